Background: an optimization exercise with open tools, aiming at small area. Do not read the settings as production practice. RTL that was checked went through simulation tests only; none was proved equivalent to the original. Order is by start time. A run may have started before the one above it ended, and the first run may already hold edits. Not every run is shown, and edits may drop behaviour that the tests do not exercise. Function not checked in runs 3 and 4: the RTL went through the layout flow alone. In runs 5 to 10 the design's own scripts or RTL, not TritonCTS, make the clock network. The clock port is modelled as an ideal driver, which makes a skipped or thinned clock tree look cheaper than it is; a real chip needs a root buffer or a tree. No activity file was given, so power comes from the tool's default toggle rates.

<file path="design/flow/design.v">
module Add_Sub
#(      
    parameter DATA_WIDTH = 16
 )
(
    input signed[DATA_WIDTH-1 : 0] A,
    input signed[DATA_WIDTH-1 : 0] B,
    output[DATA_WIDTH-1 : 0 ] result,
	output overflow,
	input cin
);
wire [DATA_WIDTH/2-1:0] c0,c1;
wire [DATA_WIDTH/2-1:0]c;
wire [DATA_WIDTH-1:0]result0;
wire [DATA_WIDTH-1:0]result1;
assign overflow = (~result[DATA_WIDTH-1]&A[DATA_WIDTH-1]&B[DATA_WIDTH-1])|(result[DATA_WIDTH-1]&(~A[DATA_WIDTH-1])&(~B[DATA_WIDTH-1]));
  genvar i;
    generate 
	 FA_Block Add1_0(A[1:0],B[1:0],1'b0,result0[1:0],c0[0]);
	 FA_Block Add1_1(A[1:0],B[1:0],1'b1,result1[1:0],c1[0]);
	 mux2X1 #(2) ms0(
				.in0(result0[1:0]),
				.in1(result1[1:0]),
				.c0(c0[0]),
				.c1(c1[0]),
				.sel(cin),
				.out(result[1:0]),
				.c(c[0]));
        for ( i = 2; i <= DATA_WIDTH-1; i = i + 2 )
        begin
						 FA_Block Add1_0(A[i+1:i],B[i+1:i],1'b0,result0[i+1:i],c0[i-i/2]);
						 FA_Block Add1_1(A[i+1:i],B[i+1:i],1'b1,result1[i+1:i],c1[i-i/2]);
						 mux2X1 #(2) ms0(
								.in0(result0[i+1:i]),
								.in1(result1[i+1:i]),
								.c0(c0[i-i/2]),
								.c1(c1[i-i/2]),
								.sel(c[i-i/2-1]),
								.out(result[i+1:i]),
								.c(c[i-i/2]));
        end 
    endgenerate  
endmodule
module FA_Block(A,B,cin,sum,cout);
input [1:0] A,B;
input cin;
output [1:0] sum;
output cout;
wire c1,c2;
full_Adder fA0(
.A(A[0]),
.B(B[0]),
.cin(cin),
.sum(sum[0]),
.cout(c1));
full_Adder fA1(
.A(A[1]),
.B(B[1]),
.cin(c1),
.sum(sum[1]),
.cout(cout));
endmodule
module mux2X1( in0,in1,c0,c1,sel,out,c);
parameter width=16; 
input [width-1:0] in0,in1;
input c0,c1;
output c;
input sel;
output [width-1:0] out;
assign out=(sel)?in1:in0;
assign c=(sel)?c1:c0;
endmodule
module full_Adder(A,B,cin,sum, cout);
input A,B,cin;
output sum, cout;
wire x,y,z;
half_Adder h1(.A(A), .B(B), .sum(x), .cout(y));
half_Adder h2(.A(x), .B(cin), .sum(sum), .cout(z));
or or_1(cout,z,y);
endmodule
module half_Adder( A,B, sum, cout );
input A,B;
output sum, cout;
xor xor_1 (sum,A,B);
and And_1 (cout,A,B);
endmodule
module shiftadd(p,a,b,clk,reset);
output signed [31:0]p;  
input signed [15:0]a,b;  
reg signed [15:0]x;  
reg signed [32:0]y;  
reg [4:0] i ;
wire [15:0] sum;
wire ov;
wire co;  
input clk,reset;
Add_Sub adder (.A(y[31:16]),.B(x),.result(sum),.overflow(ov),.cin('b0));
assign co = (y[31]&x[15]) | ((y[31]|x[15]) & ~sum[15]);
always @(posedge clk)
begin
if(reset )
begin
if(a[15] ==1 )
x=-a;
else
x=a;
if(b[15]==1)
 y[15:0]=-b;
else 
y[15:0]=b;
y[32:16]=17'b00000000000000000;  
i=5'b00000;
end
else if(i<16)
begin
case({y[1],y[0]})  
2'b00:begin
if(i < 15)
begin
y=y>>2;
i=i+2;
end
else 
begin
y=y>>1;
i=i+1;
end
end 
2'b01:begin
if(i <15)
begin
y[31:16]=sum;
y[32]=co;
y=y>>2;
i=i+2;
end
else 
begin
y[31:16]=sum;
y[32]=co;
y=y>>1;
i=i+1;
end
end
2'b10:begin
y=y>>1;
i=i+1;
end
2'b11:begin
y[31:16]=sum;
y[32]=co;
y=y>>1;
i=i+1;
end
endcase
if((a[15]^b[15] ==1) && (i ==16))
y=-y;
else 
y=y;
end
end
assign p=y;  
endmodule
module multiplier (
multiplicand,
multiplier,
o_result,
overflow_flag,
clk,
reset
);
input signed[15:0] multiplicand;
input signed [15:0] multiplier;
output signed [15:0] o_result;
input clk;
input reset;
output overflow_flag;
wire signed[31:0]result;
wire signed [31:0] bin=32'b0000000000000000000000010000000 ; 
wire signed [31:0] rounded;
shiftadd s(result,multiplicand,multiplier,clk,reset);
assign rounded = result+bin;
assign overflow_flag = ~((&rounded[31:23]) | ~(|rounded[31:23]));
assign o_result=rounded>>>8; 
endmodule
module fxmul_q88 (
input signed [15:0] multiplicand,
input signed [15:0] multiplier,
output signed [15:0] o_result,
output overflow_flag,
input clk,
input reset
);
multiplier u_mul (
.multiplicand(multiplicand),
.multiplier(multiplier),
.o_result(o_result),
.overflow_flag(overflow_flag),
.clk(clk),
.reset(reset)
);
endmodule
</file>
<file path="design/flow/run.sh">
#!/bin/bash
# synth_recipe.tcl (not shown) runs the flow's synth.tcl, then flattens the netlist and writes it again
# the make line also repeats each setting of config.mk as NAME=value (left out here)
make -C /OpenROAD-flow-scripts/flow DESIGN_CONFIG=/design/flow/config.mk WORK_HOME=/design/flow/orfs CLKGATE_MAP_FILE= SYNTH_SCRIPT=/design/flow/synth_recipe.tcl finish
</file>
<file path="design/flow/config.mk">
export PLATFORM = sky130hd
export DESIGN_NAME = fxmul_q88
export DESIGN_NICKNAME = fxmul_q88
export VERILOG_FILES = /design/flow/design.v
export SDC_FILE = /design/flow/constraint.sdc
export NUM_CORES = 4
export LEC_CHECK = 0
export CAP_MARGIN = 20
export CORE_MARGIN = 2
export CORE_UTILIZATION = 40
export SLEW_MARGIN = 20
</file>
<file path="design/flow/constraint.sdc">
create_clock -name core_clock -period 10.0 [get_ports {clk}]
set_input_delay 2.0000 -clock core_clock [delete_from_list [all_inputs] [get_ports {clk}]]
set_output_delay 2.0000 -clock core_clock [all_outputs]
set_load 0.01 [all_outputs]
</file>
==> results of run 1 <==
[registers in the layout, indices dropped and copies added (netlist names)]
signal / flops
u_mul.s.i: 5
u_mul.s.y: 33
u_mul.s.x: 16
[placed cells by master (no fill, tap or decap), types with 8 or more instances in the layout]
| master | count |
|---|---|
| nand2_1 | 70 |
| inv_1 | 50 |
| clkdlybuf4s50_1 | 49 |
| o21ai_0 | 44 |
| xnor2_1 | 44 |
| nor2_1 | 40 |
| edfxtp_1 | 32 |
| a21oi_1 | 29 |
| nand3_1 | 26 |
| xor2_1 | 23 |
| dfxtp_1 | 22 |
| ha_1 | 21 |
| or3_1 | 20 |
| a211oi_1 | 18 |
| mux2i_1 | 17 |
| o31ai_1 | 14 |
| nand4_1 | 12 |
| o211ai_1 | 11 |
| nor3_1 | 10 |
| a31oi_1 | 9 |
| and3_1 | 9 |
| nor4_1 | 8 |
| fa_1 | 8 |
[cell type report]
class | instances | area, sq um | area share [%]
multi-input combinational | 548 | 3884 | 60.72
sequential | 54 | 1401 | 21.91
timing repair buffer | 57 | 548.0 | 8.568
tap | 180 | 225.2 | 3.521
inverter | 50 | 187.7 | 2.934
clock buffer | 6 | 138.9 | 2.171
clock inverter | 2 | 11.26 | 0.1761
[cells by family after synthesis]
logic type,count (synthesis),share of synthesized area (%)
buf+inv,109,7.699
mux,25,5.468
flops,54,24.50
compound gates,191,23.32
fa+ha+maj,29,7.393
xor+xnor,67,10.26
simple gates,236,21.37
[critical path, stage by stage, from the launching register on]
cell      delay [ns]
dfxtp_1         0.49
ha_1            0.20
inv_1           0.05
fa_1            0.43
nor2_1          0.11
a21oi_1         0.06
fa_1            0.43
nor2_1          0.13
a21oi_1         0.06
fa_1            0.42
mux2i_1         0.15
fa_1            0.42
mux2i_1         0.15
fa_1            0.42
mux2i_1         0.16
fa_1            0.43
mux2i_1         0.16
fa_1            0.42
nand2_1         0.09
o21ai_0         0.11
fa_1            0.49
inv_1           0.05
mux4_2          0.48
or2_2           0.31
or3_1           0.37
o311ai_0        0.33
nand2_1         0.08
[metal layers]
layer / wire length [um] / vias up / part of all wire [%] / GRT usage, %
li1: - / 2631 / - / -
met1: 6802 / 2569 / 45 / 26.70
met2: 7417 / 118 / 50 / 34.86
met3: 573 / 18 / 3.8 / 3.205
met4: 186 / 0 / 1.2 / 5.327
met5: 0 / - / 0 / 0
[stage by stage]
stage | cells | setup WS, ns | instance area (sq um) | power [mW]
6_report | 897 | 2.901 | 6396 | 1.275
5_1_grt | 897 | 2.503 | 6396 | 1.383
4_1_cts | 897 | 2.880 | 6396 | 1.281
3_5_place_dp | 889 | 2.870 | 6246 | 1.085
3_3_place_gp | 889 | 3.086 | 6246 | 1.066
2_1_floorplan | 711 | 3.307 | 5720 | 0.8863
[where the power goes]
group	internal, mW	leakage (nW)	total, mW	switching, mW
Sequential	0.289	0.512	0.391	0.102
Combinational	0.322	1.73	0.692	0.371
Clock	0.0999	0.0772	0.192	0.0921
[how the worst max path moves through the flow]
stage / to / slack, ns / depth (start not counted) / startpoint
final: u_mul.s.y[32] / 2.90 / 26 / u_mul.s.y[16]
after global routing: u_mul.s.y[32] / 2.50 / 26 / u_mul.s.y[16]
after CTS: u_mul.s.y[30] / 2.88 / 26 / u_mul.s.y[16]
after detailed placement: u_mul.s.y[32] / 2.87 / 26 / u_mul.s.y[16]
after global placement: u_mul.s.y[30] / 3.09 / 26 / u_mul.s.y[16]
after floorplan: u_mul.s.y[30] / 3.31 / 26 / u_mul.s.y[17]
==> reports/qor.yml, run 1 <==
outcome: "complete, no violations"
synth.cell_area_sq_um: 5720
htree_levels: 2
reg2reg_to: "u_mul.s.y[32]"
fp-row-count: 43
ff2ff_path_depth: 26
worstMarginPinSlew_ns: 0.9436
hold_end: "u_mul.s.y[32]"
post-route-period-util_pct: 70.99
grt.overflow.total: 0
antenna_found_initial: 0
syn_inst: 711
clk_pin_slew_ns: 0.07
rsz0062_at_grt: "false"
drtIter0Drc: 425
netlist.area_leader.share_pct: 16.80
yosysWarnings: 1
min_path_cells: 2
clockRootBuffer: "clkbuf_16"
whs_ns: 0.4795
critPathMaxFanout: 9
startpoint_type: "flip-flop"
tns_ns: 0
reg2reg_slack_ns: 2.90
place.gp.congestion: 0.8733
ys_ff_latch: 54
dp_hpwl_um: 10920
fillers: 1388
maxCapViolations: 0
detail-route-antenna-nets: 0
clkSinkCount: 54
grt_pass1_wl_um: 24760
cp.required_ns: 10.19
slew_violations: 0
numCtsBuffers: 5
ys_seq_area_share_pct: 24.50
antenna_cells: 0
post-route-util_pct: 45.90
pin_count: 51
relSlewSlack_pct: 37.10
yosysMostFrequentCell: "nand2_1"
hold_class: "reg -> reg"
core_sq_um: 13930
drt-pass1-iter-count: 6
holdBufCountCts: 0
grt_usage_pct: 20.34
nets: 779
initial_core_util_pct: 41.05
synth_edf_count: 32
end_kind: "flip-flop"
max-vdd-ir-drop_uv: 89.33
cts_tree: "done"
skew_ns: 0.006380
dominantRegCellSynth: "edfxtp_1"
finalSetupViolCount: 0
post_drt_wl_per_cell_um: 16.70
grt_max_degree: 71
via_per_inst: 5.949
syn_area_per_cell_sq_um: 8.046
synth_area_leaders: "edfxtp_1 (17%), dfxtp_1 (7.7%), xnor2_1 (6.7%)"
yosysTopAreaCell: "edfxtp_1"
cts_resized: 0
fp.dieW_um: 123.6
grt_pass1_vias: 4976
drc: 0
synth_common_cells: "nand2_1 (70), inv_1 (50), clkbuf_1 (47), o21ai_0 (44), xnor2_1 (44)"
crit_type: "reg -> reg"
clk_latency_ns: 0.31
min_from: "u_mul.s.y[32]"
worstPathArrival_ns: 7.29
vias: 5336
power_density_nw_per_um2: 199.4
drive_gt1_share_pct: 5.439
die_y_um: 123.6
die_area_sq_um: 15270
drt-total-wl_um: 14980
areaGrowthSynthToFinish_pct: 11.81
fmax_mhz: 140.9
finalHoldViolCount: 0
r2r_start: "u_mul.s.y[16]"
postCtsSetupRepairBufs: 0
portBuffers: 50
syn_nets: 774
ys_async_sr_fraction_pct: 0
layout_min_cycle_time_ns: 7.099
synth.distinct_cells: 79
p_leak_nw: 2.315
cts.path.max_buffers: 2
==> inputs of run 2 (changes only) <==
==> design/flow/design.v (replaced) <==
module fxmul_q88 (
input signed [15:0] multiplicand,
input signed [15:0] multiplier,
output signed [15:0] o_result,
output overflow_flag,
input clk,
input reset
);
reg [15:0] acc;    
reg [7:0]  lo;     
reg [4:0]  cnt;    
reg        ovf;
wire run  = ~cnt[4];
wire last = (cnt[3:0] == 4'd15);
wire bsel = multiplier[cnt[3:0]];
wire [15:0] pp = ({16{bsel}} & multiplicand) ^ {~last, {15{last}}};
wire [16:0] c;
wire [15:0] s;
assign c[0] = 1'b1;
genvar k;
generate for (k = 0; k < 16; k = k + 1) begin : g_add
  assign s[k]   = acc[k] ^ pp[k] ^ c[k];
  assign c[k+1] = (acc[k] & pp[k]) | (c[k] & (acc[k] ^ pp[k]));
end endgenerate
wire [16:0] t = {c[16], s};
wire [8:0] top = {~t[16], t[15:8]};
wire ovf_now = ~((&top) | ~(|top));
always @(posedge clk) begin
  if (reset) begin
    acc <= 16'd129;           
    cnt <= 5'd0;
  end else begin
    cnt <= cnt + {4'd0, run};
    acc[15:8] <= t[16:9];
    if (run) begin
      acc[7:0] <= t[8:1];
      lo <= {t[0], lo[7:1]};
    end
  end
  if (last) ovf <= ovf_now;
end
assign o_result = {acc[7:0], lo};
assign overflow_flag = ovf;
endmodule
==> run 2 against run 1 <==
Via count shrank 68%. Maximum frequency shrank 26%. Largest cell class unchanged. Still clean. Non-clock buffer count grew 1. Global-route usage shrank 4.2 points. Sequential power shrank 54%. Combinational power shrank 63%. Synthesized cell count shrank 68%. Setup slack lost 2.5 ns. Utilization grew 8.1 points. Clock skew is essentially flat.
==> reports/qor.yml, run 2 <==
outcome: "complete, no violations"  # unchanged
die_area_sq_um: 5993  # was 15,270 sq um
crit_slowest_cell: "mux4_2"  # was dfxtp_1
numCtsBuffers: 5  # unchanged
hold_end: "lo[4]"  # was u_mul.s.y[32]
drt-pass1-iter-count: 4  # was 6
slew_violations: 0  # unchanged
drive_gt1_share_pct: 10.26  # was 5.439%
crit_path_max_incr_delay_ns: 0.48  # was 0.49 ns
yosysTopAreaCell: "dfxtp_1"  # was edfxtp_1
relSlewSlack_pct: 55.20  # was 37.10%
grt_max_degree: 31  # was 71
antenna_found_initial: 0  # unchanged
p_leak_nw: 1.042  # was 2.315 nW
vias: 1716  # was 5,336
portBuffers: 50  # unchanged
fp-row-count: 26  # was 43
placedCellCount: 335  # was 889
synth.cell_area_sq_um: 2156  # was 5720 sq um
synth_area_leaders: "dfxtp_1 (20%), fa_1 (14%), edfxtp_1 (13%)"  # was edfxtp_1 (17%), dfxtp_1 (7.7%), xnor2_1 (6.7%)
dp_hpwl_um: 3400  # was 10,920 um
yosysWarnings: 1  # unchanged
stdcell_count: 343  # was 897
fmax_mhz: 104.0  # was 140.9 MHz
gr-usage-met1_pct: 21.19  # was 26.70%
clk_latency_ns: 0.28  # was 0.31 ns
nets: 324  # was 779
end_kind: "flip-flop"  # unchanged
dominantRegCellSynth: "dfxtp_1"  # was edfxtp_1
yosysMostFrequentCell: "a21oi_1"  # was nand2_1
drc: 0  # unchanged
syn_nets: 281  # was 774
grt.busiest_layer: "met2"  # unchanged
detail-route-antenna-nets: 0  # unchanged
reg2reg_to: "ovf"  # was u_mul.s.y[32]
worstPathArrival_ns: 9.63  # was 7.29 ns
cts.path.max_buffers: 2  # unchanged
min_from: "lo[5]"  # was u_mul.s.y[32]
path_delay_family: "adder cells"  # unchanged
finalSetupViolCount: 0  # unchanged
synth_edf_count: 9  # was 32
rsz0062_at_grt: "false"  # unchanged
place.gp.congestion: 0.7688  # was 0.8733
critPathMaxFanout: 3  # was 9
critPathBufInv: 4  # was 2
layout_min_cycle_time_ns: 9.616  # was 7.099 ns
r2r_start: "cnt[2]"  # was u_mul.s.y[16]
grt.overflow.total: 0  # unchanged
holdBufCountCts: 0  # unchanged
pin_count: 51  # unchanged
htree_levels: 2  # unchanged
core_sq_um: 5140  # was 13,930 sq um
fillers: 521  # was 1,388
crit_type: "in -> reg"  # was reg -> reg
critPathMostFrequentCell: "fa_1"  # unchanged
areaGrowthSynthToFinish_pct: 28.84  # was 11.81%
cp.required_ns: 10.01  # was 10.19 ns
antenna_cells: 0  # unchanged
ys_seq_area_share_pct: 32.04  # was 24.50%
clk_pin_slew_ns: 0.06  # was 0.07 ns
fp.dieW_um: 77.42  # was 123.6 um
final_common_cell: "clkdlybuf4s50_1"  # was nand2_1
grt_use_met3_pct: 3.953  # was 3.205%
final_cell_mix: "clkdlybuf4s50_1 (50), a21oi_1 (22), nor2b_1 (21), nor2_1 (21), dfxtp_1 (21)"  # was nand2_1 (70), inv_1 (50), clkdlybuf4s50_1 (49)
hold_class: "reg -> reg"  # unchanged
synth.distinct_cells: 31  # was 79
ff2ff_path_depth: 26  # unchanged
via_per_inst: 5.003  # was 5.949
syn_inst: 229  # was 711
cts_tree: "done"  # unchanged
drtIter0Drc: 47  # was 425
syn_area_per_cell_sq_um: 9.414  # was 8.046 sq um
synth_common_cells: "a21oi_1 (22), dfxtp_1 (21), nor2_1 (21), nor2b_1 (21), inv_1 (20)"  # was nand2_1 (70), inv_1 (50), clkbuf_1 (47), o21ai_0 (44), xnor2_1 (44)
largest_reg_flops: 16  # was 33
post-route-period-util_pct: 96.16  # was 70.99%
ys_ff_latch: 30  # was 54
drt-total-wl_um: 4531  # was 14,980 um
whs_ns: 0.4512  # was 0.4795 ns
netlist.area_leader.share_pct: 19.50  # was 16.80%
post_drt_wl_per_cell_um: 13.21  # was 16.70 um
ys_async_sr_fraction_pct: 0  # unchanged
reg2reg_slack_ns: 1.78  # was 2.90 ns
die_y_um: 77.42  # was 123.6 um
clockRootBuffer: "clkbuf_8"  # was clkbuf_16
power_density_nw_per_um2: 190.1  # was 199.4 nW/um^2
finalHoldViolCount: 0  # unchanged
grt_pass1_vias: 1684  # was 4,976
initial_core_util_pct: 41.94  # was 41.05%
min_path_cells: 0  # was 2
startpoint_type: "input port"  # was flip-flop
power_mw: 0.5279  # was 1.275 mW
maxCapViolations: 0  # unchanged
grt_pass1_wl_um: 7762  # was 24,760 um
grt_usage_pct: 16.17  # was 20.34%
worstMarginPinSlew_ns: 0.6720  # was 0.9436 ns
clkSinkCount: 30  # was 54
grt_util_met2_pct: 26.78  # was 34.86%
max-vdd-ir-drop_uv: 101.7  # was 89.33 uV
skew_ns: 0.006150  # was 0.006380 ns
run 2: kinds of logic (layout without fill, tap and decap cells):
logic type               count (synthesis)  count (layout)  share of synthesized area (%)
AND/OR/NAND/NOR                         71              71                          16.37
AO/OA/AOI/OAI                           41              41                          13.76
buffers and inverters                   42              86                          9.576
adder cells (fa/ha/maj)                 18              18                          15.67
flip-flops                              30              30                          32.04
multiplexers                             8               8                          4.875
XOR/XNOR                                19              19                          7.719
run 2: through the flow:
step	util [%]	cell area (sq um)	setup TNS, ns	setup WS, ns
floorplan	-	2156	0	0.4788
CTS	53.65	2758	0	0.1568
finish	54.04	2778	0	0.3842
global placement	52.00	2673	0	0.0005826
detailed placement	52.00	2673	-0.1505	-0.1505
global route	54.04	2778	0	0.04644
run 2: per-layer routing:
metal	vias up	part of all wire [%]
met5	-	0
met4	0	0.55
met3	4	4.3
met2	41	51
met1	822	44
li1	849	-
run 2: report_power, final:
group	switching [mW]	internal (mW)	total [mW]
registers	0.0188	0.160	0.179
clock network	0.0465	0.0475	0.0941
logic	0.123	0.132	0.255
run 2: cell type report:
class	instances	area [sq um]	area share (%)
Tap cell	70	87.58	3.153
Inverter	20	75.07	2.703
Sequential cell	30	690.7	24.86
Multi-Input combinational cell	157	1279	46.04
Clock buffer	5	68.82	2.477
Clock inverter	3	16.27	0.5856
Timing Repair Buffer	58	560.5	20.18
run 2: worst max path at each step:
stage           to  cells after the start           start  slack [ns]
2_1_floorplan  ovf                     26   multiplier[9]        0.48
3_3_place_gp   ovf                     27   multiplier[9]      0.0006
3_5_place_dp   ovf                     27   multiplier[9]       -0.15
4_1_cts        ovf                     27   multiplier[9]        0.16
5_1_grt        ovf                     27  multiplier[11]        0.05
6_report       ovf                     27   multiplier[9]        0.38
run 2: worst reg2reg max path, stage by stage, from the launching register on:
cell and delay [ns]:
dfxtp_1 0.47, and2_1 0.61, nand2_1 0.18, buf_4 0.25, a32oi_1 0.22, xnor2_1 0.12
fa_1 0.41, fa_1 0.39, fa_2 0.35, fa_1 0.39, fa_1 0.39, fa_2 0.35
fa_2 0.35, fa_2 0.35, fa_1 0.38, fa_2 0.34, fa_1 0.38, fa_1 0.36
inv_1 0.07, fa_1 0.15, inv_1 0.05, fa_1 0.34, inv_1 0.07, fa_1 0.42
nor4bb_1 0.26, and3_1 0.18, a41oi_1 0.12
run 2: what timing repair did:
item                       CTS  global route
resized for setup            0             6
setup endpoints to repair    0             1
hold endpoints to repair     0             0
setup buffers                0             0
==> inputs of run 3 (changes only) <==
--- a/design/flow/design.v
+++ b/design/flow/design.v
@@ -12,7 +12,13 @@
 reg        ovf;
 wire run  = ~cnt[4];
 wire last = (cnt[3:0] == 4'd15);
-wire bsel = multiplier[cnt[3:0]];
+wire bsel;
+wire [3:0] m;
+mux4 u_m0 (.d(multiplier[3:0]),   .s(cnt[1:0]), .y(m[0]));
+mux4 u_m1 (.d(multiplier[7:4]),   .s(cnt[1:0]), .y(m[1]));
+mux4 u_m2 (.d(multiplier[11:8]),  .s(cnt[1:0]), .y(m[2]));
+mux4 u_m3 (.d(multiplier[15:12]), .s(cnt[1:0]), .y(m[3]));
+mux4 u_m4 (.d(m),                 .s(cnt[3:2]), .y(bsel));
 wire [15:0] pp = ({16{bsel}} & multiplicand) ^ {~last, {15{last}}};
 wire [16:0] c;
 wire [15:0] s;
@@ -42,3 +48,6 @@
 assign o_result = {acc[7:0], lo};
 assign overflow_flag = ovf;
 endmodule
+module mux4 (input [3:0] d, input [1:0] s, output y);
+assign y = s[1] ? (s[0] ? d[3] : d[2]) : (s[0] ? d[1] : d[0]);
+endmodule
==> design/flow/flow/run.sh (new file) <==
#!/bin/bash
# Standard layout, with the smallest buffer on each input and output port.
set -euo pipefail
export BUFFER_PORTS_ARGS="-buffer_cell sky130_fd_sc_hd__buf_1"
bash standard.sh > standard.log 2>&1
==> design/flow/standard.sh (new file) <==
#!/bin/bash
# synth_recipe.tcl (not shown) runs the flow's synth.tcl, then flattens the netlist and writes it again
# the make line also repeats each setting of config.mk as NAME=value (left out here)
make -C /OpenROAD-flow-scripts/flow DESIGN_CONFIG=/design/flow/config.mk WORK_HOME=/design/flow/orfs CLKGATE_MAP_FILE= SYNTH_SCRIPT=/design/flow/synth_recipe.tcl "${@:-finish}"
--- a/design/flow/config.mk
+++ b/design/flow/config.mk
@@ -5,7 +5,12 @@
 export SDC_FILE = /design/flow/constraint.sdc
 export NUM_CORES = 4
 export LEC_CHECK = 0
+export ABC_AREA = 1
 export CAP_MARGIN = 20
 export CORE_MARGIN = 2
 export CORE_UTILIZATION = 40
+export CTS_BUF_LIST = sky130_fd_sc_hd__clkbuf_8
+export CTS_CLUSTER_DIAMETER = 300
+export CTS_CLUSTER_SIZE = 40
 export SLEW_MARGIN = 20
+export SYNTH_HIERARCHICAL = 1
removed: design/flow/run.sh
==> run 3 against run 2 <==
Clock skew about the same. Critical path depth grew 9. Wire length down 24%. Via count decreased by 10%. Design area fell by 19%. Synthesized cell count increased by 8.7%. Maximum frequency up 4.7%. Register-to-register slack improved by 0.14 ns. Clock-buffer cell count unchanged. Die area decreased by 7.7%. Still clean on timing, DRC and antenna. Final cell count grew 5.5%. Global-route usage decreased by 1.9 points.
==> reports/qor.yml, run 3 <==
outcome: "complete, no violations"  # unchanged
placedCellCount: 354  # was 335
cp.depth: 36  # was 27
min_from: "lo[6]"  # was lo[5]
min_path_cells: 0  # unchanged
stdcell_count: 362  # was 343
skew_ns: 0.006334  # was 0.006150 ns
synth_edf_count: 9  # unchanged
core_sq_um: 4755  # was 5140 sq um
clockRootBuffer: "clkbuf_8"  # unchanged
final_cell_mix: "inv_1 (62), nand2_1 (58), buf_1 (50)"  # was clkdlybuf4s50_1 (50), a21oi_1 (22), nor2b_1 (21), nor2_1 (21), dfxtp_1 (21)
cts_tree: "done"  # unchanged
holdBufCountCts: 0  # unchanged
areaGrowthSynthToFinish_pct: 13.46  # was 28.84%
via_per_inst: 4.243  # was 5.003
relSlewSlack_pct: 51.38  # was 55.20%
largest_reg_flops: 16  # unchanged
dp_hpwl_um: 2635  # was 3400 um
tns_ns: 0  # unchanged
clk_latency_ns: 0.28  # about the same
drc: 0  # unchanged
critPathBufInv: 7  # was 4
numCtsBuffers: 5  # unchanged
clkSinkCount: 30  # unchanged
drt-total-wl_um: 3456  # was 4531 um
fillers: 516  # was 521
multiInputGateArea_sq_um: 959.7  # was 1279 sq um
grt_pass1_wl_um: 6065  # was 7762 um
grt_pass1_vias: 1461  # was 1,684
fp.dieW_um: 74.37  # was 77.42 um
crit_slowest_cell: "fa_1"  # was mux4_2
r2r_start: "cnt[0]"  # was cnt[2]
nets: 346  # was 324
synth.distinct_cells: 19  # was 31
p_leak_nw: 1.057  # was 1.042 nW
ys_seq_area_share_pct: 34.87  # was 32.04%
startpoint_type: "input port"  # unchanged
slew_violations: 0  # unchanged
pin_count: 51  # unchanged
yosysTopAreaCell: "dfxtp_1"  # unchanged
postCtsSetupRepairBufs: 0  # unchanged
worst_slack_ns: 0.8124  # was 0.3842 ns
syn_inst: 249  # was 229
cts_resized: 0  # unchanged
yosysWarnings: 7  # was 1
dominantRegCellSynth: "dfxtp_1"  # unchanged
drive_gt1_share_pct: 4.068  # was 10.26%
path_delay_family: "adder cells"  # unchanged
layout_min_cycle_time_ns: 9.188  # was 9.616 ns
grt_max_degree: 18  # was 31
fp-row-count: 25  # was 26
post_drt_wl_per_cell_um: 9.547  # was 13.21 um
finalSetupViolCount: 0  # unchanged
syn_area_per_cell_sq_um: 7.954  # was 9.414 sq um
antenna_cells: 0  # unchanged
grt.overflow.total: 0  # unchanged
netlist.area_leader.share_pct: 21.23  # was 19.50%
syn_nets: 301  # was 281
ys_async_sr_fraction_pct: 0  # unchanged
critPathMostFrequentCell: "fa_1"  # unchanged
critPathMaxFanout: 3  # unchanged
synth_common_cells: "inv_1 (62), nand2_1 (58), dfxtp_1 (21), nor2_1 (20), fa_1 (15)"  # was a21oi_1 (22), dfxtp_1 (21), nor2_1 (21), nor2b_1 (21), inv_1 (20)
final_common_cell: "inv_1"  # was clkdlybuf4s50_1
reg2reg_slack_ns: 1.92  # was 1.78 ns
drtIter0Drc: 65  # was 47
grt_usage_pct: 14.31  # was 16.17%
hold_end: "lo[5]"  # was lo[4]
antenna_found_initial: 0  # unchanged
seqCellArea_sq_um: 690.7  # unchanged
post-route-period-util_pct: 91.88  # was 96.16%
maxCapViolations: 0  # unchanged
crit_type: "in -> reg"  # unchanged
hold_class: "reg -> reg"  # unchanged
htree_levels: 2  # unchanged
place.gp.congestion: 0.7566  # was 0.7688
worstPathArrival_ns: 9.23  # was 9.63 ns
synth.cell_area_sq_um: 1981  # was 2156 sq um
ff2ff_path_depth: 35  # was 26
max-vdd-ir-drop_uv: 94.09  # was 101.7 uV
worstMarginPinSlew_ns: 0.7293  # was 0.6720 ns
finalHoldViolCount: 0  # unchanged
clk_pin_slew_ns: 0.07  # was 0.06 ns
detail-route-antenna-nets: 0  # unchanged
pre_cts_ws_ns: 0.4989  # was -0.1505 ns
die_y_um: 74.37  # was 77.42 um
cp.required_ns: 10.04  # was 10.01 ns
power_density_nw_per_um2: 203.5  # was 190.1 nW/um^2
synth_area_leaders: "dfxtp_1 (21%), fa_1 (15%), edfxtp_1 (14%)"  # was dfxtp_1 (20%), fa_1 (14%), edfxtp_1 (13%)
die_area_sq_um: 5530  # was 5993 sq um
portBuffers: 50  # unchanged
yosysMostFrequentCell: "inv_1"  # was a21oi_1
rsz0062_at_grt: "false"  # unchanged
drt-pass1-iter-count: 4  # unchanged
ys_ff_latch: 30  # unchanged
fmax_mhz: 108.8  # was 104.0 MHz
initial_core_util_pct: 41.66  # was 41.94%
end_kind: "flip-flop"  # unchanged
cts.path.max_buffers: 2  # unchanged
reg2reg_to: "ovf"  # unchanged
vias: 1536  # was 1,716
crit_path_max_incr_delay_ns: 0.42  # was 0.48 ns
-- run 3: changes by cell type after synthesis, moves of 8 or more --
cell,previous run,this run
inv_1,20,62
xnor2_1,18,2
a32oi_1,15,0
nor2b_1,21,0
nand3_1,2,12
xor2_1,1,14
a21oi_1,22,8
nand2_1,18,58
o21ai_0,0,8
-- run 3: cell families after synthesis --
family,count (synthesis),synth area share (%)
fa+ha+maj,18,17.06
buf+inv,75,16.68
compound gates,16,4.043
xor+xnor,17,7.897
simple gates,93,19.46
flops,30,34.87
-- run 3: modules after synthesis, one instance, submodules excluded --
| module | copies in the design | cell area (sq um) | cells | flip-flops and latches |
|---|---|---|---|---|
| fxmul_q88 | 1 | 1724 | 184 | 30 |
| mux4 | 5 | 51.30 | 13 | 0 |
-- run 3: final cells by class --
cell class                      instances  area share, %
Timing Repair Buffer                   51          8.686
Clock inverter                          3         0.7238
Clock buffer                            5          3.062
Tap cell                               67          3.731
Sequential cell                        30          30.73
Inverter                               62          10.36
Multi-Input combinational cell        144          42.71
-- run 3: per-stage QoR --
step | hold slack (ns) | utilization, % | power (mW) | instance area, sq um
3_5_place_dp | 0.4373 | 45.47 | 0.3683 | 2162
3_3_place_gp | 0.4349 | 45.47 | 0.3651 | 2162
4_1_cts | 0.4530 | 47.26 | 0.4650 | 2247
6_report | 0.4480 | 47.26 | 0.4572 | 2247
2_1_floorplan | 0.4551 | - | 0.3378 | 1981
5_1_grt | 0.4609 | 47.26 | 0.5065 | 2247
-- run 3: power by group --
part	internal, mW	switching [mW]	leakage, nW
sequential	0.160	0.0195	0.261
clock	0.0475	0.0467	0.0416
combinational	0.0758	0.108	0.754
total	0.283	0.174	1.06
-- run 3: how the worst max path moves through the flow --
stage                              start   to
after global placement    multiplier[11]  ovf
after global routing      multiplier[11]  ovf
after detailed placement  multiplier[11]  ovf
after floorplan           multiplier[15]  ovf
final                     multiplier[11]  ovf
after CTS                 multiplier[11]  ovf
-- run 3: per-layer routing --
layer / vias up / global-route usage, % / wire length, um
li1: 804 / - / -
met1: 691 / 17.45 / 1564
met2: 35 / 23.99 / 1654
met3: 6 / 4.201 / 185
met4: 0 / 5.357 / 52
met5: - / 0 / 0
==> inputs of run 4 (changes only) <==
==> design/flow/design.v (replaced) <==
module fxmul_q88 (
input signed [15:0] multiplicand,
input signed [15:0] multiplier,
output signed [15:0] o_result,
output overflow_flag,
input clk,
input reset
);
reg [15:0] acc;    
reg [7:0]  lo;     
reg [3:0]  cnt;    
reg        busy;   
reg        ovf;
wire last = &cnt;
wire bsel = multiplier[cnt];
wire [15:0] pp = ({16{bsel}} & multiplicand) ^ {~last, {15{last}}};
wire [16:0] c;
wire [15:0] s;
assign c[0] = 1'b1;
genvar k;
generate for (k = 0; k < 16; k = k + 1) begin : g_add
  assign s[k]   = acc[k] ^ pp[k] ^ c[k];
  assign c[k+1] = (acc[k] & pp[k]) | (c[k] & (acc[k] ^ pp[k]));
end endgenerate
wire [16:0] t = {c[16], s};
wire [8:0] top = {~t[16], t[15:8]};
wire ovf_now = ~((&top) | ~(|top));
always @(posedge clk) begin
  if (reset) begin
    acc  <= 16'd129;
    cnt  <= 4'd0;
    busy <= 1'b1;
  end else begin
    cnt  <= cnt + 4'd1;
    busy <= busy & ~last;
    acc[15:8] <= t[16:9];
    if (busy) begin
      acc[7:0] <= t[8:1];
      lo <= {t[0], lo[7:1]};
    end
  end
  if (last & busy) ovf <= ovf_now;
end
assign o_result = {acc[7:0], lo};
assign overflow_flag = ovf;
endmodule
==> design/flow/flow/run.sh (replaced) <==
#!/bin/bash
# Standard synthesis, then the logic between its registers replaced by a
# hand-mapped netlist (gen_netlist.py; the registers keep their names and
# cells), then the standard layout with the smallest port buffers and a
# small clock tree.
set -euo pipefail
R=orfs/results/${FLOW_PLATFORM}/fxmul_q88/base
export BUFFER_PORTS_ARGS="-buffer_cell sky130_fd_sc_hd__buf_1"
export CTS_ARGS="-sink_clustering_enable -repair_clock_nets -dont_use_dummy_load -buf_list sky130_fd_sc_hd__clkbuf_4 -root_buf sky130_fd_sc_hd__clkbuf_4 -sink_clustering_size 40 -sink_clustering_max_diameter 500"
bash standard.sh synth > synth.log 2>&1
cp $R/1_2_yosys.v std_1_2_yosys.v
python3 flow/gen_netlist.py std_1_2_yosys.v $R/1_2_yosys.v > gen.log 2>&1
touch $R/1_2_yosys.v
bash standard.sh > layout.log 2>&1
==> design/flow/flow/gen_netlist.py (new file) <==
#!/usr/bin/env python3
"""Write a hand-mapped gate netlist of fxmul_q88 that keeps the standard
synthesis's registers (same instance names and cell types).

usage: gen_netlist.py STD_NETLIST OUT_NETLIST

The registers are read from STD_NETLIST (the standard synthesis of the RTL);
the logic between them is placed here cell by cell, following
rtl/fxmul_q88.v exactly (same next-state function for every register).
"""
import re
import sys

P = "sky130_fd_sc_hd__"

std = open(sys.argv[1]).read()
regs = {}
for cell, inst in re.findall(r"\b(" + P + r"\w*df\w*)\s+(\\\S+|\w+)\s*\(", std):
    name = inst.lstrip("\\").split("$")[0]
    regs[name] = (cell, inst)

want = (["acc[%d]" % i for i in range(16)] + ["lo[%d]" % i for i in range(8)]
        + ["cnt[%d]" % i for i in range(4)] + ["busy", "ovf"])
missing = [w for w in want if w not in regs]
extra = [r for r in regs if r not in want]
if missing or extra:
    sys.exit("register mismatch: missing %s extra %s" % (missing, extra))

cells = []
n = [0]


def g(cell, **pins):
    n[0] += 1
    conn = ", ".join(".%s(%s)" % (p, v) for p, v in pins.items())
    cells.append("  %s%s g%d (%s);" % (P, cell, n[0], conn))


def ff(reg, d, de=None):
    cell, inst = regs[reg]
    base = cell[len(P):]
    q = "q_" + reg.replace("[", "_").replace("]", "")
    if base.startswith("edfxtp"):
        assert de is not None, reg
        conn = ".CLK(clk), .D(%s), .DE(%s), .Q(%s)" % (d, de, q)
    elif base.startswith("dfxtp"):
        assert de is None, reg
        conn = ".CLK(clk), .D(%s), .Q(%s)" % (d, q)
    else:
        sys.exit("unexpected register cell %s for %s" % (cell, reg))
    if inst.startswith("\\"):
        inst = inst + " "
    cells.append("  %s %s(%s);" % (cell, inst, conn))


def Q(reg):
    return "q_" + reg.replace("[", "_").replace("]", "")


a = ["multiplicand[%d]" % i for i in range(16)]
b = ["multiplier[%d]" % i for i in range(16)]
load = "reset"
acc = [Q("acc[%d]" % i) for i in range(16)]
lo = [Q("lo[%d]" % i) for i in range(8)]
cnt = [Q("cnt[%d]" % i) for i in range(4)]
busy = Q("busy")
ovf = Q("ovf")

# bsel = multiplier[cnt]
for j in range(4):
    g("mux4_2", A0=b[4 * j], A1=b[4 * j + 1], A2=b[4 * j + 2], A3=b[4 * j + 3],
      S0=cnt[0], S1=cnt[1], X="m%d" % j)
g("mux4_2", A0="m0", A1="m1", A2="m2", A3="m3", S0=cnt[2], S1=cnt[3], X="bsel")

# nL = ~last
g("nand4_1", A=cnt[0], B=cnt[1], C=cnt[2], D=cnt[3], Y="nL")
# nX = ~(bsel ^ last)
g("xor2_1", A="bsel", B="nL", X="nX")
# pp[j] = a[j] ? bsel^last : last   (j < 15), via inverting mux
for j in range(15):
    g("mux2i_1", A0="nL", A1="nX", S=a[j], Y="pp%d" % j)
# pp[15] = a15 ? ~(bsel^last) : ~last
g("mux2_1", A0="nL", A1="nX", S=a[15], X="pp15")

# adder, carry-in 1
g("xnor2_1", A=acc[0], B="pp0", Y="s0")
g("or2_1", A=acc[0], B="pp0", X="c1")
for k in range(1, 16):
    g("fa_1", A=acc[k], B="pp%d" % k, CIN="c%d" % k, COUT="c%d" % (k + 1), SUM="s%d" % k)
t = ["s%d" % k for k in range(16)] + ["c16"]

# acc[15:8] <= reset ? 0 : t[16:9]
for k in range(8, 16):
    g("nor2b_1", A=load, B_N=t[k + 1], Y="dacc%d" % k)
    ff("acc[%d]" % k, "dacc%d" % k)
# acc[7:0] <= reset ? K : busy ? t[8:1] : acc[7:0]   (K = 129)
for k in range(8):
    g("mux2i_1", A0=acc[k], A1=t[k + 1], S=busy, Y="hacc%d" % k)
    if k in (0, 7):
        g("or2b_1", A=load, B_N="hacc%d" % k, X="dacc%d" % k)
    else:
        g("nor2_1", A=load, B="hacc%d" % k, Y="dacc%d" % k)
    ff("acc[%d]" % k, "dacc%d" % k)
# lo <= {t[0], lo[7:1]} when busy
for k in range(8):
    ff("lo[%d]" % k, t[0] if k == 7 else lo[k + 1], de=busy)

# cnt <= reset ? 0 : cnt + 1
g("nor2_1", A=load, B=cnt[0], Y="dc0")
g("xnor2_1", A=cnt[1], B=cnt[0], Y="x1")
g("nor2_1", A=load, B="x1", Y="dc1")
g("nand2_1", A=cnt[0], B=cnt[1], Y="n01")
g("xor2_1", A=cnt[2], B="n01", X="x2")
g("nor2_1", A=load, B="x2", Y="dc2")
g("nand3_1", A=cnt[0], B=cnt[1], C=cnt[2], Y="n012")
g("xor2_1", A=cnt[3], B="n012", X="x3")
g("nor2_1", A=load, B="x3", Y="dc3")
for k in range(4):
    ff("cnt[%d]" % k, "dc%d" % k)

# busy <= reset | (busy & ~last)
g("a21o_1", A1=busy, A2="nL", B1=load, X="dbusy")
ff("busy", "dbusy")

# ovf <= ovf_now when last & busy
g("nor2b_1", A="nL", B_N=busy, Y="ovf_en")
g("nand4_1", A=t[12], B=t[13], C=t[14], D=t[15], Y="nh")
g("nand4_1", A=t[8], B=t[9], C=t[10], D=t[11], Y="nl")
g("nor2_1", A="nh", B="nl", Y="all1")
g("nor4_1", A=t[12], B=t[13], C=t[14], D=t[15], Y="zh")
g("nor4_1", A=t[8], B=t[9], C=t[10], D=t[11], Y="zl")
g("and2_1", A="zh", B="zl", X="all0")
# ovf_now = ~(t16 ? all0 : all1)
g("mux2i_1", A0="all1", A1="all0", S=t[16], Y="ovf_now")
ff("ovf", "ovf_now", de="ovf_en")

# outputs
assigns = []
for k in range(8):
    assigns.append("  assign o_result[%d] = %s;" % (k, lo[k]))
    assigns.append("  assign o_result[%d] = %s;" % (k + 8, acc[k]))
assigns.append("  assign overflow_flag = %s;" % ovf)

wires = set()
for line in cells:
    for v in re.findall(r"\.\w+\(([^)]*)\)", line):
        if "[" not in v and v not in ("clk", "reset"):
            wires.add(v)

out = ["module fxmul_q88 (multiplicand, multiplier, o_result, overflow_flag, clk, reset);",
       "  input [15:0] multiplicand;", "  input [15:0] multiplier;",
       "  output [15:0] o_result;", "  output overflow_flag;",
       "  input clk;", "  input reset;"]
out += ["  wire %s;" % w for w in sorted(wires)]
out += cells + assigns + ["endmodule", ""]
open(sys.argv[2], "w").write("\n".join(out))
print("wrote %s: %d cells" % (sys.argv[2], len(cells)))
--- a/design/flow/config.mk
+++ b/design/flow/config.mk
@@ -9,8 +9,4 @@
 export CAP_MARGIN = 20
 export CORE_MARGIN = 2
 export CORE_UTILIZATION = 40
-export CTS_BUF_LIST = sky130_fd_sc_hd__clkbuf_8
-export CTS_CLUSTER_DIAMETER = 300
-export CTS_CLUSTER_SIZE = 40
 export SLEW_MARGIN = 20
-export SYNTH_HIERARCHICAL = 1
==> run 4 against run 3 <==
Hold slack got worse by 0.017 ns. First-iteration DRC count decreased by 25%. Still clean on timing, DRC and antenna. Non-clock buffer count increased by 2. Total power decreased by 5.0%. Wire length decreased by 15%. Critical path type unchanged. Highest routed layer unchanged.
==> reports/qor.yml, run 4 <==
skew_ns: 0.02082  # was 0.006334 ns
post_drt_wl_per_cell_um: 13.43  # was 9.547 um
relSlewSlack_pct: 36.96  # was 51.38%
clk_latency_ns: 0.31  # was 0.28 ns
whs_ns: 0.4308  # was 0.4480 ns
drt-total-wl_um: 2928  # was 3456 um
multiInputGateArea_sq_um: 917.1  # was 959.7 sq um
syn_nets: 161  # was 301
grt_pass1_wl_um: 4802  # was 6065 um
crit_type: "in -> reg"  # unchanged
end_kind: "flip-flop"  # unchanged
cts.path.max_buffers: 2  # unchanged
finalHoldViolCount: 0  # unchanged
critPathMaxFanout: 3  # unchanged
critPathMostFrequentCell: "fa_1"  # unchanged
fp.dieW_um: 66.68  # was 74.37 um
holdBufCountCts: 0  # unchanged
power_density_nw_per_um2: 226.8  # was 203.5 nW/um^2
synth.cell_area_sq_um: 1572  # was 1981 sq um
startpoint_type: "input port"  # unchanged
max-vdd-ir-drop_uv: 99.53  # was 94.09 uV
largest_reg_flops: 16  # unchanged
die_area_sq_um: 4446  # was 5530 sq um
grt_pass1_vias: 1147  # was 1,461
drc: 0  # unchanged
cp.required_ns: 10.07  # was 10.04 ns
fillers: 343  # was 516
crit_slowest_cell: "mux4_2"  # was fa_1
syn_area_per_cell_sq_um: 14.03  # was 7.954 sq um
die_y_um: 66.68  # was 74.37 um
post-route-period-util_pct: 97.07  # was 91.88%
syn_inst: 112  # was 249
fp-row-count: 22  # was 25
numCtsBuffers: 5  # unchanged
slew_violations: 0  # unchanged
grt_max_degree: 22  # was 18
seqCellArea_sq_um: 690.7  # unchanged
core_sq_um: 3716  # was 4755 sq um
yosysWarnings: 1  # was 7
nets: 221  # was 346
worstPathArrival_ns: 9.78  # was 9.23 ns
via_per_inst: 4.885  # was 4.243
dp_hpwl_um: 2240  # was 2635 um
cts_tree: "done"  # unchanged
rsz0062_at_grt: "false"  # unchanged
postCtsSetupRepairBufs: 0  # unchanged
detail-route-antenna-nets: 0  # unchanged
cp_cell_sequence: "buf_1, mux4_2, mux4_2, xor2_4, mux2i_1, or2_1, fa_1, fa_2, fa_1, fa_2, fa_1, fa_2, fa_2, fa_2, fa_1, fa_1, fa_1, fa_2, fa_1, fa_2, fa_1, nor4_1, and2_1, mux2i_1"
place.gp.congestion: 0.6867  # was 0.7566
vias: 1065  # was 1,536
crit_path_max_incr_delay_ns: 0.54  # was 0.42 ns
final_cell_area_sq_um: 1916  # was 2247 sq um
worstMarginPinSlew_ns: 0.9457  # was 0.7293 ns
clockRootBuffer: "clkbuf_4"  # was clkbuf_8
antenna_cells: 0  # unchanged
initial_core_util_pct: 42.29  # was 41.66%
clk_pin_slew_ns: 0.09  # was 0.07 ns
final_common_cell: "buf_1"  # was inv_1
drt-pass1-iter-count: 3  # was 4
grt.overflow.total: 0  # unchanged
place_area_sq_um: 1866  # was 2162 sq um
hold_class: "reg -> reg"  # unchanged
grt_usage_pct: 14.85  # was 14.31%
outcome: "complete, no violations"  # unchanged
p_leak_nw: 0.7831  # was 1.057 nW
maxCapViolations: 0  # unchanged
pin_count: 51  # unchanged
drtIter0Drc: 49  # was 65
post-route-util_pct: 51.55  # was 47.26%
fmax_mhz: 103.0  # was 108.8 MHz
antenna_found_initial: 0  # unchanged
portBuffers: 50  # unchanged
htree_levels: 2  # unchanged
drive_gt1_share_pct: 12.35  # was 4.068%
areaGrowthSynthToFinish_pct: 21.90  # was 13.46%
clkSinkCount: 30  # unchanged
layout_min_cycle_time_ns: 9.707  # was 9.188 ns
finalSetupViolCount: 0  # unchanged
final_cell_mix: "buf_1 (50), mux2i_1 (24), dfxtp_1 (21)"  # was inv_1 (62), nand2_1 (58), buf_1 (50)
-- run 4: critical path: cells and delay by family --
kind	cells	cell delay, ns
adder cells (fa/ha/maj)	15	5.70
multiplexers	4	1.18
AND/OR/NAND/NOR	3	0.69
XOR/XNOR	1	0.15
buffers and inverters	1	0.07
-- run 4: stage by stage --
stage / setup TNS (ns) / setup WS [ns] / cells / total power, mW
4_1_cts: 0 / 0.1653 / 218 / 0.4385
5_1_grt: 0 / 0.02007 / 218 / 0.4743
3_5_place_dp: -0.1585 / -0.1585 / 213 / 0.3784
6_report: 0 / 0.2931 / 218 / 0.4344
3_3_place_gp: -0.09763 / -0.09763 / 213 / 0.3714
2_1_floorplan: 0 / 0.01304 / 112 / 0.3198
-- run 4: final cells by class --
class,instances,share of cell area [%]
sequential,30,36.05
clock buffer,5,1.960
tap,48,3.135
timing repair buffer,53,10.97
multi-input combinational,82,47.88
-- run 4: power by group --
group	internal, mW	leakage, nW	total (mW)	switching (mW)
clock network	0.0234	0.0230	0.0591	0.0357
logic	0.0853	0.485	0.169	0.0839
registers	0.172	0.275	0.206	0.0336
-- run 4: path summary, 6_finish.rpt --
path                                startpoint  cells past startpoint  slack, ns  endpoint
worst min register to register           lo[3]                      0       0.43     lo[2]
worst max register to register          cnt[0]                     23       1.35       ovf
worst max-delay path            multiplier[15]                     24       0.29       ovf
worst min-delay path                     lo[3]                      0       0.43     lo[2]
-- run 4: what timing repair did --
action                                  CTS  global route
endpoints found under the setup margin    0             1
endpoints found under the hold margin     0             0
resized for setup                         0             5
-- run 4: routing by layer --
metal  wire [um]  vias to the layer above  global-route usage, %
li1            -                      517                      -
met3         184                        4                  6.250
met4          32                        0                  5.102
met5           0                        -                      0
met2        1486                       28                  25.87
met1        1224                      516                  16.12
==> inputs of run 5 (changes only) <==
==> design/flow/design.v (replaced) <==
module fxmul_q88 (
input signed [15:0] multiplicand,
input signed [15:0] multiplier,
output signed [15:0] o_result,
output overflow_flag,
input clk,
input reset
);
reg [15:0] acc;    
reg [7:0]  lo;     
reg [3:0]  cnt;    
reg        busy;   
wire zero3 = ~(cnt[0] | cnt[1] | cnt[2]);
wire fb = zero3 | (cnt[0] ^ cnt[3]);
wire last = cnt[3] & zero3;           
wire [3:0] cnt_next = reset ? 4'd0 : {cnt[2:0], fb};
wire [15:0] brow = {multiplier[4],  multiplier[5],  multiplier[6],  multiplier[11],
                    multiplier[9],  multiplier[7],  multiplier[12], ~multiplier[15],
                    multiplier[3],  multiplier[10], multiplier[8],  multiplier[14],
                    multiplier[2],  multiplier[13], multiplier[1],  multiplier[0]};
wire xsel = brow[cnt];
wire [15:0] pp;
genvar j;
generate for (j = 0; j < 15; j = j + 1) begin : g_pp
  assign pp[j] = multiplicand[j] ? xsel : last;
end endgenerate
assign pp[15] = multiplicand[15] ? ~xsel : ~last;
wire [16:0] c;
wire [15:0] s;
assign c[0] = 1'b1;
genvar k;
generate for (k = 0; k < 16; k = k + 1) begin : g_add
  assign s[k]   = acc[k] ^ pp[k] ^ c[k];
  assign c[k+1] = (acc[k] & pp[k]) | (c[k] & (acc[k] ^ pp[k]));
end endgenerate
wire [16:0] t = {c[16], s};
wire [8:0] top = {~acc[15], acc[14:7]};
always @(posedge clk) begin
  cnt  <= cnt_next;
  if (reset) begin
    acc  <= 16'd129;
    lo   <= 8'd0;
    busy <= 1'b1;
  end else begin
    busy <= busy & ~last;
    if (busy) begin
      acc <= t[16:1];
      lo  <= {t[0], lo[7:1]};
    end
  end
end
assign o_result = {acc[7:0], lo};
assign overflow_flag = ~((&top) | ~(|top));
endmodule
==> design/flow/flow/run.sh (replaced) <==
#!/bin/bash
# Standard synthesis, then the logic between its registers replaced by a
# hand-mapped netlist (gen_netlist.py; the registers keep their names and
# cells), then the standard layout with the smallest port buffers and a
# two-buffer clock tree (cts_hook.tcl).
set -euo pipefail
R=orfs/results/${FLOW_PLATFORM}/fxmul_q88/base
export BUFFER_PORTS_ARGS="-buffer_cell sky130_fd_sc_hd__buf_1"
export PRE_CTS_TCL=$PWD/flow/cts_hook.tcl
export CLOCK_BUFFER_CELL=sky130_fd_sc_hd__clkbuf_8
export CLOCK_BUFFER_CELL2=sky130_fd_sc_hd__clkbuf_4
export CLOCK_SPLIT_FRACTION=0.62
bash standard.sh synth > synth.log 2>&1
cp $R/1_2_yosys.v std_1_2_yosys.v
python3 flow/gen_netlist.py std_1_2_yosys.v $R/1_2_yosys.v > gen.log 2>&1
touch $R/1_2_yosys.v
bash standard.sh > layout.log 2>&1
==> design/flow/flow/cts_hook.tcl (new file) <==
# Clock tree for a design this small: the registers, split by x position into
# two groups, each get one clock buffer (a clkbuf_8 for the larger group and
# a clkbuf_4 for the rest), both driven straight from the clock port.  No
# H-tree, no dummy loads.  Replaces clock_tree_synthesis for this run; the
# rest of ORFS's CTS step (placement legalisation, timing repair) runs as
# usual.
proc clock_tree_synthesis { args } {
  set loads [get_pins -of_objects [get_nets clk] -filter "direction == input"]
  set pl {}
  foreach p $loads {
    set bbox [[[sta::sta_to_db_pin $p] getInst] getBBox]
    lappend pl [list [expr {([$bbox xMin] + [$bbox xMax]) / 2}] $p]
  }
  set pl [lsort -integer -index 0 $pl]
  set n [llength $pl]
  set n1 [expr {int(round($n * $::env(CLOCK_SPLIT_FRACTION)))}]
  set g1 {}
  set g2 {}
  set i 0
  foreach e $pl {
    if { $i < $n1 } { lappend g1 [lindex $e 1] } else { lappend g2 [lindex $e 1] }
    incr i
  }
  puts "clock buffers: [llength $g1] and [llength $g2] clock pins"
  insert_buffer -buffer_cell $::env(CLOCK_BUFFER_CELL) -net clk -load_pins $g1 \
    -buffer_name clkbuf_0_clk -net_name clknet_0_clk
  insert_buffer -buffer_cell $::env(CLOCK_BUFFER_CELL2) -net clk -load_pins $g2 \
    -buffer_name clkbuf_1_clk -net_name clknet_1_clk
  set_propagated_clock [all_clocks]
}
==> design/flow/flow/gen_netlist.py (replaced) <==
#!/usr/bin/env python3
"""Write a hand-mapped gate netlist of fxmul_q88 that keeps the standard
synthesis's registers (same instance names and cell types).

usage: gen_netlist.py STD_NETLIST OUT_NETLIST

The registers are read from STD_NETLIST (the standard synthesis of the RTL);
the logic between them is placed here cell by cell, following
rtl/fxmul_q88.v exactly (same next-state function for every register).
"""
import re
import sys

P = "sky130_fd_sc_hd__"

std = open(sys.argv[1]).read()
regs = {}
for cell, inst in re.findall(r"\b(" + P + r"\w*df\w*)\s+(\\\S+|\w+)\s*\(", std):
    name = inst.lstrip("\\").split("$")[0]
    regs[name] = (cell, inst)

want = (["acc[%d]" % i for i in range(16)] + ["lo[%d]" % i for i in range(8)]
        + ["cnt[%d]" % i for i in range(4)] + ["busy"])
missing = [w for w in want if w not in regs]
extra = [r for r in regs if r not in want]
if missing or extra:
    sys.exit("register mismatch: missing %s extra %s" % (missing, extra))

cells = []
n = [0]


def g(cell, **pins):
    n[0] += 1
    conn = ", ".join(".%s(%s)" % (p, v) for p, v in pins.items())
    cells.append("  %s%s g%d (%s);" % (P, cell, n[0], conn))


def ff(reg, d, de=None):
    cell, inst = regs[reg]
    base = cell[len(P):]
    q = Q(reg)
    if base.startswith("edfxtp"):
        assert de is not None, reg
        conn = ".CLK(clk), .D(%s), .DE(%s), .Q(%s)" % (d, de, q)
    elif base.startswith("dfxtp"):
        assert de is None, reg
        conn = ".CLK(clk), .D(%s), .Q(%s)" % (d, q)
    else:
        sys.exit("unexpected register cell %s for %s" % (cell, reg))
    if inst.startswith("\\"):
        inst = inst + " "
    cells.append("  %s %s(%s);" % (cell, inst, conn))


def Q(reg):
    # register outputs keep the RTL's names (acc[3], busy, ...)
    return reg


a = ["multiplicand[%d]" % i for i in range(16)]
b = ["multiplier[%d]" % i for i in range(16)]
load = "reset"
acc = [Q("acc[%d]" % i) for i in range(16)]
lo = [Q("lo[%d]" % i) for i in range(8)]
cnt = [Q("cnt[%d]" % i) for i in range(4)]
busy = Q("busy")

# xsel = brow[cnt]
# state v of the row counter stands for row ROW[v]
ROW = [0, 1, 13, 2, 14, 8, 10, 3, 15, 12, 7, 9, 11, 6, 5, 4]
# state 8 (row 15) takes ~b15
g("inv_1", A=b[15], Y="nb15")
br = [b[ROW[v]] if ROW[v] != 15 else "nb15" for v in range(16)]
for j in range(4):
    g("mux4_2", A0=br[4 * j], A1=br[4 * j + 1], A2=br[4 * j + 2], A3=br[4 * j + 3],
      S0=cnt[0], S1=cnt[1], X="m%d" % j)
g("mux4_2", A0="m0", A1="m1", A2="m2", A3="m3", S0=cnt[2], S1=cnt[3], X="xsel")
xsel = "xsel"

# last = cnt[3] & zero3 (zero3 = ~(cnt[0]|cnt[1]|cnt[2]), from the counter)
g("nand2_1", A=cnt[3], B="zero3", Y="nL")
# nX = ~xsel = ~(b_i ^ last), one inverter for bits 0..7, one for 8..15
g("inv_2", A=xsel, Y="nXa")
g("inv_2", A=xsel, Y="nXb")
# pp[j] = a[j] ? xsel : last   (j < 15), via inverting mux
for j in range(15):
    g("mux2i_1", A0="nL", A1="nXa" if j < 8 else "nXb", S=a[j], Y="pp%d" % j)
# pp[15] = a15 ? ~xsel : ~last
g("mux2_1", A0="nL", A1="nXb", S=a[15], X="pp15")

# adder, carry-in 1
g("xnor2_1", A=acc[0], B="pp0", Y="s0")
g("or2_1", A=acc[0], B="pp0", X="c1")
for k in range(1, 16):
    g("fa_1", A=acc[k], B="pp%d" % k, CIN="c%d" % k, COUT="c%d" % (k + 1), SUM="s%d" % k)
t = ["s%d" % k for k in range(16)] + ["c16"]

# hold selects: busyp = busy & ~reset, nbusyp = ~busy & ~reset, in two
# copies (a: acc[15:4], b: acc[3:0] and lo) to keep each net's fanout at 12
for h in "ab":
    g("nor2b_1", A=load, B_N=busy, Y="busyp_" + h)
    g("nor2_1", A=load, B=busy, Y="nbusyp_" + h)
# acc[15:8] <= reset ? 0 : busy ? t[16:9] : acc[15:8]
for k in range(8, 16):
    g("a22o_1", A1="busyp_a", A2=t[k + 1], B1="nbusyp_a", B2=acc[k], X="dacc%d" % k)
    ff("acc[%d]" % k, "dacc%d" % k)
# acc[7:0] <= reset ? K : busy ? t[8:1] : acc[7:0]   (K = 129)
for k in range(8):
    h = "a" if k >= 4 else "b"
    if k in (0, 7):
        g("a221o_1", A1="busyp_" + h, A2=t[k + 1], B1="nbusyp_" + h, B2=acc[k], C1=load, X="dacc%d" % k)
    else:
        g("a22o_1", A1="busyp_" + h, A2=t[k + 1], B1="nbusyp_" + h, B2=acc[k], X="dacc%d" % k)
    ff("acc[%d]" % k, "dacc%d" % k)
# lo <= reset ? 0 : busy ? {t[0], lo[7:1]} : lo
for k in range(8):
    g("a22o_1", A1="busyp_b", A2=t[0] if k == 7 else lo[k + 1], B1="nbusyp_b", B2=lo[k], X="dlo%d" % k)
    ff("lo[%d]" % k, "dlo%d" % k)

# cnt <= reset ? 0 : {cnt[2:0], fb},  fb = zero3 | (cnt[0] ^ cnt[3])
g("nor3_1", A=cnt[0], B=cnt[1], C=cnt[2], Y="zero3")
g("xor2_1", A=cnt[0], B=cnt[3], X="x03")
g("nor2_1", A="zero3", B="x03", Y="nfb")
g("nor2_1", A=load, B="nfb", Y="dc0")
for k in range(1, 4):
    g("nor2b_1", A=load, B_N=cnt[k - 1], Y="dc%d" % k)
for k in range(4):
    ff("cnt[%d]" % k, "dc%d" % k)

# busy <= reset | (busy & ~last)
g("a21o_1", A1=busy, A2="nL", B1=load, X="dbusy")
ff("busy", "dbusy")

# overflow_flag: acc[15:7] = S[31:23] (S[31] flipped) not all equal
g("nand4_1", A=acc[11], B=acc[12], C=acc[13], D=acc[14], Y="nh")
g("nand4_1", A=acc[7], B=acc[8], C=acc[9], D=acc[10], Y="nl")
g("nor4_1", A=acc[11], B=acc[12], C=acc[13], D=acc[14], Y="zh")
g("nor4_1", A=acc[7], B=acc[8], C=acc[9], D=acc[10], Y="zl")
g("nor3_1", A=acc[15], B="nh", C="nl", Y="ones")
g("a31oi_1", A1=acc[15], A2="zh", A3="zl", B1="ones", Y="ovf")

# outputs
assigns = []
for k in range(8):
    assigns.append("  assign o_result[%d] = %s;" % (k, lo[k]))
    assigns.append("  assign o_result[%d] = %s;" % (k + 8, acc[k]))
assigns.append("  assign overflow_flag = ovf;")

wires = set()
for line in cells:
    for v in re.findall(r"\.\w+\(([^)]*)\)", line):
        if "[" not in v and v not in ("clk", "reset") and v not in regs:
            wires.add(v)

out = ["module fxmul_q88 (multiplicand, multiplier, o_result, overflow_flag, clk, reset);",
       "  input [15:0] multiplicand;", "  input [15:0] multiplier;",
       "  output [15:0] o_result;", "  output overflow_flag;",
       "  input clk;", "  input reset;"]
out += ["  wire [15:0] acc;", "  wire [7:0] lo;", "  wire [3:0] cnt;",
        "  wire busy;"]
out += ["  wire %s;" % w for w in sorted(wires)]
out += cells + assigns + ["endmodule", ""]
open(sys.argv[2], "w").write("\n".join(out))
print("wrote %s: %d cells" % (sys.argv[2], len(cells)))
==> run 5 against run 4 <==
Global-route usage barely moved. Maximum frequency rose by 1.4%. Final cell count fell by 1.8%. Hold slack improved by 0.061 ns. Critical path type unchanged.
==> reports/qor.yml, run 5 <==
outcome: "complete, no violations"  # unchanged
pre_cts_ws_ns: 0.2447  # was -0.1585 ns
pin_count: 51  # unchanged
areaGrowthSynthToFinish_pct: 18.42  # was 21.90%
p_sw_mw: 0.1185  # was 0.1532 mW
clk_pin_slew_ns: 0.12  # was 0.09 ns
initial_core_util_pct: 41.32  # was 42.29%
vias: 1139  # was 1,065
grt_max_degree: 19  # was 22
fmax_mhz: 104.5  # was 103.0 MHz
yosysWarnings: 1  # unchanged
slew_violations: 0  # unchanged
largest_reg_flops: 16  # unchanged
drt-pass1-iter-count: 4  # was 3
cp-endpoint: "acc[14]"  # was ovf
cts_resized: 0  # unchanged
antenna_cells: 0  # unchanged
synth.cell_area_sq_um: 1501  # was 1572 sq um
post-route-period-util_pct: 95.73  # was 97.07%
max-vdd-ir-drop_uv: 126.6  # was 99.53 uV
power.internal_mw: 0.2233  # was 0.2812 mW
swShare_pct: 34.67  # was 35.27%
postCtsSetupRepairBufs: 0  # unchanged
dp_hpwl_um: 2255  # was 2240 um
crit_type: "in -> reg"  # unchanged
pwr-share-clk_pct: 13.2  # was 13.6%
tns_ns: 0  # unchanged
die_y_um: 65.27  # was 66.68 um
p_comb_share_pct: 35.7  # was 38.9%
portBuffers: 50  # unchanged
rsz0062_at_grt: "false"  # unchanged
power_density_nw_per_um2: 192.3  # was 226.8 nW/um^2
final_cell_mix: "buf_1 (50), dfxtp_1 (29), a22o_1 (22)"  # was buf_1 (50), mux2i_1 (24), dfxtp_1 (21)
whs_ns: 0.4917  # was 0.4308 ns
grt_pass1_vias: 1188  # was 1,147
drive_gt1_share_pct: 6.024  # was 12.35%
nets: 217  # was 221
syn_inst: 113  # was 112
drc: 0  # unchanged
end_kind: "flip-flop"  # unchanged
hold_class: "reg -> reg"  # unchanged
post_drt_wl_per_cell_um: 13.97  # was 13.43 um
drtIter0Drc: 55  # was 49
place.gp.congestion: 0.7692  # was 0.6867
grt_pass1_wl_um: 5250  # was 4802 um
final_cell_area_sq_um: 1778  # was 1916 sq um
r2r_start: "cnt[0]"  # unchanged
final_common_cell: "buf_1"  # unchanged
critPathMaxFanout: 2  # was 3
finalSetupViolCount: 0  # unchanged
relSlewSlack_pct: 44.16  # was 36.96%
drt-total-wl_um: 2989  # was 2928 um
worstMarginPinSlew_ns: 0.8345  # was 0.9457 ns
cp.required_ns: 10.07  # about the same
reg2reg_to: "acc[14]"  # was ovf
place_area_sq_um: 1757  # was 1866 sq um
ff2ff_path_depth: 21  # was 23
finalHoldViolCount: 0  # unchanged
p_leak_nw: 0.7079  # was 0.7831 nW
skew_ns: 0.01178  # was 0.02082 ns
p_seq_share_pct: 51.2  # was 47.4%
grt_usage_pct: 14.86  # was 14.85%
fp-row-count: 22  # unchanged
grt.overflow.total: 0  # unchanged
syn_area_per_cell_sq_um: 13.29  # was 14.03 sq um
die_area_sq_um: 4260  # was 4446 sq um
holdBufCountCts: 0  # unchanged
fp.dieW_um: 65.27  # was 66.68 um
worst_slack_ns: 0.4274  # was 0.2931 ns
clk_latency_ns: 0.18  # was 0.31 ns
startpoint_type: "input port"  # unchanged
via_per_inst: 5.322  # was 4.885
detail-route-antenna-nets: 0  # unchanged
layout_min_cycle_time_ns: 9.573  # was 9.707 ns
syn_nets: 162  # was 161
reg2reg_slack_ns: 1.70  # was 1.35 ns
maxCapViolations: 0  # unchanged
core_sq_um: 3633  # was 3716 sq um
worstPathArrival_ns: 9.64  # was 9.78 ns
power_mw: 0.3418  # was 0.4344 mW
crit_start: "multiplier[15]"  # unchanged
antenna_found_initial: 0  # unchanged
run 5: metrics by stage:
step / util, % / cells
4_1_cts: 48.93 / 214
3_5_place_dp: 48.35 / 212
6_report: 48.93 / 214
5_1_grt: 48.93 / 214
2_1_floorplan: - / 113
3_3_place_gp: 48.35 / 212
run 5: how the worst min path moves through the flow:
stage / slack [ns] / from / cells past startpoint / endpoint
final: 0.49 / lo[0] / 1 / lo[0]
after global routing: 0.52 / cnt[2] / 1 / cnt[3]
after CTS: 0.50 / lo[0] / 1 / lo[0]
after detailed placement: 0.47 / lo[0] / 1 / lo[0]
after global placement: 0.46 / lo[0] / 1 / lo[0]
after floorplan: 0.47 / cnt[2] / 1 / cnt[3]
run 5: power by group through the flow:
stage | combinational, mW | clock [mW] | sequential, mW
detailed placement | 0.122 | 0 | 0.178
global placement | 0.119 | 0 | 0.177
CTS | 0.124 | 0.0472 | 0.176
floorplan | 0.0819 | 0 | 0.180
global route | 0.142 | 0.0507 | 0.182
finish | 0.122 | 0.0450 | 0.175
run 5: layer usage:
layer | global-route usage [%] | part of all wire [%] | vias to the layer above
met3 | 1.541 | 4.3 | 4
met5 | 0 | 0 | -
met1 | 19.96 | 45 | 571
li1 | - | - | 538
met4 | 1.563 | 0.90 | 0
met2 | 26.79 | 50 | 26
run 5: cell type report, clock buffers not listed:
cell class / count / area [sq um]
Inverter: 3 / 11.26
Timing Repair Buffer: 51 / 195.2
Sequential cell: 29 / 580.6
Tap cell: 48 / 60.06
Fill cell: 364 / 1856
Multi-Input combinational cell: 81 / 909.6
run 5: worst max-delay path: stages:
cell,delay (ns)
buf_1,0.06
inv_1,0.04
mux4_2,0.44
mux4_2,0.51
inv_2,0.07
mux2i_1,0.09
or2_1,0.26
fa_1,0.40
fa_1,0.40
fa_1,0.39
fa_1,0.39
fa_1,0.39
fa_1,0.38
fa_1,0.38
fa_1,0.38
fa_1,0.39
fa_1,0.41
fa_1,0.40
fa_1,0.39
fa_1,0.39
fa_1,0.39
fa_1,0.43
a22o_1,0.24
==> inputs of run 6 (changes only) <==
--- a/design/flow/flow/gen_netlist.py
+++ b/design/flow/flow/gen_netlist.py
@@ -80,14 +80,15 @@
 
 # last = cnt[3] & zero3 (zero3 = ~(cnt[0]|cnt[1]|cnt[2]), from the counter)
 g("nand2_1", A=cnt[3], B="zero3", Y="nL")
-# nX = ~xsel = ~(b_i ^ last), one inverter for bits 0..7, one for 8..15
-g("inv_2", A=xsel, Y="nXa")
-g("inv_2", A=xsel, Y="nXb")
+# nX = ~xsel = ~(b_i ^ last); bit 0 (the start of the carry chain) gets
+# an inverter of its own
+g("inv_1", A=xsel, Y="nX0")
+g("inv_2", A=xsel, Y="nX")
 # pp[j] = a[j] ? xsel : last   (j < 15), via inverting mux
 for j in range(15):
-    g("mux2i_1", A0="nL", A1="nXa" if j < 8 else "nXb", S=a[j], Y="pp%d" % j)
+    g("mux2i_1", A0="nL", A1="nX0" if j == 0 else "nX", S=a[j], Y="pp%d" % j)
 # pp[15] = a15 ? ~xsel : ~last
-g("mux2_1", A0="nL", A1="nXb", S=a[15], X="pp15")
+g("mux2_1", A0="nL", A1="nX", S=a[15], X="pp15")
 
 # adder, carry-in 1
 g("xnor2_1", A=acc[0], B="pp0", Y="s0")
==> run 6 against run 5 <==
Critical endpoint unchanged. First-iteration DRC count rose by 5.5%. Setup slack improved by 0.027 ns. Via count rose by 0.88%.
==> reports/qor.yml, run 6 <==
syn_nets: 162  # unchanged
worst_slack_ns: 0.4545  # was 0.4274 ns
grt.overflow.total: 0  # unchanged
worstMarginPinSlew_ns: 0.8407  # was 0.8345 ns
path_delay_family: "adder cells"  # unchanged
cp_cell_sequence: "buf_1, inv_1, mux4_2, mux4_2, inv_1, mux2i_1, or2_1, fa_1, fa_1, fa_1, fa_1, fa_1, fa_1, fa_1, fa_1, fa_1, fa_1, fa_1, fa_1, fa_1, fa_1, fa_1, a22o_1"  # was buf_1, inv_1, mux4_2, mux4_2, inv_2, mux2i_1, or2_1, fa_1, fa_1, fa_1, fa_1, fa_1, fa_1, fa_1, fa_1, fa_1, fa_1, fa_1, fa_1, fa_1, fa_1, fa_1, a22o_1
drive_gt1_share_pct: 5.422  # was 6.024%
relSlewSlack_pct: 43.84  # was 44.16%
power.internal_mw: 0.2234  # was 0.2233 mW
hold_class: "reg -> reg"  # unchanged
fmax_mhz: 104.8  # was 104.5 MHz
slew_violations: 0  # unchanged
cts_resized: 0  # unchanged
fp.dieW_um: 65.27  # unchanged
vias: 1149  # was 1,139
syn_area_per_cell_sq_um: 13.29  # unchanged
finalHoldViolCount: 0  # unchanged
p_leak_nw: 0.7090  # was 0.7079 nW
grt_max_degree: 19  # unchanged
drc: 0  # unchanged
antenna_cells: 0  # unchanged
finalSetupViolCount: 0  # unchanged
areaGrowthSynthToFinish_pct: 18.42  # unchanged
drtIter0Drc: 58  # was 55
die_y_um: 65.27  # unchanged
clk_latency_ns: 0.16  # was 0.18 ns
p_comb_share_pct: 35.9  # was 35.7%
postCtsSetupRepairBufs: 0  # unchanged
dp_hpwl_um: 2324  # was 2255 um
grt_pass1_wl_um: 5106  # was 5250 um
final_common_cell: "buf_1"  # unchanged
pin_count: 51  # unchanged
post_drt_wl_per_cell_um: 14.06  # was 13.97 um
post-route-util_pct: 48.93  # unchanged
cp.depth: 23  # unchanged
skew_ns: 0.002761  # was 0.01178 ns
holdBufCountCts: 0  # unchanged
power_density_nw_per_um2: 191.4  # was 192.3 nW/um^2
initial_core_util_pct: 41.32  # unchanged
nets: 217  # unchanged
p_sw_mw: 0.1168  # was 0.1185 mW
maxCapViolations: 0  # unchanged
placedCellCount: 212  # unchanged
syn_inst: 113  # unchanged
crit_slowest_cell: "mux4_2"  # unchanged
drt-pass1-iter-count: 4  # unchanged
crit_type: "in -> reg"  # unchanged
outcome: "complete, no violations"  # unchanged
clk_pin_slew_ns: 0.11  # was 0.12 ns
worstPathArrival_ns: 9.61  # was 9.64 ns
tns_ns: 0  # unchanged
final_cell_mix: "buf_1 (50), dfxtp_1 (29), a22o_1 (22)"  # unchanged
critPathMaxFanout: 2  # unchanged
detail-route-antenna-nets: 0  # unchanged
drt-total-wl_um: 3008  # was 2989 um
startpoint_type: "input port"  # unchanged
pre_cts_ws_ns: 0.2104  # was 0.2447 ns
core_sq_um: 3633  # unchanged
cp.required_ns: 10.07  # about the same
place.gp.congestion: 0.7784  # was 0.7692
post-route-period-util_pct: 95.45  # was 95.73%
p_seq_share_pct: 51.7  # was 51.2%
power_mw: 0.3402  # was 0.3418 mW
layout_min_cycle_time_ns: 9.545  # was 9.573 ns
die_area_sq_um: 4260  # unchanged
antenna_found_initial: 0  # unchanged
grt_usage_pct: 14.72  # was 14.86%
final_cell_area_sq_um: 1778  # unchanged
critPathBufInv: 3  # unchanged
critPathMostFrequentCell: "fa_1"  # unchanged
synth.cell_area_sq_um: 1501  # unchanged
pwr-share-clk_pct: 12.4  # was 13.2%
via_per_inst: 5.369  # was 5.322
portBuffers: 50  # unchanged
whs_ns: 0.5085  # was 0.4917 ns
yosysWarnings: 1  # unchanged
min_path_cells: 1  # unchanged
largest_reg_flops: 16  # unchanged
fp-row-count: 22  # unchanged
fillers: 356  # was 364
grt_pass1_vias: 1156  # was 1,188
ff2ff_path_depth: 21  # unchanged
rsz0062_at_grt: "false"  # unchanged
end_kind: "flip-flop"  # unchanged
stdcell_count: 214  # unchanged
place_area_sq_um: 1757  # unchanged
swShare_pct: 34.33  # was 34.67%
max-vdd-ir-drop_uv: 94.83  # was 126.6 uV
crit_path_max_incr_delay_ns: 0.50  # was 0.51 ns
[run 6: final timing paths]
kind,startpoint,endpoint,slack [ns]
min reg2reg,cnt[2],cnt[3],0.51
max,multiplier[15],acc[14],0.45
min,cnt[2],cnt[3],0.51
max reg2reg,cnt[0],acc[14],1.73
[run 6: per-layer routing]
metal,up-vias,global-route usage [%],share of wire (%)
met5,-,0,0
met4,0,1.563,0.90
met3,3,1.541,5.1
met2,32,29.72,55
met1,573,17.00,39
li1,541,-,-
[run 6: power groups by stage]
stage	clock, mW	sequential [mW]	combinational, mW
after global routing	0.0476	0.182	0.139
final	0.0421	0.176	0.122
after floorplan	0	0.180	0.0817
after detailed placement	0	0.180	0.124
after CTS	0.0440	0.177	0.124
after global placement	0	0.179	0.118
[run 6: cell type report, clock buffers not listed]
cell class	count	area [sq um]	area share (%)
flip-flops and latches	29	580.6	32.65
multi-input cells	81	909.6	51.16
repair buffers	51	195.2	10.98
well taps	48	60.06	3.378
inverters	3	11.26	0.6334
==> inputs of run 7 (changes only) <==
--- a/design/flow/flow/gen_netlist.py
+++ b/design/flow/flow/gen_netlist.py
@@ -80,13 +80,11 @@
 
 # last = cnt[3] & zero3 (zero3 = ~(cnt[0]|cnt[1]|cnt[2]), from the counter)
 g("nand2_1", A=cnt[3], B="zero3", Y="nL")
-# nX = ~xsel = ~(b_i ^ last); bit 0 (the start of the carry chain) gets
-# an inverter of its own
-g("inv_1", A=xsel, Y="nX0")
-g("inv_2", A=xsel, Y="nX")
+# nX = ~xsel = ~(b_i ^ last)
+g("inv_4", A=xsel, Y="nX")
 # pp[j] = a[j] ? xsel : last   (j < 15), via inverting mux
 for j in range(15):
-    g("mux2i_1", A0="nL", A1="nX0" if j == 0 else "nX", S=a[j], Y="pp%d" % j)
+    g("mux2i_1", A0="nL", A1="nX", S=a[j], Y="pp%d" % j)
 # pp[15] = a15 ? ~xsel : ~last
 g("mux2_1", A0="nL", A1="nX", S=a[15], X="pp15")
 
==> run 7 against run 6 <==
Still clean. Sequential share of layout area about the same. Synthesized cell count down 0.88%. Maximum frequency down 0.57%. First-iteration DRC count down 17%. Design area about the same. Critical endpoint unchanged.
==> reports/qor.yml, run 7 <==
syn_area_per_cell_sq_um: 13.39  # was 13.29 sq um
pin_count: 51  # unchanged
startpoint_type: "input port"  # unchanged
syn_nets: 161  # was 162
holdBufCountCts: 0  # unchanged
core_sq_um: 3633  # unchanged
p_leak_nw: 0.7039  # was 0.7090 nW
antenna_cells: 0  # unchanged
fp.dieW_um: 65.24  # was 65.27 um
drive_gt1_share_pct: 5.455  # was 5.422%
finalHoldViolCount: 0  # unchanged
critPathBufInv: 4  # was 3
fmax_mhz: 104.2  # was 104.8 MHz
via_per_inst: 5.197  # was 5.369
grt_pass1_wl_um: 5285  # was 5106 um
tns_ns: 0  # unchanged
grt_pass1_vias: 1178  # was 1,156
grt_usage_pct: 15.37  # was 14.72%
hold_class: "reg -> reg"  # unchanged
pre_cts_ws_ns: 0.2074  # was 0.2104 ns
cp.required_ns: 10.07  # about the same
critPathMostFrequentCell: "fa_1"  # unchanged
worstPathArrival_ns: 9.67  # was 9.61 ns
max-vdd-ir-drop_uv: 109.9  # was 94.83 uV
largest_reg_flops: 16  # unchanged
relSlewSlack_pct: 40.99  # was 43.84%
yosysWarnings: 1  # unchanged
post-route-period-util_pct: 96.00  # was 95.45%
nets: 216  # was 217
postCtsSetupRepairBufs: 0  # unchanged
vias: 1107  # was 1,149
post_drt_wl_per_cell_um: 14.72  # was 14.06 um
final_common_cell: "buf_1"  # unchanged
antenna_found_initial: 0  # unchanged
cp.depth: 23  # unchanged
outcome: "complete, no violations"  # unchanged
path_delay_family: "adder cells"  # unchanged
clk_pin_slew_ns: 0.11  # about the same
synth.cell_area_sq_um: 1500  # was 1501 sq um
maxCapViolations: 0  # unchanged
drt-pass1-iter-count: 4  # unchanged
areaGrowthSynthToFinish_pct: 18.43  # was 18.42%
layout_min_cycle_time_ns: 9.600  # was 9.545 ns
fp-row-count: 22  # unchanged
critPathMaxFanout: 15  # was 2
worstMarginPinSlew_ns: 0.8834  # was 0.8407 ns
die_area_sq_um: 4256  # was 4260 sq um
portBuffers: 50  # unchanged
drc: 0  # unchanged
dp_hpwl_um: 2396  # was 2324 um
cp_cell_sequence: "buf_1, inv_1, mux4_2, mux4_2, inv_4, buf_4, mux2i_1, fa_1, fa_1, fa_1, fa_1, fa_1, fa_1, fa_1, fa_1, fa_1, fa_1, fa_1, fa_1, fa_1, fa_1, fa_1, a22o_1"  # was buf_1, inv_1, mux4_2, mux4_2, inv_1, mux2i_1, or2_1, fa_1, fa_1, fa_1, fa_1, fa_1, fa_1, fa_1, fa_1, fa_1, fa_1, fa_1, fa_1, fa_1, fa_1, fa_1, a22o_1
ff2ff_path_depth: 21  # unchanged
skew_ns: 0.003766  # was 0.002761 ns
syn_inst: 112  # was 113
initial_core_util_pct: 41.29  # was 41.32%
crit_type: "in -> reg"  # unchanged
detail-route-antenna-nets: 0  # unchanged
end_kind: "flip-flop"  # unchanged
die_y_um: 65.24  # was 65.27 um
clk_latency_ns: 0.16  # about the same
crit_path_max_incr_delay_ns: 0.50  # about the same
worst_slack_ns: 0.3999  # was 0.4545 ns
drt-total-wl_um: 3136  # was 3008 um
grt.overflow.total: 0  # unchanged
cts_resized: 0  # unchanged
min_path_cells: 1  # unchanged
finalSetupViolCount: 0  # unchanged
rsz0062_at_grt: "false"  # unchanged
slew_violations: 0  # unchanged
place.gp.congestion: 0.7342  # was 0.7784
grt_max_degree: 19  # unchanged
final_cell_mix: "buf_1 (50), dfxtp_1 (29), a22o_1 (22)"  # unchanged
crit_slowest_cell: "mux4_2"  # unchanged
drtIter0Drc: 48  # was 58
power_density_nw_per_um2: 193.2  # was 191.4 nW/um^2
==> run 7: per-stage QoR <==
step / util [%] / power [mW] / hold WS [ns] / std cells / instance area, sq um
finish: 48.90 / 0.3433 / 0.4887 / 213 / 1777
global route: 48.90 / 0.3729 / 0.5027 / 213 / 1777
floorplan: - / 0.2616 / 0.4735 / 112 / 1500
detailed placement: 48.31 / 0.3042 / 0.4657 / 211 / 1755
global placement: 48.31 / 0.2979 / 0.4594 / 211 / 1755
CTS: 48.90 / 0.3467 / 0.4905 / 213 / 1777
==> run 7: layout make-up, clock buffers not listed <==
type,instances,area [sq um]
Multi-Input combinational cell,81,909.6
Inverter,2,10.01
Sequential cell,29,580.6
Timing Repair Buffer,51,195.2
Fill cell,352,1857
Tap cell,48,60.06
==> run 7: routing by layer <==
| metal | wire [um] | global-route usage [%] | part of all wire, % | vias to the layer above |
|---|---|---|---|---|
| met5 | 0 | 0 | 0 | - |
| met4 | 17 | 1.563 | 0.54 | 0 |
| met3 | 148 | 1.541 | 4.7 | 2 |
| met2 | 1616 | 28.70 | 52 | 24 |
| met1 | 1353 | 19.84 | 43 | 546 |
| li1 | - | - | - | 535 |
==> run 7: final timing paths <==
| check | start | end | slack (ns) |
|---|---|---|---|
| worst min register to register | lo[0] | lo[0] | 0.49 |
| worst max register to register | cnt[0] | acc[14] | 1.67 |
| worst min-delay path | lo[0] | lo[0] | 0.49 |
| worst max-delay path | multiplier[15] | acc[14] | 0.40 |
==> run 7: worst reg2reg max path, delay by kind of cell, from the launching register on <==
family                   cells  cell delay [ns]
flip-flops                   1             0.55
adder cells (fa/ha/maj)     15             6.00
AO/OA/AOI/OAI                1             0.24
buffers and inverters        2             0.27
multiplexers                 3             1.19
==> run 7: power breakdown <==
| group | switching, mW | internal [mW] | total [mW] | leakage [nW] |
|---|---|---|---|---|
| registers | 0.0344 | 0.142 | 0.177 | 0.239 |
| logic | 0.0565 | 0.0672 | 0.124 | 0.453 |
| clock network | 0.0286 | 0.0142 | 0.0428 | 0.0118 |
==> inputs of run 8 (changes only) <==
--- a/design/flow/flow/gen_netlist.py
+++ b/design/flow/flow/gen_netlist.py
@@ -81,7 +81,7 @@
 # last = cnt[3] & zero3 (zero3 = ~(cnt[0]|cnt[1]|cnt[2]), from the counter)
 g("nand2_1", A=cnt[3], B="zero3", Y="nL")
 # nX = ~xsel = ~(b_i ^ last)
-g("inv_4", A=xsel, Y="nX")
+g("inv_2", A=xsel, Y="nX")
 # pp[j] = a[j] ? xsel : last   (j < 15), via inverting mux
 for j in range(15):
     g("mux2i_1", A0="nL", A1="nX", S=a[j], Y="pp%d" % j)
--- a/design/flow/config.mk
+++ b/design/flow/config.mk
@@ -9,4 +9,5 @@
 export CAP_MARGIN = 20
 export CORE_MARGIN = 2
 export CORE_UTILIZATION = 40
+export GPL_TIMING_DRIVEN = 0
 export SLEW_MARGIN = 20
==> run 8 against run 7 <==
Largest cell class unchanged. Sequential share of layout area rose by 0.092 points. Synthesized area fell by 0.17%. Via count fell by 0.54%. Highest routed layer unchanged. First-iteration DRC count fell by 17%. Still clean on timing, DRC and antenna. Combinational power barely moved.
==> reports/qor.yml, run 8 <==
p_leak_nw: 0.6991  # was 0.7039 nW
maxCapViolations: 0  # unchanged
fp.dieW_um: 65.19  # was 65.24 um
post_drt_wl_per_cell_um: 13.92  # was 14.72 um
grt_pass1_vias: 1097  # was 1,178
fillers: 360  # was 352
pin_count: 51  # unchanged
syn_inst: 112  # unchanged
worstMarginPinSlew_ns: 0.8390  # was 0.8834 ns
placedCellCount: 210  # was 211
antenna_found_initial: 0  # unchanged
cp.required_ns: 10.07  # about the same
die_area_sq_um: 4250  # was 4256 sq um
stdcell_count: 212  # was 213
core_sq_um: 3633  # unchanged
final_common_cell: "buf_1"  # unchanged
synth.cell_area_sq_um: 1498  # was 1500 sq um
clk_latency_ns: 0.16  # about the same
tns_ns: 0  # unchanged
finalHoldViolCount: 0  # unchanged
place.gp.congestion: 0.7655  # was 0.7342
grt_pass1_wl_um: 4878  # was 5285 um
syn_nets: 161  # unchanged
final_cell_area_sq_um: 1772  # was 1777 sq um
seqCellArea_sq_um: 580.6  # unchanged
grt_usage_pct: 14.04  # was 15.37%
slew_violations: 0  # unchanged
post-route-period-util_pct: 97.17  # was 96.00%
drc: 0  # unchanged
multiInputGateArea_sq_um: 909.6  # unchanged
detail-route-antenna-nets: 0  # unchanged
yosysWarnings: 1  # unchanged
fmax_mhz: 102.9  # was 104.2 MHz
startpoint_type: "input port"  # unchanged
drtIter0Drc: 40  # was 48
post-route-util_pct: 48.76  # was 48.90%
fp-row-count: 22  # unchanged
holdBufCountCts: 0  # unchanged
power_density_nw_per_um2: 191.7  # was 193.2 nW/um^2
nets: 215  # was 216
grt_max_degree: 19  # unchanged
antenna_cells: 0  # unchanged
crit_type: "in -> reg"  # unchanged
final_cell_mix: "buf_1 (50), dfxtp_1 (29), a22o_1 (22)"  # unchanged
largest_reg_flops: 16  # unchanged
layout_min_cycle_time_ns: 9.717  # was 9.600 ns
postCtsSetupRepairBufs: 0  # unchanged
via_per_inst: 5.193  # was 5.197
end_kind: "flip-flop"  # unchanged
power_mw: 0.3395  # was 0.3433 mW
vias: 1101  # was 1,107
relSlewSlack_pct: 43.86  # was 40.99%
outcome: "complete, no violations"  # unchanged
place_area_sq_um: 1745  # was 1755 sq um
drt-pass1-iter-count: 4  # unchanged
areaGrowthSynthToFinish_pct: 18.30  # was 18.43%
syn_area_per_cell_sq_um: 13.37  # was 13.39 sq um
rsz0062_at_grt: "false"  # unchanged
finalSetupViolCount: 0  # unchanged
worstPathArrival_ns: 9.78  # was 9.67 ns
hold_class: "reg -> reg"  # unchanged
max-vdd-ir-drop_uv: 106.9  # was 109.9 uV
grt.overflow.total: 0  # unchanged
critPathMaxFanout: 16  # was 15
clk_pin_slew_ns: 0.11  # about the same
drt-total-wl_um: 2952  # was 3136 um
portBuffers: 50  # unchanged
skew_ns: 0.003987  # was 0.003766 ns
dp_hpwl_um: 2239  # was 2396 um
initial_core_util_pct: 41.22  # was 41.29%
drive_gt1_share_pct: 4.878  # was 5.455%
die_y_um: 65.19  # was 65.24 um
run 8: cell types whose count changed in the layout (fill, tap and decap cells not counted):
cell,delta
buf_4,-1
inv_6,+1
inv_4,-1
run 8: power by group:
group,total [mW],internal [mW],switching [mW],leakage (nW)
clock network,0.0419,0.0141,0.0278,0.0118
registers,0.176,0.142,0.0337,0.239
logic,0.121,0.0658,0.0556,0.449
run 8: cell type report, clock buffers not listed:
cell class	count	area share, %
repair buffers	50	10.59
well taps	48	3.390
flip-flops and latches	29	32.77
inverters	2	0.7062
multi-input cells	81	51.34
run 8: repair_timing:
| item | CTS | global route |
|---|---|---|
| gates resized for setup | 0 | 3 |
| hold endpoints to repair | 0 | 0 |
| endpoints found under the setup margin | 0 | 2 |
run 8: worst max-delay path: stages:
cell     delay (ns)
buf_1          0.07
inv_1          0.04
mux4_2         0.45
mux4_2         0.52
inv_6          0.15
mux2i_1        0.11
or2_1          0.27
fa_1           0.39
fa_1           0.39
fa_1           0.38
fa_1           0.39
fa_1           0.39
fa_1           0.39
fa_1           0.40
fa_1           0.39
fa_1           0.39
fa_1           0.39
fa_1           0.42
fa_1           0.40
fa_1           0.40
fa_1           0.40
fa_1           0.43
a22o_1         0.23
run 8: path summary, 6_finish.rpt:
| path | start | end | slack (ns) | cells past startpoint |
|---|---|---|---|---|
| hold / removal | lo[0] | lo[0] | 0.49 | 1 |
| setup reg to reg | cnt[0] | acc[14] | 1.58 | 21 |
| setup / recovery | multiplier[15] | acc[14] | 0.28 | 23 |
| hold reg to reg | lo[0] | lo[0] | 0.49 | 1 |
run 8: stage by stage:
stage / hold slack (ns) / setup slack [ns]
2_1_floorplan: 0.4735 / 0.4865
3_5_place_dp: 0.4758 / -0.003865
4_1_cts: 0.5013 / 0.1585
5_1_grt: 0.5136 / 0.02602
6_report: 0.4907 / 0.2832
3_3_place_gp: 0.4595 / 0.08085
run 8: per-layer routing:
layer  track usage, %  vias up  part of all wire, %  routed length [um]
li1                 -      536                    -                   -
met1            18.42      536                   44                1292
met2            26.02       27                   51                1493
met3            1.199        2                  5.0                 148
met4            1.563        0                 0.58                  17
met5                0        -                    0                   0
==> inputs of run 9 (changes only) <==
--- a/design/flow/config.mk
+++ b/design/flow/config.mk
@@ -10,4 +10,5 @@
 export CORE_MARGIN = 2
 export CORE_UTILIZATION = 40
 export GPL_TIMING_DRIVEN = 0
+export SETUP_SLACK_MARGIN = -0.3
 export SLEW_MARGIN = 20
==> run 9 against run 8 <==
Maximum frequency decreased by 0.99%. Still clean. Register-to-register slack lost 0.10 ns. Via count stayed put. Critical endpoint unchanged. Setup slack lost 0.097 ns. Largest cell class unchanged. Highest routed layer unchanged.
==> reports/qor.yml, run 9 <==
nets: 215  # unchanged
grt_usage_pct: 14.04  # unchanged
crit_path_max_incr_delay_ns: 0.48  # was 0.52 ns
critPathMostFrequentCell: "fa_1"  # unchanged
crit_type: "in -> reg"  # unchanged
p_leak_nw: 0.6989  # was 0.6991 nW
drt-pass1-iter-count: 4  # unchanged
clk_latency_ns: 0.16  # about the same
worstMarginPinSlew_ns: 0.8390  # about the same
cp_cell_sequence: "buf_1, inv_1, mux4_2, mux4_2, inv_2, mux2i_1, or2_1, fa_1, fa_1, fa_1, fa_1, fa_1, fa_1, fa_1, fa_1, fa_1, fa_1, fa_1, fa_1, fa_1, fa_1, fa_1, a22o_1"  # was buf_1, inv_1, mux4_2, mux4_2, inv_6, mux2i_1, or2_1, fa_1, fa_1, fa_1, fa_1, fa_1, fa_1, fa_1, fa_1, fa_1, fa_1, fa_1, fa_1, fa_1, fa_1, fa_1, a22o_1
final_common_cell: "buf_1"  # unchanged
initial_core_util_pct: 41.22  # unchanged
fmax_mhz: 101.9  # was 102.9 MHz
multiInputGateArea_sq_um: 909.6  # unchanged
maxCapViolations: 0  # unchanged
drtIter0Drc: 39  # was 40
drt-total-wl_um: 2950  # was 2952 um
pin_count: 51  # unchanged
finalHoldViolCount: 0  # unchanged
skew_ns: 0.003987  # unchanged
r2r_start: "cnt[0]"  # unchanged
worstPathArrival_ns: 9.88  # was 9.78 ns
critPathMaxFanout: 16  # unchanged
seqCellArea_sq_um: 580.6  # unchanged
vias: 1101  # unchanged
drc: 0  # unchanged
hold_class: "reg -> reg"  # unchanged
tns_ns: 0  # unchanged
portBuffers: 50  # unchanged
end_kind: "flip-flop"  # unchanged
cp-endpoint: "acc[14]"  # unchanged
power_mw: 0.3385  # was 0.3395 mW
slew_violations: 0  # unchanged
syn_inst: 112  # unchanged
worst_slack_ns: 0.1862  # was 0.2832 ns
yosysWarnings: 1  # unchanged
clk_pin_slew_ns: 0.11  # about the same
reg2reg_slack_ns: 1.48  # was 1.58 ns
drive_gt1_share_pct: 4.878  # unchanged
postCtsSetupRepairBufs: 0  # unchanged
cts_resized: 0  # unchanged
max-vdd-ir-drop_uv: 106.9  # about the same
areaGrowthSynthToFinish_pct: 17.96  # was 18.30%
outcome: "complete, no violations"  # unchanged
largest_reg_flops: 16  # unchanged
syn_area_per_cell_sq_um: 13.37  # unchanged
fp-row-count: 22  # unchanged
antenna_cells: 0  # unchanged
cp.required_ns: 10.07  # about the same
pre_cts_ws_ns: -0.003865  # unchanged
holdBufCountCts: 0  # unchanged
startpoint_type: "input port"  # unchanged
grt_max_degree: 19  # unchanged
placedCellCount: 210  # unchanged
stdcell_count: 212  # unchanged
detail-route-antenna-nets: 0  # unchanged
fillers: 360  # unchanged
fp.dieW_um: 65.19  # unchanged
grt_pass1_vias: 1097  # unchanged
via_per_inst: 5.193  # unchanged
crit_start: "multiplier[15]"  # unchanged
finalSetupViolCount: 0  # unchanged
reg2reg_to: "acc[14]"  # unchanged
ff2ff_path_depth: 21  # unchanged
relSlewSlack_pct: 43.86  # unchanged
dp_hpwl_um: 2239  # unchanged
antenna_found_initial: 0  # unchanged
layout_min_cycle_time_ns: 9.814  # was 9.717 ns
die_area_sq_um: 4250  # unchanged
synth.cell_area_sq_um: 1498  # unchanged
grt_pass1_wl_um: 4878  # unchanged
post_drt_wl_per_cell_um: 13.92  # about the same
post-route-period-util_pct: 98.14  # was 97.17%
die_y_um: 65.19  # unchanged
final_cell_mix: "buf_1 (50), dfxtp_1 (29), a22o_1 (22)"  # unchanged
power_density_nw_per_um2: 191.6  # was 191.7 nW/um^2
syn_nets: 161  # unchanged
place.gp.congestion: 0.7655  # unchanged
crit_slowest_cell: "mux4_2"  # unchanged
core_sq_um: 3633  # unchanged
grt.overflow.total: 0  # unchanged
-- run 9: cell types whose count changed in the layout (fill, tap and decap cells not counted) --
cell,previous run,this run
inv_2,0,1
inv_6,1,0
-- run 9: layout make-up, clock buffers not listed --
class | instances | share of cell area, %
multi-input cells | 81 | 51.49
flip-flops and latches | 29 | 32.86
repair buffers | 50 | 10.62
well taps | 48 | 3.399
inverters | 2 | 0.4249
-- run 9: report_power, final --
part           internal [mW]  leakage (nW)  switching, mW
combinational         0.0653         0.448         0.0550
clock                 0.0141        0.0118         0.0278
sequential             0.142         0.239         0.0337
total                  0.222         0.699          0.117
-- run 9: per-stage QoR --
step	cell area (sq um)	hold slack [ns]	utilization [%]
after global routing	1767	0.5136	48.62
final	1767	0.4907	48.62
after floorplan	1498	0.4735	-
after detailed placement	1745	0.4758	48.04
after global placement	1745	0.4595	48.04
after CTS	1767	0.5013	48.62
-- run 9: worst max-delay path, delay by kind of cell --
family	cells	cell delay, ns
adder cells (fa/ha/maj)	15	5.95
AO/OA/AOI/OAI	1	0.23
multiplexers	3	1.09
buffers and inverters	3	0.36
AND/OR/NAND/NOR	1	0.27
-- run 9: worst min path at each step --
stage                start      to  slack [ns]  cells after the start
global placement     lo[0]   lo[0]        0.46                      1
detailed placement   lo[0]   lo[0]        0.48                      1
global route         lo[0]   lo[0]        0.51                      1
finish               lo[0]   lo[0]        0.49                      1
floorplan           cnt[2]  cnt[3]        0.47                      1
CTS                  lo[0]   lo[0]        0.50                      1
-- run 9: metal layers --
| metal | wire length, um | up-vias | global-route usage, % |
|---|---|---|---|
| li1 | - | 536 | - |
| met1 | 1290 | 536 | 18.42 |
| met2 | 1493 | 27 | 26.02 |
| met3 | 148 | 2 | 1.199 |
| met4 | 17 | 0 | 1.563 |
| met5 | 0 | - | 0 |
==> inputs of run 10 (changes only) <==
--- a/design/flow/flow/gen_netlist.py
+++ b/design/flow/flow/gen_netlist.py
@@ -95,18 +95,17 @@
     g("fa_1", A=acc[k], B="pp%d" % k, CIN="c%d" % k, COUT="c%d" % (k + 1), SUM="s%d" % k)
 t = ["s%d" % k for k in range(16)] + ["c16"]
 
-# hold selects: busyp = busy & ~reset, nbusyp = ~busy & ~reset, in two
-# copies (a: acc[15:4], b: acc[3:0] and lo) to keep each net's fanout at 12
-for h in "ab":
-    g("nor2b_1", A=load, B_N=busy, Y="busyp_" + h)
-    g("nor2_1", A=load, B=busy, Y="nbusyp_" + h)
+# hold selects: busyp = busy & ~reset, nbusyp = ~busy & ~reset (fanout 24,
+# hence the x2 drive)
+g("nor2b_2", A=load, B_N=busy, Y="busyp_a")
+g("nor2_2", A=load, B=busy, Y="nbusyp_a")
 # acc[15:8] <= reset ? 0 : busy ? t[16:9] : acc[15:8]
 for k in range(8, 16):
     g("a22o_1", A1="busyp_a", A2=t[k + 1], B1="nbusyp_a", B2=acc[k], X="dacc%d" % k)
     ff("acc[%d]" % k, "dacc%d" % k)
 # acc[7:0] <= reset ? K : busy ? t[8:1] : acc[7:0]   (K = 129)
 for k in range(8):
-    h = "a" if k >= 4 else "b"
+    h = "a"
     if k in (0, 7):
         g("a221o_1", A1="busyp_" + h, A2=t[k + 1], B1="nbusyp_" + h, B2=acc[k], C1=load, X="dacc%d" % k)
     else:
@@ -114,7 +113,7 @@
     ff("acc[%d]" % k, "dacc%d" % k)
 # lo <= reset ? 0 : busy ? {t[0], lo[7:1]} : lo
 for k in range(8):
-    g("a22o_1", A1="busyp_b", A2=t[0] if k == 7 else lo[k + 1], B1="nbusyp_b", B2=lo[k], X="dlo%d" % k)
+    g("a22o_1", A1="busyp_a", A2=t[0] if k == 7 else lo[k + 1], B1="nbusyp_a", B2=lo[k], X="dlo%d" % k)
     ff("lo[%d]" % k, "dlo%d" % k)
 
 # cnt <= reset ? 0 : {cnt[2:0], fb},  fb = zero3 | (cnt[0] ^ cnt[3])
==> run 10 against run 9 <==
Clock skew grew 0.0057 ns. Clock power grew 6.4%. Synthesized area shrank 0.33%. Hold slack gained 0.0086 ns. Via count shrank 0.27%. Final cell count shrank 0.94%. Sequential share of layout area grew 0.093 points. Largest power group unchanged.
==> reports/qor.yml, run 10 <==
finalHoldViolCount: 0  # unchanged
syn_nets: 159  # was 161
post_drt_wl_per_cell_um: 14.56  # was 13.92 um
synth.cell_area_sq_um: 1493  # was 1498 sq um
fp-row-count: 22  # unchanged
pwr-share-clk_pct: 13.0  # was 12.4%
relSlewSlack_pct: 34.49  # was 43.86%
largest_reg_flops: 16  # unchanged
p_comb_share_pct: 35.3  # was 35.6%
pin_count: 51  # unchanged
syn_area_per_cell_sq_um: 13.57  # was 13.37 sq um
p_seq_share_pct: 51.6  # was 52.0%
detail-route-antenna-nets: 0  # unchanged
syn_inst: 110  # was 112
core_sq_um: 3633  # unchanged
drtIter0Drc: 29  # was 39
fmax_mhz: 101.7  # was 101.9 MHz
via_per_inst: 5.229  # was 5.193
worstMarginPinSlew_ns: 0.9816  # was 0.8390 ns
max-vdd-ir-drop_uv: 91.28  # was 106.9 uV
postCtsSetupRepairBufs: 0  # unchanged
worstPathArrival_ns: 9.90  # was 9.88 ns
p_leak_nw: 0.6963  # was 0.6989 nW
yosysWarnings: 1  # unchanged
grt_pass1_wl_um: 5181  # was 4878 um
grt_pass1_vias: 1144  # was 1,097
crit_type: "in -> reg"  # unchanged
outcome: "complete, no violations"  # unchanged
layout_min_cycle_time_ns: 9.829  # was 9.814 ns
skew_ns: 0.009725  # was 0.003987 ns
final_cell_mix: "buf_1 (50), dfxtp_1 (29), a22o_1 (22)"  # unchanged
initial_core_util_pct: 41.08  # was 41.22%
clk_latency_ns: 0.17  # was 0.16 ns
end_kind: "flip-flop"  # unchanged
holdBufCountCts: 0  # unchanged
cp.required_ns: 10.07  # about the same
finalSetupViolCount: 0  # unchanged
fillers: 374  # was 360
die_y_um: 65.09  # was 65.19 um
cts_resized: 0  # unchanged
hold_class: "reg -> reg"  # unchanged
power_density_nw_per_um2: 194.1  # was 191.6 nW/um^2
grt_max_degree: 25  # was 19
drive_gt1_share_pct: 6.173  # was 4.878%
portBuffers: 50  # unchanged
drc: 0  # unchanged
nets: 213  # was 215
critPathMostFrequentCell: "fa_1"  # unchanged
grt_usage_pct: 15.22  # was 14.04%
fp.dieW_um: 65.09  # was 65.19 um
critPathMaxFanout: 16  # unchanged
startpoint_type: "input port"  # unchanged
power.internal_mw: 0.2223  # was 0.2220 mW
place.gp.congestion: 0.7649  # was 0.7655
swShare_pct: 35.00  # was 34.44%
post-route-period-util_pct: 98.29  # was 98.14%
slew_violations: 0  # unchanged
worst_slack_ns: 0.1711  # was 0.1862 ns
crit_slowest_cell: "mux4_2"  # unchanged
grt.overflow.total: 0  # unchanged
vias: 1098  # was 1,101
post-route-util_pct: 48.48  # was 48.62%
maxCapViolations: 0  # unchanged
pre_cts_ws_ns: -0.05796  # was -0.003865 ns
drt-pass1-iter-count: 4  # unchanged
final_common_cell: "buf_1"  # unchanged
antenna_found_initial: 0  # unchanged
areaGrowthSynthToFinish_pct: 18.02  # was 17.96%
crit_path_max_incr_delay_ns: 0.48  # about the same
dp_hpwl_um: 2277  # was 2239 um
drt-total-wl_um: 3057  # was 2950 um
cp_cell_sequence: "buf_1, inv_1, mux4_2, mux4_2, inv_2, mux2i_1, or2_1, fa_1, fa_1, fa_1, fa_1, fa_1, fa_1, fa_1, fa_1, fa_1, fa_1, fa_1, fa_1, fa_1, fa_1, fa_1, a22o_1"  # unchanged
die_area_sq_um: 4236  # was 4250 sq um
clk_pin_slew_ns: 0.11  # about the same
antenna_cells: 0  # unchanged
p_sw_mw: 0.1197  # was 0.1166 mW
[run 10: power groups by stage]
stage	Combinational, mW	Sequential (mW)	Clock [mW]
after floorplan	0.0814	0.180	0
after global placement	0.116	0.177	0
after detailed placement	0.123	0.180	0
after CTS	0.123	0.177	0.0459
after global routing	0.140	0.182	0.0498
final	0.121	0.177	0.0446
[run 10: critical path: cells and delay by family]
kind / cells / cell delay, ns
compound gates: 1 / 0.24
buf+inv: 3 / 0.33
simple gates: 1 / 0.27
fa+ha+maj: 15 / 5.97
mux: 3 / 1.09
[run 10: final timing paths]
kind	startpoint	slack [ns]	endpoint	cells past startpoint
min reg2reg	lo[0]	0.50	lo[0]	1
min	lo[0]	0.50	lo[0]	1
max	multiplier[15]	0.17	acc[14]	23
max reg2reg	cnt[0]	1.42	acc[14]	21
[run 10: per-stage QoR]
stage               hold WS (ns)  instances  TNS (ns)  total power [mW]  area [sq um]
global placement          0.4567        208         0            0.2932          1740
floorplan                 0.4621        110         0            0.2610          1493
global route              0.5242        210   -0.2029            0.3721          1762
CTS                       0.5040        210         0            0.3461          1762
finish                    0.4993        210         0            0.3420          1762
detailed placement        0.4754        208  -0.07217            0.3025          1740
[run 10: cell type report, clock buffers not listed]
class	count	area [sq um]	share of cell area, %
flip-flops and latches	29	580.6	32.95
inverters	2	7.507	0.4261
multi-input cells	79	904.6	51.35
repair buffers	50	187.7	10.65
well taps	48	60.06	3.409
[run 10: routing by layer]
layer / wire length, um / vias to the layer above / global-route usage [%]
li1: - / 529 / -
met1: 1365 / 544 / 20.83
met2: 1551 / 23 / 27.58
met3: 125 / 2 / 1.215
met4: 15 / 0 / 1.042
met5: 0 / - / 0

==> afterwards: timing with drivers on the ports <==
Ports are ideal in the flow. The routed layouts listed here were re-timed in OpenROAD. Step 1 sets driving cells, clkbuf_16 on the clock port and buf_2 on the other inputs (assumed; they add their load-dependent delay and slew). Step 2 times the ports against the registers' clock, not the clock port: input delays grow and output delays shrink by t, the midpoint of the rising clock arrivals with the driver on. Three values: no drivers, after step 1, after step 2; two values: the first two.
run | t (ns) | setup slack, ns | slew at the worst register clock pin (ns) | pins driven straight from the clock port
run 1 | 0.347 | 2.901 / 2.901 / 2.901 | 0.08 / 0.08 | 1
run 2 | 0.302 | 0.384 / 0.379 / 0.077 | 0.07 / 0.07 | 1
run 3 | 0.303 | 0.812 / 0.816 / 0.513 | 0.07 / 0.07 | 1
run 4 | 0.330 | 0.293 / 0.293 / -0.037 | 0.09 / 0.09 | 1
run 5 | 0.201 | 0.427 / 0.426 / 0.225 | 0.12 / 0.12 | 2
run 6 | 0.193 | 0.455 / 0.461 / 0.269 | 0.11 / 0.11 | 2
run 7 | 0.193 | 0.400 / 0.401 / 0.209 | 0.11 / 0.11 | 2
run 8 | 0.192 | 0.283 / 0.290 / 0.098 | 0.11 / 0.11 | 2
run 9 | 0.192 | 0.186 / 0.193 / 0.001 | 0.11 / 0.11 | 2
run 10 | 0.200 | 0.171 / 0.177 / -0.022 | 0.12 / 0.12 | 2
With both steps, setup timing fails in run 4 and run 10, where it was met with ideal ports. For run 4, which loses most, drivers alone change the setup slack by 0.000 ns; drivers and shift together by -0.330 ns.
